Context: an optimization exercise on an open-source flow, tuned for small area, a short achievable clock period and few clock cycles per item. The choices shown serve that exercise and are no tape-out recipe.
Function was checked by simulation only, so behaviour that the tests miss may differ from the original.
Runs are listed by start time; runs that overlapped did not see each other's results, and the first one shown may already differ from the original design.
The series may have gaps, and a smaller design here may also do less where the tests do not look.
Power and IR drop assume default switching activity.

==> design/flow/design.v <==
`timescale 1ns/1ps
`default_nettype none
module mdu_rv64 #(
    parameter int XLEN = 64
)(
    input  wire                 clk,
    input  wire                 rst_n,
    input  wire                 req_valid,
    output logic                req_ready,
    input  wire [XLEN-1:0]      rs1_data,
    input  wire [XLEN-1:0]      rs2_data,
    input  wire [2:0]           funct3,
    input  wire                 is_word_op,
    output logic                resp_valid,
    output logic [XLEN-1:0]     result
);
    localparam logic [2:0] F3_MUL    = 3'b000;
    localparam logic [2:0] F3_MULH   = 3'b001;
    localparam logic [2:0] F3_MULHSU = 3'b010;
    localparam logic [2:0] F3_MULHU  = 3'b011;
    localparam logic [2:0] F3_DIV    = 3'b100;
    localparam logic [2:0] F3_DIVU   = 3'b101;
    localparam logic [2:0] F3_REM    = 3'b110;
    localparam logic [2:0] F3_REMU   = 3'b111;
    typedef enum logic [2:0] {
        S_IDLE,
        S_MUL_STAGE1,
        S_MUL_STAGE2,
        S_MUL_DONE,
        S_DIV_COMPUTE,
        S_DIV_DONE
    } state_t;
    state_t state, next_state;
    logic [XLEN-1:0]  op1_reg, op2_reg;
    logic [2:0]       funct3_reg;
    logic             is_word_reg;
    logic             op1_signed, op2_signed;
    logic             is_div_op;
    logic             result_negate;
    logic             remainder_negate;
    logic signed [XLEN:0]       mul_op1_signed;
    logic signed [XLEN:0]       mul_op2_signed;
    logic signed [2*XLEN+1:0]   mul_result_full;
    logic [2*XLEN-1:0]          mul_result_reg;
    logic [XLEN-1:0]  dividend_reg;
    logic [XLEN-1:0]  divisor_reg;
    logic [XLEN-1:0]  quotient_reg;
    logic [XLEN-1:0]  remainder_reg;
    logic [6:0]       div_counter;
    logic             div_by_zero;
    logic             div_overflow;
    wire [6:0] div_iterations = is_word_reg ? 7'd32 : 7'd64;
    wire [XLEN-1:0] op1_word = is_word_op ?
        (op1_signed ? {{32{rs1_data[31]}}, rs1_data[31:0]} : {32'b0, rs1_data[31:0]}) :
        rs1_data;
    wire [XLEN-1:0] op2_word = is_word_op ?
        (op2_signed ? {{32{rs2_data[31]}}, rs2_data[31:0]} : {32'b0, rs2_data[31:0]}) :
        rs2_data;
    logic [5:0]      bit_idx;
    logic [XLEN:0]   temp_remainder;
    logic [XLEN-1:0] div_q_final;
    logic [XLEN-1:0] div_r_final;
    always_comb begin
        bit_idx        = (is_word_reg ? 6'd31 : 6'd63) - div_counter[5:0];
        temp_remainder = {remainder_reg, dividend_reg[bit_idx]};
    end
    always_comb begin
        div_q_final = result_negate    ? -quotient_reg  : quotient_reg;
        div_r_final = remainder_negate ? -remainder_reg : remainder_reg;
    end
    always_comb begin
        op1_signed = 1'b0;
        op2_signed = 1'b0;
        is_div_op  = 1'b0;
        case (funct3)
            F3_MUL:    begin op1_signed = 1'b1; op2_signed = 1'b1; end
            F3_MULH:   begin op1_signed = 1'b1; op2_signed = 1'b1; end
            F3_MULHSU: begin op1_signed = 1'b1; op2_signed = 1'b0; end
            F3_MULHU:  begin op1_signed = 1'b0; op2_signed = 1'b0; end
            F3_DIV:    begin op1_signed = 1'b1; op2_signed = 1'b1; is_div_op = 1'b1; end
            F3_DIVU:   begin op1_signed = 1'b0; op2_signed = 1'b0; is_div_op = 1'b1; end
            F3_REM:    begin op1_signed = 1'b1; op2_signed = 1'b1; is_div_op = 1'b1; end
            F3_REMU:   begin op1_signed = 1'b0; op2_signed = 1'b0; is_div_op = 1'b1; end
            default: ;
        endcase
    end
    wire mul_op1_sgn_r = (funct3_reg == F3_MUL) || (funct3_reg == F3_MULH) ||
                         (funct3_reg == F3_MULHSU);
    wire mul_op2_sgn_r = (funct3_reg == F3_MUL) || (funct3_reg == F3_MULH);
    always_ff @(posedge clk) begin
        if (state == S_MUL_STAGE1) begin
            mul_op1_signed <= mul_op1_sgn_r ? $signed({op1_reg[XLEN-1], op1_reg}) :
                                              $signed({1'b0,            op1_reg});
            mul_op2_signed <= mul_op2_sgn_r ? $signed({op2_reg[XLEN-1], op2_reg}) :
                                              $signed({1'b0,            op2_reg});
        end
        if (state == S_MUL_STAGE2)
            mul_result_full <= mul_op1_signed * mul_op2_signed;
    end
    always_comb begin
        next_state = state;
        case (state)
            S_IDLE: begin
                if (req_valid && req_ready) begin
                    if (is_div_op)
                        next_state = S_DIV_COMPUTE;
                    else
                        next_state = S_MUL_STAGE1;
                end
            end
            S_MUL_STAGE1:  next_state = S_MUL_STAGE2;
            S_MUL_STAGE2:  next_state = S_MUL_DONE;
            S_MUL_DONE:    next_state = S_IDLE;
            S_DIV_COMPUTE: begin
                if (div_counter >= (div_iterations - 7'd1) || div_by_zero || div_overflow)
                    next_state = S_DIV_DONE;
            end
            S_DIV_DONE:    next_state = S_IDLE;
            default:       next_state = S_IDLE;
        endcase
    end
    always_ff @(posedge clk or negedge rst_n) begin
        if (!rst_n) begin
            state            <= S_IDLE;
            req_ready        <= 1'b1;
            resp_valid       <= 1'b0;
            result           <= '0;
            op1_reg          <= '0;
            op2_reg          <= '0;
            funct3_reg       <= '0;
            is_word_reg      <= 1'b0;
            mul_result_reg   <= '0;
            dividend_reg     <= '0;
            divisor_reg      <= '0;
            quotient_reg     <= '0;
            remainder_reg    <= '0;
            div_counter      <= '0;
            div_by_zero      <= 1'b0;
            div_overflow     <= 1'b0;
            result_negate    <= 1'b0;
            remainder_negate <= 1'b0;
        end else begin
            state <= next_state;
            case (state)
                S_IDLE: begin
                    resp_valid <= 1'b0;
                    if (req_valid && req_ready) begin
                        req_ready   <= 1'b0;
                        funct3_reg  <= funct3;
                        is_word_reg <= is_word_op;
                        op1_reg     <= op1_word;
                        op2_reg     <= op2_word;
                        if (is_div_op) begin
                            div_counter <= '0;
                            div_by_zero <= (op2_word == '0);
                            if (op1_signed && op2_signed) begin
                                if (is_word_op)
                                    div_overflow <= (rs1_data[31:0] == 32'h8000_0000) &&
                                                    (rs2_data[31:0] == 32'hFFFF_FFFF);
                                else
                                    div_overflow <= (rs1_data == 64'h8000_0000_0000_0000) &&
                                                    (rs2_data == 64'hFFFF_FFFF_FFFF_FFFF);
                            end else begin
                                div_overflow <= 1'b0;
                            end
                            if (funct3 == F3_DIV) begin
                                result_negate    <= (op1_word[XLEN-1] ^ op2_word[XLEN-1]) &&
                                                    op1_signed && (op2_word != '0);
                                remainder_negate <= op1_word[XLEN-1] && op1_signed;
                            end else if (funct3 == F3_REM) begin
                                result_negate    <= op1_word[XLEN-1] && op1_signed;
                                remainder_negate <= op1_word[XLEN-1] && op1_signed;
                            end else begin
                                result_negate    <= 1'b0;
                                remainder_negate <= 1'b0;
                            end
                            dividend_reg  <= (op1_signed && op1_word[XLEN-1]) ? -op1_word : op1_word;
                            divisor_reg   <= (op2_signed && op2_word[XLEN-1]) ? -op2_word : op2_word;
                            quotient_reg  <= '0;
                            remainder_reg <= '0;
                        end
                    end
                end
                S_MUL_STAGE1, S_MUL_STAGE2: ;
                S_MUL_DONE: begin
                    resp_valid <= 1'b1;
                    req_ready  <= 1'b1;
                    case (funct3_reg)
                        F3_MUL: begin
                            if (is_word_reg)
                                result <= {{32{mul_result_full[31]}}, mul_result_full[31:0]};
                            else
                                result <= mul_result_full[XLEN-1:0];
                        end
                        F3_MULH, F3_MULHSU, F3_MULHU:
                            result <= mul_result_full[2*XLEN-1:XLEN];
                        default:
                            result <= mul_result_full[XLEN-1:0];
                    endcase
                end
                S_DIV_COMPUTE: begin
                    if (!div_by_zero && !div_overflow) begin
                        if (temp_remainder >= {1'b0, divisor_reg}) begin
                            remainder_reg <= temp_remainder[XLEN-1:0] - divisor_reg;
                            quotient_reg  <= {quotient_reg[XLEN-2:0], 1'b1};
                        end else begin
                            remainder_reg <= temp_remainder[XLEN-1:0];
                            quotient_reg  <= {quotient_reg[XLEN-2:0], 1'b0};
                        end
                        div_counter <= div_counter + 1;
                    end
                end
                S_DIV_DONE: begin
                    resp_valid <= 1'b1;
                    req_ready  <= 1'b1;
                    if (div_by_zero) begin
                        case (funct3_reg)
                            F3_DIV, F3_DIVU: result <= '1;
                            F3_REM, F3_REMU: begin
                                if (is_word_reg)
                                    result <= {{32{op1_reg[31]}}, op1_reg[31:0]};
                                else
                                    result <= op1_reg;
                            end
                            default: result <= '0;
                        endcase
                    end else if (div_overflow) begin
                        case (funct3_reg)
                            F3_DIV: begin
                                if (is_word_reg)
                                    result <= {{32{1'b1}}, 32'h8000_0000};
                                else
                                    result <= 64'h8000_0000_0000_0000;
                            end
                            F3_REM: result <= '0;
                            default: result <= '0;
                        endcase
                    end else begin
                        case (funct3_reg)
                            F3_DIV, F3_DIVU: begin
                                if (is_word_reg)
                                    result <= {{32{div_q_final[31]}}, div_q_final[31:0]};
                                else
                                    result <= div_q_final;
                            end
                            F3_REM, F3_REMU: begin
                                if (is_word_reg)
                                    result <= {{32{div_r_final[31]}}, div_r_final[31:0]};
                                else
                                    result <= div_r_final;
                            end
                            default: result <= '0;
                        endcase
                    end
                end
                default: begin
                    req_ready  <= 1'b1;
                    resp_valid <= 1'b0;
                end
            endcase
        end
    end
endmodule
==> design/flow/run.sh <==
#!/bin/bash
# synth_recipe.tcl (not shown) runs the flow's synth.tcl, then flattens the netlist and writes it again
# the make line also repeats each setting of config.mk as NAME=value (left out here)
make -C /OpenROAD-flow-scripts/flow DESIGN_CONFIG=/design/flow/config.mk WORK_HOME=/design/flow/orfs CLKGATE_MAP_FILE= SYNTH_SCRIPT=/design/flow/synth_recipe.tcl finish
==> design/flow/config.mk <==
export PLATFORM = sky130hd
export DESIGN_NAME = mdu_rv64
export DESIGN_NICKNAME = mdu_rv64
export VERILOG_FILES = /design/flow/design.v
export SDC_FILE = /design/flow/constraint.sdc
export NUM_CORES = 4
export LEC_CHECK = 0
export CAP_MARGIN = 20
export CORE_MARGIN = 2
export CORE_UTILIZATION = 35
export PLACE_DENSITY = 0.5
export SETUP_SLACK_MARGIN = 0.3
export SLEW_MARGIN = 20
==> design/flow/constraint.sdc <==
create_clock -name core_clock -period 11.0 [get_ports {clk}]
set_input_delay 2.2000 -clock core_clock [delete_from_list [all_inputs] [get_ports {clk}]]
set_output_delay 2.2000 -clock core_clock [all_outputs]
set_load 0.01 [all_outputs]
==> results of run 1 <==
==> synthesized netlist by cell type, types with 9 or more instances <==
cell type and count:
a211oi_1 18, a21o_1 110, a21oi_1 464, a221oi_1 62, a22o_1 18, a31oi_1 41
a32oi_1 16, and2_1 2086, and3_1 41, buf_1 27, buf_2 13, clkbuf_1 1178
dfrtp_1 467, edfxtp_1 258, fa_1 4469, ha_1 516, inv_1 4202, mux2i_1 45
mux4_2 21, nand2_1 2953, nand2b_1 38, nand3_1 75, nand3b_1 9, nand4_1 63
nor2_1 322, nor2b_1 78, nor3_1 77, nor4_1 36, o211ai_1 28, o21a_1 26
o21ai_0 615, o21ai_1 10, o21bai_1 35, o221ai_1 35, o22ai_1 24, o31ai_1 76
o41ai_1 23, or2_2 17, or3_1 41, or4_1 25, xnor2_1 216, xor2_1 232
==> critical path, delay by kind of cell (launching register included) <==
family | cells | cell delay (ns)
xor gates and xnor gates | 1 | 0.54
and+or+nand+nor | 3 | 0.65
buffers and inverters | 4 | 0.49
AOI/OAI and AO/OA | 7 | 1.90
DFF | 1 | 0.95
adders and majority gates | 11 | 5.59
==> final cells by class <==
class                   count  area [um2]  share of cell area, %
flip-flops and latches    726       19500                   10.0
diodes                     13        32.5                 0.0168
inverters                4202       15800                   8.15
multi-input cells       13100      140000                   72.3
well taps                6757        8450                   4.36
repair buffers            644        7030                   3.63
clock buffers             122        2540                   1.31
clock inverters            43         345                  0.178
==> what timing repair did <==
action                     4_1_cts  5_1_grt
pin swaps                        0        2
setup buffers                    6       23
setup endpoints to repair        6       20
gates resized for setup          0        9
hold buffers                     0        0
==> layer usage <==
metal / GRT usage [%] / wire length [um]
met5: 0 / 162
met4: 5.72 / 16700
met3: 2.79 / 32500
met2: 40.0 / 293000
met1: 33.2 / 268000
==> through the flow <==
stage	std cells	utilization [%]	cell area (um2)	hold slack [ns]	setup slack (ns)
2_1_floorplan	19300	-	180000	0.425	0.427
3_3_place_gp	25400	37.2	190000	0.431	0.269
3_5_place_dp	25400	37.2	190000	0.429	0.268
4_1_cts	25600	37.7	193000	0.444	0.306
5_1_grt	25600	37.8	194000	0.457	0.247
6_report	25600	37.8	194000	0.445	0.557
==> worst max path at each step <==
stage / startpoint / endpoint / depth (start not counted)
after CTS: mul_op1_signed[53] / mul_result_full[114] / 28
after global routing: mul_op1_signed[51] / mul_result_full[114] / 30
after detailed placement: mul_op1_signed[55] / mul_result_full[114] / 27
after floorplan: mul_op1_signed[64] / mul_result_full[127] / 30
final: mul_op1_signed[51] / mul_result_full[98] / 26
after global placement: mul_op1_signed[50] / mul_result_full[114] / 27
==> kinds of logic (layout without fill, tap and decap cells) <==
family	after synthesis	in the layout
flops	726	726
compound gates	1696	1696
mux	70	70
xor+xnor	448	448
simple gates	5908	5908
buf+inv	5421	5011
fa+ha+maj	4985	4985
other cells	0	13
==> impl_metrics.csv, run 1 <==
group,metric,value,unit
synthesis,synth_top_family_by_area,"adder cells",
synthesis,yosysTopAreaCell,"fa_1",
setup_path,worstPathArrival,10.87,ns
setup_path,crit_top_cell,"fa_1",
min_path,min_from,"op2_reg[42]",
floorplanning,die_w,721,um
setup_path,cp_max_fo,15,
synthesis,synth_cell_types,95,
timing,tightest_slew,1.13,ns
detailed_routing,wire_per_inst,23.8,um
cells_and_area,area_growth,7.76,%
synthesis,synth_area,180000,um2
status,outcome,"finished clean",
global_route,grt_antenna_before_repair,37,
timing,hold_violations,0,
floorplanning,rows,263,
synthesis,yosys.area_share.simple,16.0,%
floorplanning,core,512000,um2
global_route,grt_max_degree,160,
global_route,grt_pass1_wl,932,mm
setup_path,cpMaxStageDelayCell,"edfxtp_1",
setup_path,rr_startpoint,"mul_op1_signed[51]",
cells_and_area,largest_register,"mul_result_full",
cells_and_area,top_regs,"mul_result_full x128, mul_op1_signed x65, mul_op2_signed x65",
cells_and_area,drive_above_1_share,3.69,%
timing,setup_tns,0,ns
setup_path,worst-r2r-cell-count,26,
detailed_routing,detail_route.first_pass.iterations,6,
global_route,grt_usage,23.9,%
placed_design,io_buffers,200,
detailed_routing,viasPerCell,5.03,
detailed_routing,wl,611,mm
synthesis,synth_nets,24400,
clock_network,cts-buffers-inserted,90,
setup_path,crit_required,11.43,ns
synthesis,yosysWarnings,1,
timing,rsz0062_at_grt,"yes",
min_path,hold_depth,0,
timing,clock_skew,0.0463,ns
detailed_routing,first_iter_violations,9014,
setup_path,r2r-end,"mul_result_full[98]",
setup_path,end_kind,"flop",
setup_path,slowest_delay,0.95,ns
synthesis,netlist_instances,19300,
synthesis,synth-xor-area-share,2.18,%
setup_path,reg2reg_setup_slack,0.56,ns
timing,fin_crit,10.44,ns
detailed_routing,route.vias.total,129000,
timing,timing.fmax,95.8,MHz
synthesis,ys_ff_latch,726,
min_path,holdPathEnd,"mul_op2_signed[42]",
synthesis,synth.avg_cell_area,9.34,um2
setup_path,cp-start-kind,"flop",
synthesis,ys_seq_area_share,10.8,%
min_path,hp-class,"flop to flop",
clock_network,cts.reportedPaths.clkPinSlew,0.06,ns
cells_and_area,nNetsFinal,23900,
global_route,globalRouteOverflowTotal,0,
floorplanning,io-pin-count,201,
synthesis,synth-edff-count,258,
placed_design,hpwlAfterDp,506,mm
synthesis,synthArstFlopShare,64.5,%
clock_network,clock_latency,0.74,ns
timing,final_max_slew_viol_count,0,
timing,finalCritPeriodShare,94.9,%
detailed_routing,drt.antenna.violating_nets,0,
detailed_routing,post-route-drc-count,0,
clock_network,cts_tree,"yes",
clock_network,clockBufferDepth,3,
cells_and_area,largest_reg_flops,128,
floorplanning,start_util,35.1,%
clock_network,cts_sinks,726,
timing,setup_viol_count_final,0,
synthesis,synthTopCellsByArea,"fa_1 50%, inv_1 8.8%, and2_1 7.3%",
synthesis,ys.flop_type,"dfrtp_1",
synthesis,synthAdderAreaFrac,53.4,%
synthesis,synth_compound_area_share,5.74,%
placed_design,gp_congestion,0.933,
setup_path,crit_type,"flop to flop",
synthesis,synthMuxAreaShare,0.539,%
floorplanning,die_h,721,um
synthesis,synth_top_area_share,49.8,%
cells_and_area,layout_commonest_cell,"fa_1",
floorplanning,dieArea,519000,um2
cells_and_area,fillers,51500,
global_route,grt_pass1_vias,141000,
clock_network,cts_max_level,3,
run,cap_viol_max_count,0,
timing,maxSlewHeadroom,24.4,%
clock_network,cts_root_buf,"clkbuf_16",
cells_and_area,final_cell_mix,"4467 x fa_1, 4199 x inv_1, 2952 x nand2_1, 2081 x and2_1, 614 x o21ai_0",
Testbench counts, summed over its fixed seeds: cycles 62,970, items 2,400.
Power of run 1 is left out: the tool's default activity adds up to more than one toggle a clock period on the data nets, which glitch-free logic cannot reach.
==> run 2: changes to the inputs <==
==> design/flow/design.v (replaced) <==
`timescale 1ns/1ps
`default_nettype none
module mdu_rv64 #(
    parameter int XLEN = 64
)(
    input  wire                 clk,
    input  wire                 rst_n,
    input  wire                 req_valid,
    output logic                req_ready,
    input  wire [XLEN-1:0]      rs1_data,
    input  wire [XLEN-1:0]      rs2_data,
    input  wire [2:0]           funct3,
    input  wire                 is_word_op,
    output logic                resp_valid,
    output logic [XLEN-1:0]     result
);
    localparam logic [2:0] F3_MUL    = 3'b000;
    localparam logic [2:0] F3_MULH   = 3'b001;
    localparam logic [2:0] F3_MULHSU = 3'b010;
    localparam logic [2:0] F3_MULHU  = 3'b011;
    localparam logic [2:0] F3_DIV    = 3'b100;
    localparam logic [2:0] F3_DIVU   = 3'b101;
    localparam logic [2:0] F3_REM    = 3'b110;
    localparam logic [2:0] F3_REMU   = 3'b111;
    localparam int W = 70;    
    typedef enum logic [2:0] {
        S_IDLE  = 3'd0,
        S_MIT   = 3'd1,    
        S_MEXT  = 3'd2,    
        S_PRE   = 3'd3,    
        S_ALN   = 3'd4,    
        S_DIT   = 3'd5,    
        S_FIN   = 3'd6     
    } state_t;
    state_t state;
    logic [65:0] X;      
    logic [63:0] Y;      
    logic [65:0] Z;      
    logic        bm1;    
    logic [6:0]  cnt;
    logic [6:0]  clzd;   
    logic [2:0]  f_q;
    logic        w_q;
    logic        dvd_neg, dvs_neg;
    wire is_div = f_q[2];
    wire s1 = (f_q == F3_MUL) || (f_q == F3_MULH) || (f_q == F3_MULHSU) ||
              (f_q == F3_DIV) || (f_q == F3_REM);
    wire s2 = (f_q == F3_MUL) || (f_q == F3_MULH) ||
              (f_q == F3_DIV) || (f_q == F3_REM);
    wire [63:0] xe = w_q ? {{32{s2 & X[31]}}, X[31:0]} : X[63:0];
    wire [63:0] ye = w_q ? {{32{s1 & Y[31]}}, Y[31:0]} : Y;
    wire        xe_neg = s2 & xe[63];
    wire        ye_neg = s1 & ye[63];
    logic [65:0] A;
    logic [2:0]  blo, bhi;      
    logic        zsel_y, zinv, zzero;
    always_comb begin
        A   = (state == S_MIT || state == S_MEXT) ? {{2{xe_neg}}, xe} : X;
        blo = 3'b000;
        bhi = 3'b000;
        zsel_y = 1'b0;
        zinv   = 1'b0;
        zzero  = 1'b0;
        case (state)
            S_MIT: begin
                blo = {Y[1], Y[0], bm1};
                bhi = {Y[3], Y[2], Y[1]};
            end
            S_MEXT: blo = 3'b010;                           
            S_DIT:  blo = dvs_neg ? 3'b010 : 3'b110;        
            S_PRE: begin                                    
                zsel_y = 1'b1;
                zinv   = ye_neg;
            end
            S_FIN: begin                                    
                zsel_y = ~f_q[1];
                zinv   = 1'b1;
            end
            default: zzero = 1'b1;
        endcase
    end
    function automatic [W-1:0] booth_pp(input [65:0] a, input [2:0] t, input hi);
        reg one, two, neg;
        reg [W-1:0] m;
        begin
            one = t[1] ^ t[0];
            two = (t == 3'b011) || (t == 3'b100);
            neg = t[2] & ~(t[1] & t[0]);
            m   = one ? {{(W-66){a[65]}}, a} : two ? {{(W-67){a[65]}}, a, 1'b0} : {W{1'b0}};
            if (hi) m = {m[W-3:0], 2'b00};
            booth_pp = neg ? ~m : m;
        end
    endfunction
    wire nlo = blo[2] & ~(blo[1] & blo[0]);
    wire nhi = bhi[2] & ~(bhi[1] & bhi[0]);
    wire [W-1:0] pp0 = booth_pp(A, blo, 1'b0);
    wire [W-1:0] pp1 = booth_pp(A, bhi, 1'b1);
    wire [65:0]  zraw = zzero ? 66'd0 : (zsel_y ? {{2{ye[63] & s1}}, ye} : Z);
    wire [W-1:0] zop = {{(W-66){zraw[65]}}, zraw} ^ {W{zinv}};
    wire [W-1:0] cs_s = zop ^ pp0 ^ pp1;
    wire [W-1:0] cs_c = {((zop[W-2:0] & pp0[W-2:0]) | (zop[W-2:0] & pp1[W-2:0]) |
                          (pp0[W-2:0] & pp1[W-2:0])), nlo};
    wire         cin  = nhi | zinv;
    wire [W-1:0] S    = cs_s + cs_c + {{(W-1){1'b0}}, cin};
    function automatic [6:0] clz64(input [63:0] v);
        reg [31:0] v5;
        reg [15:0] v4;
        reg [7:0]  v3;
        reg [3:0]  v2;
        reg [1:0]  v1;
        reg [5:0]  n;
        begin
            n[5] = ~|v[63:32];  v5 = n[5] ? v[31:0]  : v[63:32];
            n[4] = ~|v5[31:16]; v4 = n[4] ? v5[15:0] : v5[31:16];
            n[3] = ~|v4[15:8];  v3 = n[3] ? v4[7:0]  : v4[15:8];
            n[2] = ~|v3[7:4];   v2 = n[2] ? v3[3:0]  : v3[7:4];
            n[1] = ~|v2[3:2];   v1 = n[1] ? v2[1:0]  : v2[3:2];
            n[0] = ~v1[1];
            clz64 = (v == 64'd0) ? 7'd64 : {1'b0, n};
        end
    endfunction
    wire [63:0] dvs_abs1 = xe_neg ? ~xe : xe;
    wire [6:0]  clz_dvs  = clz64(dvs_abs1);
    wire [65:0] dvs_norm = {{2{xe_neg}}, xe} << clz_dvs;
    wire        dvs_zero = (xe == 64'd0);
    wire [6:0]  clz_dvd  = clz64(Z[63:0]);
    wire [7:0]  nsteps   = {1'b0, clzd} - {1'b0, clz_dvd};    
    wire        qzero    = nsteps[7];
    wire         qbit  = ~S[W-1];
    wire [63:0]  y_mul = {S[3:0], Y[63:4]};
    wire [63:0]  y_div = {Y[62:0], qbit};
    wire [65:0]  z_div = qbit ? S[65:0] : Z;
    wire [63:0]  rem_dvd = w_q ? {{32{Y[31]}}, Y[31:0]} : Y;    
    wire         need_neg = f_q[1] ? (s1 & dvd_neg) : (s1 & (dvd_neg ^ dvs_neg));
    wire         mulh_ext = ~w_q && (f_q == F3_MULHU) && Y[3];
    wire         wsign = (xe_neg ^ ye_neg) && (xe != 64'd0) && (ye != 64'd0);
    function automatic [63:0] wfix(input [63:0] v, input w);
        wfix = w ? {{32{v[31]}}, v[31:0]} : v;
    endfunction
    wire acc = req_valid && req_ready;
    always_ff @(posedge clk or negedge rst_n) begin
        if (!rst_n) begin
            state      <= S_IDLE;
            req_ready  <= 1'b1;
            resp_valid <= 1'b0;
        end else begin
            resp_valid <= 1'b0;
            case (state)
                S_IDLE: begin
                    if (acc) begin
                        req_ready <= 1'b0;
                        if (funct3[2])                          state <= S_PRE;
                        else if (is_word_op && funct3 != F3_MUL) state <= S_PRE;
                        else                                    state <= S_MIT;
                    end
                end
                S_MIT: if (cnt == 7'd0) begin
                    if (mulh_ext) state <= S_MEXT;
                    else begin
                        state <= S_IDLE; req_ready <= 1'b1; resp_valid <= 1'b1;
                    end
                end
                S_MEXT: begin
                    state <= S_IDLE; req_ready <= 1'b1; resp_valid <= 1'b1;
                end
                S_PRE: begin
                    if (!is_div || dvs_zero) begin
                        state <= S_IDLE; req_ready <= 1'b1; resp_valid <= 1'b1;
                    end else
                        state <= S_ALN;
                end
                S_ALN: begin
                    if (qzero) begin
                        state <= S_IDLE; req_ready <= 1'b1; resp_valid <= 1'b1;
                    end else
                        state <= S_DIT;
                end
                S_DIT: if (cnt == 7'd0) begin
                    if (need_neg) state <= S_FIN;
                    else begin
                        state <= S_IDLE; req_ready <= 1'b1; resp_valid <= 1'b1;
                    end
                end
                S_FIN: begin
                    state <= S_IDLE; req_ready <= 1'b1; resp_valid <= 1'b1;
                end
                default: begin
                    state <= S_IDLE; req_ready <= 1'b1;
                end
            endcase
        end
    end
    always_ff @(posedge clk) begin
        case (state)
            S_IDLE: begin
                X   <= {2'b00, rs2_data};
                Y   <= rs1_data;
                Z   <= '0;
                bm1 <= 1'b0;
                f_q <= funct3;
                w_q <= is_word_op;
                cnt <= is_word_op ? 7'd7 : 7'd15;
            end
            S_MIT: begin
                Z   <= S[69:4];
                Y   <= y_mul;
                bm1 <= Y[3];
                cnt <= cnt - 7'd1;
                if (cnt == 7'd0)
                    result <= (f_q == F3_MUL) ? wfix(w_q ? y_mul[63:32] : y_mul, w_q)
                                              : S[67:4];
            end
            S_MEXT: result <= S[63:0];
            S_PRE: begin
                Z       <= S[65:0];
                X       <= dvs_norm;
                clzd    <= clz_dvs;
                dvd_neg <= ye_neg;
                dvs_neg <= xe_neg;
                if (!is_div)
                    result <= {64{wsign}};
                else
                    result <= f_q[1] ? rem_dvd : 64'hFFFF_FFFF_FFFF_FFFF;
            end
            S_ALN: begin
                X      <= $signed(X) >>> clz_dvd;
                Y      <= '0;
                cnt    <= nsteps[6:0];
                result <= f_q[1] ? rem_dvd : 64'd0;
            end
            S_DIT: begin
                Z   <= z_div;
                Y   <= y_div;
                X   <= $signed(X) >>> 1;
                cnt <= cnt - 7'd1;
                if (cnt == 7'd0)
                    result <= wfix(f_q[1] ? z_div[63:0] : y_div, w_q);
            end
            S_FIN: result <= wfix(S[63:0], w_q);
            default: ;
        endcase
    end
endmodule
==> run 2 against run 1 <==
Net effect:
- still clean
- area after synthesis down 78%
- count of clock-buffer cells in the layout is 72 lower
- setup slack better by 1.3 ns
- register-to-register slack better by 1.3 ns
- first-iteration DRC count down 25%
- critical path type unchanged
- largest cell class unchanged
==> impl_metrics.csv, run 2 <==
group,metric,value,unit
status,outcome,"finished clean",
timing,setup_viol_count_final,0,
synthesis,synth-edff-count,281,
setup_path,reg2reg_setup_slack,1.86,ns
detailed_routing,viasPerCell,6.87,
global_route,grt_pass1_wl,314,mm
pwr,p_leak,16.9,nW
detailed_routing,first_iter_violations,6776,
setup_path,cp-start-kind,"flop",
setup_path,cp_top_family,"compound AO/OA/AOI/OAI gates",
clock_network,cts-buffers-inserted,40,
setup_path,cp_max_fo,48,
detailed_routing,wire_per_inst,34.7,um
detailed_routing,wl_met1,87.2,mm
synthesis,yosysTopAreaCell,"edfxtp_1",
pwr,powerDensity,93.4,nW/um2
detailed_routing,dr.max_layer_used,"met5",
setup_path,startpoint,"state[1]",
setup_path,end_kind,"flop",
global_route,grt_max_degree,130,
placed_design,post-place-ws,2.14,ns
min_path,min_from,"req_ready",
floorplanning,dieArea,115000,um2
floorplanning,io-pin-count,201,
synthesis,yosys-top-cells-count,"486 x nand2_1, 412 x a21oi_1, 395 x o21ai_0, 392 x mux2i_1, 364 x clkbuf_1",
detailed_routing,met3WireLength,24.3,mm
cells_and_area,top_regs,"X x66, Z x66",
placed_design,hpwlAfterDp,161,mm
synthesis,synth_cell_types,111,
synthesis,ys.flop_type,"edfxtp_1",
timing,maxSlewHeadroom,22.4,%
setup_path,cpMaxStageDelayCell,"nor2_1",
clock_network,cts.reportedPaths.clkPinSlew,0.06,ns
synthesis,synthArstFlopShare,1.75,%
detailed_routing,detail_route.first_pass.iterations,9,
clock_network,cts_sinks,286,
detailed_routing,drt.antenna.violating_nets,0,
timing,final_max_slew_viol_count,0,
synthesis,netlist_instances,4979,
detailed_routing,post-route-drc-count,0,
floorplanning,start_util,35.2,%
synthesis,synth_top_area_share,21.4,%
global_route,grt_usage,37.0,%
placed_design,gp_congestion,1.06,
timing,hold_violations,0,
setup_path,worstPathArrival,9.43,ns
clock_network,cts_tree,"yes",
clock_network,cts_max_level,2,
timing,finalCritPeriodShare,83.1,%
timing,fin_crit,9.14,ns
clock_network,cts_root_buf,"clkbuf_16",
timing,clock_skew,0.0599,ns
synthesis,ys_seq_area_share,21.7,%
synthesis,yosysMostFrequentCell,"nand2_1",
setup_path,slowest_delay,0.74,ns
synthesis,synth_area,39400,um2
setup_path,crit_required,11.29,ns
cells_and_area,drive_above_1_share,8.62,%
floorplanning,die_w,339,um
detailed_routing,route.vias.total,44200,
floorplanning,die_h,339,um
setup_path,path_buf_inv,6,
timing,timing.fmax,109,MHz
timing,tightest_slew,1.15,ns
setup_path,rr_startpoint,"state[1]",
pwr,p_total,4.13,mW
run,cap_viol_max_count,0,
cells_and_area,final_cell_mix,"481 x nand2_1, 411 x a21oi_1, 392 x mux2i_1, 392 x o21ai_0, 292 x nor2_1",
clock_network,post-cts-setup-buffers,0,
placed_design,io_buffers,200,
cells_and_area,layout_commonest_cell,"nand2_1",
detailed_routing,wl,223,mm
synthesis,ys_ff_latch,286,
clock_network,cts_hold_buf,0,
global_route,grt_pass1_vias,41600,
global_route,grt_antenna_before_repair,7,
synthesis,synth_nets,5272,
cells_and_area,area_growth,12.2,%
pwr,ir_drop,0.105,mV
timing,setup_ws,1.86,ns
synthesis,synthTopCellsByArea,"edfxtp_1 21%, mux2i_1 10%, a21oi_1 5.2%",
timing,rsz0062_at_grt,"no",
min_path,hp-class,"flop to flop",
clock_network,clock_latency,0.64,ns
timing,hold_ws,0.571,ns
clock_network,cts_resized,0,
setup_path,crit_type,"flop to flop",
synthesis,yosysWarnings,1,
global_route,globalRouteOverflowTotal,0,
floorplanning,core,112000,um2
cells_and_area,nNetsFinal,5194,
floorplanning,rows,123,
synthesis,synth.avg_cell_area,7.91,um2
clock_network,clockBufferDepth,3,
timing,setup_tns,0,ns
detailed_routing,dr_wl_met2,94.3,mm
## run 2: layout make-up
cell class,instances,area [um2]
inverter,99,374
timing repair buffer,381,3420
clock inverter,24,297
multi-input combinational,4093,28600
sequential,286,8570
antenna,2,5.00
fill,11700,67800
tap,1500,1880
clock buffer,50,1040
## run 2: logic make-up (layout without fill, tap and decap cells)
logic type	after synthesis	count (layout)	synth area share (%)
other	0	2	0
AOI/OAI and AO/OA	1861	1861	31.0
DFF	286	286	21.7
adders and majority gates	158	158	6.39
muxes	475	475	13.0
xor gates and xnor gates	283	283	6.29
and+or+nand+nor	1316	1316	15.5
buffers and inverters	600	554	6.14
## run 2: routing by layer
layer | vias up | global-route usage [%]
li1 | 18800 | -
met1 | 21400 | 48.8
met2 | 3314 | 55.3
met3 | 678 | 7.20
met4 | 8 | 23.3
met5 | - | 0
## run 2: worst paths after layout
| kind | end | depth (start not counted) |
|---|---|---|
| setup / recovery | Z[65] | 29 |
| hold / removal | req_ready | 2 |
| setup reg to reg | Z[65] | 29 |
| hold reg to reg | req_ready | 2 |
| max in group asynchronous | req_ready | 1 |
| min in group asynchronous | state[2] | 1 |
## run 2: per-stage QoR
step	cell area, um2	util, %	std cells
2_1_floorplan	39400	-	4979
3_3_place_gp	42900	38.3	6359
3_5_place_dp	42900	38.3	6359
4_1_cts	44200	39.4	6433
5_1_grt	44200	39.4	6433
6_report	44200	39.5	6435
## run 2: worst min-delay path: stages (launching register included)
cell and delay [ns]:
dfstp_2 0.37, a21oi_1 0.13, a31oi_1 0.06
## run 2: power breakdown
group | internal, mW | switching [mW]
Combinational | 0.448 | 0.965
Sequential | 1.22 | 0.0872
Clock | 0.797 | 0.612
Total | 2.47 | 1.66
Testbench counts for the RTL of run 2, summed over its fixed seeds: cycles 25,156, items 2,400.
==> run 3: changes to the inputs <==
==> design/flow/design.v (replaced) <==
`timescale 1ns/1ps
`default_nettype none
module mdu_rv64 #(
    parameter int XLEN = 64
)(
    input  wire                 clk,
    input  wire                 rst_n,
    input  wire                 req_valid,
    output logic                req_ready,
    input  wire [XLEN-1:0]      rs1_data,
    input  wire [XLEN-1:0]      rs2_data,
    input  wire [2:0]           funct3,
    input  wire                 is_word_op,
    output logic                resp_valid,
    output logic [XLEN-1:0]     result
);
    localparam logic [2:0] F3_MUL    = 3'b000;
    localparam logic [2:0] F3_MULH   = 3'b001;
    localparam logic [2:0] F3_MULHSU = 3'b010;
    localparam logic [2:0] F3_MULHU  = 3'b011;
    localparam logic [2:0] F3_DIV    = 3'b100;
    localparam logic [2:0] F3_DIVU   = 3'b101;
    localparam logic [2:0] F3_REM    = 3'b110;
    localparam logic [2:0] F3_REMU   = 3'b111;
    localparam int W = 70;    
    logic st_idle, st_mit, st_mext, st_pre, st_dit, st_fin;
    logic [65:0] X;      
    logic [63:0] Y;      
    logic [65:0] Z;      
    logic [6:0]  cnt;
    logic [2:0]  f_q;
    logic        w_q;
    logic        dvd_neg, dvs_neg;
    logic        one_lo, two_lo, neg_lo, one_hi, two_hi, neg_hi;
    logic        zsel_y, zinv;
    assign result = Z[63:0];
    wire is_div = f_q[2];
    wire s1 = (f_q == F3_MUL) || (f_q == F3_MULH) || (f_q == F3_MULHSU) ||
              (f_q == F3_DIV) || (f_q == F3_REM);
    wire s2 = (f_q == F3_MUL) || (f_q == F3_MULH) ||
              (f_q == F3_DIV) || (f_q == F3_REM);
    wire [63:0] xe = X[63:0];
    wire [63:0] ye = Y;
    wire        xe_neg = X[65];
    logic       ye_neg;
    wire [65:0]  A   = X;
    wire [W-1:0] Ae  = {{(W-66){A[65]}}, A};
    wire [W-1:0] A2  = {Ae[W-2:0], 1'b0};
    wire [W-1:0] m0  = ({W{one_lo}} & Ae) | ({W{two_lo}} & A2);
    wire [W-1:0] m1  = ({W{one_hi}} & Ae) | ({W{two_hi}} & A2);
    wire [W-1:0] pp0 = m0 ^ {W{neg_lo}};
    wire [W-1:0] pp1 = {m1[W-3:0], 2'b00} ^ {W{neg_hi}};
    wire [65:0]  zraw = zsel_y ? {{2{ye_neg}}, ye} : Z;
    wire [W-1:0] zop  = {{(W-66){zraw[65]}}, zraw} ^ {W{zinv}};
    wire [W-1:0] cs_s = zop ^ pp0 ^ pp1;
    wire [W-1:0] cs_c = {((zop[W-2:0] & pp0[W-2:0]) | (zop[W-2:0] & pp1[W-2:0]) |
                          (pp0[W-2:0] & pp1[W-2:0])), neg_lo};
    wire         cin  = neg_hi | zinv;
    function automatic [W-1:0] ks_add(input [W-1:0] a, input [W-1:0] b, input ci);
        reg [W-1:0] g, p, gn, pn, p0;
        integer d, i;
        begin
            p0 = a ^ b;
            g  = a & b;
            p  = p0;
            g[0] = g[0] | (p0[0] & ci);
            for (d = 1; d < W; d = d * 2) begin
                gn = g;
                pn = p;
                for (i = d; i < W; i = i + 1) begin
                    gn[i] = g[i] | (p[i] & g[i-d]);
                    pn[i] = p[i] & p[i-d];
                end
                g = gn;
                p = pn;
            end
            ks_add = p0 ^ {g[W-2:0], ci};
        end
    endfunction
    wire [W-1:0] S = ks_add(cs_s, cs_c, cin);
    function automatic [6:0] clz64(input [63:0] v);
        reg [31:0] v5;
        reg [15:0] v4;
        reg [7:0]  v3;
        reg [3:0]  v2;
        reg [1:0]  v1;
        reg [5:0]  n;
        begin
            n[5] = ~|v[63:32];  v5 = n[5] ? v[31:0]  : v[63:32];
            n[4] = ~|v5[31:16]; v4 = n[4] ? v5[15:0] : v5[31:16];
            n[3] = ~|v4[15:8];  v3 = n[3] ? v4[7:0]  : v4[15:8];
            n[2] = ~|v3[7:4];   v2 = n[2] ? v3[3:0]  : v3[7:4];
            n[1] = ~|v2[3:2];   v1 = n[1] ? v2[1:0]  : v2[3:2];
            n[0] = ~v1[1];
            clz64 = (v == 64'd0) ? 7'd64 : {1'b0, n};
        end
    endfunction
    logic [6:0] cd;      
    logic [6:0] cz;      
    logic       dvs_zero;
    wire [7:0]  sh     = {1'b0, cd} + {7'd0, ye_neg} - {1'b0, cz};    
    wire        qzero  = sh[7];
    wire [65:0] dvs_al = $signed(X) <<< sh[6:0];
    wire         qbit  = ~S[W-1];
    wire [63:0]  y_mul = {S[3:0], Y[63:4]};
    wire [63:0]  y_div = {Y[62:0], qbit};
    wire [65:0]  z_div = qbit ? S[65:0] : Z;
    wire [63:0]  rem_dvd = w_q ? {{32{Y[31]}}, Y[31:0]} : Y;    
    wire         need_neg = f_q[1] ? (s1 & dvd_neg) : (s1 & (dvd_neg ^ dvs_neg));
    wire         mulh_ext = ~w_q && (f_q == F3_MULHU) && Y[3];
    wire         wsign = (xe_neg ^ ye_neg) && (xe != 64'd0) && (ye != 64'd0);
    wire         last  = (cnt == 7'd0);
    function automatic [63:0] wfix(input [63:0] v, input w);
        wfix = w ? {{32{v[31]}}, v[31:0]} : v;
    endfunction
    wire in_pre  = funct3[2] | (is_word_op & (funct3 != F3_MUL));
    wire in_s1   = (funct3 == F3_MUL) || (funct3 == F3_MULH) || (funct3 == F3_MULHSU) ||
                   (funct3 == F3_DIV) || (funct3 == F3_REM);
    wire in_s2   = (funct3 == F3_MUL) || (funct3 == F3_MULH) ||
                   (funct3 == F3_DIV) || (funct3 == F3_REM);
    wire [63:0] in_a = is_word_op ? {{32{in_s1 & rs1_data[31]}}, rs1_data[31:0]} : rs1_data;
    wire [63:0] in_b = is_word_op ? {{32{in_s2 & rs2_data[31]}}, rs2_data[31:0]} : rs2_data;
    wire        in_yneg = in_s1 & in_a[63];
    wire        in_xneg = in_s2 & in_b[63];
    wire pre_done = ~is_div | dvs_zero | qzero;
    always_ff @(posedge clk or negedge rst_n) begin
        if (!rst_n) begin
            st_idle    <= 1'b1;
            st_mit     <= 1'b0;
            st_mext    <= 1'b0;
            st_pre     <= 1'b0;
            st_dit     <= 1'b0;
            st_fin     <= 1'b0;
            req_ready  <= 1'b1;
            resp_valid <= 1'b0;
        end else begin
            resp_valid <= 1'b0;
            if (st_idle) begin
                if (req_valid) begin
                    st_idle   <= 1'b0;
                    req_ready <= 1'b0;
                    st_pre    <= in_pre;
                    st_mit    <= ~in_pre;
                end
            end
            if (st_mit && last) begin
                st_mit <= 1'b0;
                if (mulh_ext) st_mext <= 1'b1;
                else begin
                    st_idle <= 1'b1; req_ready <= 1'b1; resp_valid <= 1'b1;
                end
            end
            if (st_mext) begin
                st_mext <= 1'b0;
                st_idle <= 1'b1; req_ready <= 1'b1; resp_valid <= 1'b1;
            end
            if (st_pre) begin
                st_pre <= 1'b0;
                if (pre_done) begin
                    st_idle <= 1'b1; req_ready <= 1'b1; resp_valid <= 1'b1;
                end else
                    st_dit <= 1'b1;
            end
            if (st_dit && last) begin
                st_dit <= 1'b0;
                if (need_neg) st_fin <= 1'b1;
                else begin
                    st_idle <= 1'b1; req_ready <= 1'b1; resp_valid <= 1'b1;
                end
            end
            if (st_fin) begin
                st_fin  <= 1'b0;
                st_idle <= 1'b1; req_ready <= 1'b1; resp_valid <= 1'b1;
            end
        end
    end
    logic [65:0] z_nx;
    logic [63:0] y_nx;
    wire  [63:0] mul_lo = wfix(w_q ? {32'd0, y_mul[63:32]} : y_mul, w_q);
    always_comb begin
        if (st_idle)
            z_nx = '0;
        else if (st_mit)
            z_nx = (last && !mulh_ext && f_q == F3_MUL) ? {2'b00, mul_lo} : S[69:4];
        else if (st_pre)
            z_nx = !is_div ? {66{wsign}} :
                   dvs_zero ? {2'b00, f_q[1] ? rem_dvd : 64'hFFFF_FFFF_FFFF_FFFF} :
                   qzero ? {2'b00, f_q[1] ? rem_dvd : 64'd0} : S[65:0];
        else if (st_dit)
            z_nx = (!last || need_neg) ? z_div
                                       : {2'b00, wfix(f_q[1] ? z_div[63:0] : y_div, w_q)};
        else if (st_mext)
            z_nx = {2'b00, S[63:0]};
        else
            z_nx = {2'b00, wfix(S[63:0], w_q)};
        if (st_idle)     y_nx = in_a;
        else if (st_mit) y_nx = y_mul;
        else if (st_pre) y_nx = '0;
        else             y_nx = y_div;
    end
    always_ff @(posedge clk) begin
        Z <= z_nx;
        Y <= y_nx;
        one_lo <= 1'b0; two_lo <= 1'b0; neg_lo <= 1'b0;
        one_hi <= 1'b0; two_hi <= 1'b0; neg_hi <= 1'b0;
        zsel_y <= 1'b0; zinv <= 1'b0;
        if (st_idle) begin
            X   <= {{2{in_xneg}}, in_b};
            ye_neg   <= in_yneg;
            cd       <= clz64(in_b ^ {64{in_xneg}});
            cz       <= clz64(in_a ^ {64{in_yneg}});
            dvs_zero <= (in_b == 64'd0);
            f_q <= funct3;
            w_q <= is_word_op;
            cnt <= is_word_op ? 7'd7 : 7'd15;
            one_lo <= rs1_data[0];
            two_lo <= rs1_data[1] & ~rs1_data[0];
            neg_lo <= rs1_data[1];
            one_hi <= rs1_data[2] ^ rs1_data[1];
            two_hi <= (rs1_data[3] & ~rs1_data[2] & ~rs1_data[1]) |
                      (~rs1_data[3] & rs1_data[2] & rs1_data[1]);
            neg_hi <= rs1_data[3] & ~(rs1_data[2] & rs1_data[1]);
            if (in_pre) begin
                one_lo <= 1'b0; two_lo <= 1'b0; neg_lo <= 1'b0;
                one_hi <= 1'b0; two_hi <= 1'b0; neg_hi <= 1'b0;
                zsel_y <= 1'b1;
                zinv   <= in_yneg;
            end
        end
        if (st_mit) begin
            cnt <= cnt - 7'd1;
            if (!last) begin
                one_lo <= Y[4] ^ Y[3];
                two_lo <= (Y[5] & ~Y[4] & ~Y[3]) | (~Y[5] & Y[4] & Y[3]);
                neg_lo <= Y[5] & ~(Y[4] & Y[3]);
                one_hi <= Y[6] ^ Y[5];
                two_hi <= (Y[7] & ~Y[6] & ~Y[5]) | (~Y[7] & Y[6] & Y[5]);
                neg_hi <= Y[7] & ~(Y[6] & Y[5]);
            end else if (mulh_ext) begin
                one_lo <= 1'b1;                           
            end
        end
        if (st_pre) begin
            dvd_neg <= ye_neg;
            dvs_neg <= xe_neg;
            X       <= dvs_al;
            cnt     <= sh[6:0];
            one_lo  <= 1'b1;
            neg_lo  <= ~xe_neg;                           
        end
        if (st_dit) begin
            X    <= $signed(X) >>> 1;
            cnt  <= cnt - 7'd1;
            if (!last) begin
                one_lo <= 1'b1;
                neg_lo <= ~dvs_neg;
            end else if (need_neg) begin
                zsel_y <= ~f_q[1];
                zinv   <= 1'b1;
            end
        end
    end
endmodule
--- a/design/flow/config.mk
+++ b/design/flow/config.mk
@@ -9,5 +9,5 @@
 export CORE_MARGIN = 2
 export CORE_UTILIZATION = 35
 export PLACE_DENSITY = 0.5
-export SETUP_SLACK_MARGIN = 0.3
+export SETUP_SLACK_MARGIN = 5
 export SLEW_MARGIN = 20
==> run 3 against run 2 <==
Net effect:
- first-iteration DRC count is 17% lower
- sequential share of layout area decreased by 3.9 points
- synthesized cell count fell by 6.9%
- register-to-register slack better by 3.3 ns
- die area decreased by 15%
- area after synthesis decreased by 16%
- setup slack improved by 3.2 ns
- global-route usage shrank 2.4 points
- worst hold slack worse by 0.14 ns
- critical path type is now input pin to flop
- critical endpoint is now cd[0]
==> impl_metrics.csv, run 3 <==
group,metric,value,unit
timing,clock_skew,0.0377,ns
global_route,globalRouteOverflowTotal,0,
cells_and_area,nNetsFinal,4784,
detailed_routing,first_iter_violations,5610,
setup_path,end_kind,"flop",
floorplanning,rows,113,
global_route,grt_antenna_before_repair,6,
synthesis,ys_ff_latch,241,
global_route,grt_usage,34.5,%
synthesis,synthTopCellsByArea,"edfxtp_1 8.6%, dfxtp_1 8.3%, a21oi_1 6.3%",
synthesis,ys.flop_type,"dfxtp_1",
clock_network,cts.reportedPaths.clkPinSlew,0.06,ns
cells_and_area,layout_commonest_cell,"nand2_1",
synthesis,synth_area,33300,um2
detailed_routing,post-route-drc-count,0,
synthesis,ys_seq_area_share,17.5,%
cells_and_area,stdcell_count,5788,
global_route,grt_pass1_wl,252,mm
clock_network,cts-buffers-inserted,35,
cells_and_area,area_growth,13.7,%
setup_path,cp_max_fo,29,
clock_network,cts_hold_buf,0,
status,outcome,"finished clean",
cells_and_area,top_regs,"X x66, Z x66, Y x64",
clock_network,cts_root_buf,"clkbuf_16",
floorplanning,die_h,312,um
synthesis,netlist_instances,4634,
run,cap_viol_max_count,0,
clock_network,cts_sinks,241,
cells_and_area,final_cell_mix,"454 x nand2_1, 416 x a21oi_1, 362 x o21ai_0, 340 x nor2_1, 213 x xor2_1",
setup_path,cp-start-kind,"input pin",
placed_design,gp_congestion,1.01,
detailed_routing,route.vias.total,38200,
timing,hold_violations,0,
timing,finalCritPeriodShare,53.7,%
detailed_routing,detail_route.first_pass.iterations,7,
placed_design,dpl-instance-area,35700,um2
global_route,grt_pass1_vias,35400,
timing,final_max_slew_viol_count,0,
synthesis,synthArstFlopShare,3.32,%
synthesis,yosysWarnings,1,
timing,setup_viol_count_final,0,
floorplanning,die_w,312,um
detailed_routing,drt.antenna.violating_nets,0,
setup_path,crit_type,"input pin to flop",
min_path,hold_depth,1,
timing,hold_ws,0.427,ns
clock_network,cts_tree,"yes",
floorplanning,core,94600,um2
timing,fin_crit,5.91,ns
placed_design,io_buffers,200,
timing,rsz0062_at_grt,"yes",
synthesis,synth.avg_cell_area,7.18,um2
clock_network,clock_latency,0.58,ns
timing,maxSlewHeadroom,16.1,%
placed_design,placed_cells,5684,
placed_design,hpwlAfterDp,130,mm
min_path,hp-class,"flop to flop",
setup_path,worstPathArrival,6.29,ns
floorplanning,dieArea,97600,um2
timing,timing.fmax,169,MHz
clock_network,cts_max_level,2,
timing,setup_tns,0,ns
global_route,grt_max_degree,85,
synthesis,synth_nets,4927,
floorplanning,start_util,35.2,%
cells_and_area,fin_area,37800,um2
synthesis,synth_cell_types,88,
detailed_routing,wl,177,mm
clock_network,clockBufferDepth,3,
detailed_routing,viasPerCell,6.60,
setup_path,crit_required,11.38,ns
cells_and_area,drive_above_1_share,8.18,%
synthesis,yosysTopAreaCell,"edfxtp_1",
synthesis,synth_top_area_share,8.57,%
setup_path,worst-r2r-cell-count,19,
detailed_routing,wire_per_inst,30.7,um
synthesis,yosysMostFrequentCell,"nand2_1",
synthesis,synth-edff-count,95,
synthesis,yosys-top-cells-count,"457 x nand2_1, 419 x a21oi_1, 378 x o21ai_0, 366 x clkbuf_1, 348 x nor2_1",
timing,tightest_slew,1.25,ns
floorplanning,io-pin-count,201,
run 3: worst paths after layout:
path | startpoint | endpoint | slack [ns]
max | is_word_op | cd[0] | 5.09
min | st_fin | st_fin | 0.43
max in group asynchronous | rst_n | req_ready | 8.69
max reg2reg | zsel_y | Z[51] | 5.16
min in group asynchronous | rst_n | st_dit | 1.94
min reg2reg | st_fin | st_fin | 0.43
run 3: critical path, stage by stage:
cell,delay [ns]
buf_12,0.14
buf_12,0.15
nand2b_4,0.14
a21oi_2,0.06
buf_8,0.18
or4_4,0.58
a211oi_4,0.35
nand2_2,0.12
buf_12,0.19
mux2i_2,0.17
xnor2_2,0.18
or4_4,0.55
a32o_2,0.28
o211a_1,0.26
a2111o_1,0.46
a311oi_1,0.26
run 3: cell families after synthesis:
family	after synthesis	synth area share [%]
buffers and inverters	708	8.77
AND/OR/NAND/NOR	1369	19.3
AO/OA/AOI/OAI	1646	32.1
adder cells (fa/ha/maj)	158	7.57
flip-flops	241	17.5
XOR/XNOR	289	7.61
multiplexers	223	7.17
run 3: cell type report:
cell class | count | area, um2
Antenna cell | 10 | 25.0
Clock buffer | 47 | 1010
Clock inverter | 12 | 90.1
Fill cell | 9928 | 56800
Inverter | 188 | 721
Multi-Input combinational cell | 3685 | 25200
Sequential cell | 241 | 5850
Tap cell | 1265 | 1580
Timing Repair Buffer | 339 | 3330
Timing Repair inverter | 1 | 8.76
run 3: repair_timing:
action | CTS | global route
endpoints found under the hold margin | 0 | 0
resized for setup | 89 | 94
pin swaps | 3 | 18
endpoints found under the setup margin | 78 | 67
setup buffers | 12 | 20
gates cloned | 0 | 3
run 3: stage by stage:
step	util (%)	setup slack (ns)
finish	40.0	5.09
global route	40.0	4.97
CTS	39.3	4.96
detailed placement	37.7	2.59
global placement	37.7	2.67
floorplan	-	4.97
run 3: metal layers:
layer	global-route usage (%)	vias up	share of wire (%)
met2	51.4	2548	42
met4	19.1	6	6.5
met5	0	-	0.026
li1	-	16700	-
met3	7.64	529	11
met1	46.2	18400	40
Testbench counts for the RTL of run 3, summed over its fixed seeds: cycles 24,156, items 2,400.
Power of run 3 is left out: the tool's default activity adds up to more than one toggle a clock period on the data nets, which glitch-free logic cannot reach.
==> run 4: changes to the inputs <==
==> design/flow/design.v (replaced) <==
`timescale 1ns/1ps
`default_nettype none
module mdu_rv64 #(
    parameter int XLEN = 64
)(
    input  wire                 clk,
    input  wire                 rst_n,
    input  wire                 req_valid,
    output logic                req_ready,
    input  wire [XLEN-1:0]      rs1_data,
    input  wire [XLEN-1:0]      rs2_data,
    input  wire [2:0]           funct3,
    input  wire                 is_word_op,
    output logic                resp_valid,
    output logic [XLEN-1:0]     result
);
    localparam logic [2:0] F3_MUL    = 3'b000;
    localparam logic [2:0] F3_MULH   = 3'b001;
    localparam logic [2:0] F3_MULHSU = 3'b010;
    localparam logic [2:0] F3_MULHU  = 3'b011;
    localparam logic [2:0] F3_DIV    = 3'b100;
    localparam logic [2:0] F3_DIVU   = 3'b101;
    localparam logic [2:0] F3_REM    = 3'b110;
    localparam logic [2:0] F3_REMU   = 3'b111;
    localparam int W = 70;    
    logic st_idle, st_mit, st_mext, st_pre, st_dit, st_fin;
    logic [65:0] X;      
    logic [63:0] Y;      
    logic [65:0] Z;      
    logic [6:0]  cnt;
    logic [2:0]  f_q;
    logic        w_q;
    logic        dvd_neg, dvs_neg;
    logic        one_lo, two_lo, neg_lo, one_hi, two_hi, neg_hi;
    logic        zsel_y, zsel_z, zinv;
    logic        rdy_q;
    assign result = Z[63:0];
    wire is_div = f_q[2];
    wire s1 = (f_q == F3_MUL) || (f_q == F3_MULH) || (f_q == F3_MULHSU) ||
              (f_q == F3_DIV) || (f_q == F3_REM);
    wire s2 = (f_q == F3_MUL) || (f_q == F3_MULH) ||
              (f_q == F3_DIV) || (f_q == F3_REM);
    wire [63:0] xe = X[63:0];
    wire [63:0] ye = Y;
    wire        xe_neg = X[65];
    logic       ye_neg;
    wire [65:0]  A   = X;
    wire [W-1:0] Ae  = {{(W-66){A[65]}}, A};
    wire [W-1:0] A2  = {Ae[W-2:0], 1'b0};
    wire [W-1:0] m0  = ({W{one_lo}} & Ae) | ({W{two_lo}} & A2);
    wire [W-1:0] m1  = ({W{one_hi}} & Ae) | ({W{two_hi}} & A2);
    wire [W-1:0] pp0 = m0 ^ {W{neg_lo}};
    wire [W-1:0] pp1 = {m1[W-3:0], 2'b00} ^ {W{neg_hi}};
    wire [65:0]  zraw = ({66{zsel_y}} & {{2{ye_neg}}, ye}) | ({66{zsel_z}} & Z);
    wire [W-1:0] zop  = {{(W-66){zraw[65]}}, zraw} ^ {W{zinv}};
    wire [W-1:0] cs_s = zop ^ pp0 ^ pp1;
    wire [W-1:0] cs_c = {((zop[W-2:0] & pp0[W-2:0]) | (zop[W-2:0] & pp1[W-2:0]) |
                          (pp0[W-2:0] & pp1[W-2:0])), neg_lo};
    wire         cin  = neg_hi | zinv;
    function automatic [W-1:0] ks_add(input [W-1:0] a, input [W-1:0] b, input ci);
        reg [W-1:0] g, p, gn, pn, p0;
        integer d, i;
        begin
            p0 = a ^ b;
            g  = a & b;
            p  = p0;
            g[0] = g[0] | (p0[0] & ci);
            for (d = 1; d < W; d = d * 2) begin
                gn = g;
                pn = p;
                for (i = d; i < W; i = i + 1) begin
                    gn[i] = g[i] | (p[i] & g[i-d]);
                    pn[i] = p[i] & p[i-d];
                end
                g = gn;
                p = pn;
            end
            ks_add = p0 ^ {g[W-2:0], ci};
        end
    endfunction
    wire [W-1:0] S = ks_add(cs_s, cs_c, cin);
    function automatic [6:0] clz64(input [63:0] v);
        reg [31:0] z1, c1;
        reg [15:0] z2; reg [31:0] c2;
        reg [7:0]  z3; reg [23:0] c3;
        reg [3:0]  z4; reg [15:0] c4;
        reg [1:0]  z5; reg [9:0]  c5;
        reg        z6; reg [5:0]  c6;
        integer i;
        begin
            for (i = 0; i < 32; i = i + 1) begin
                z1[i] = ~(v[2*i+1] | v[2*i]);
                c1[i] = ~v[2*i+1];
            end
            for (i = 0; i < 16; i = i + 1) begin
                z2[i] = z1[2*i+1] & z1[2*i];
                c2[2*i +: 2] = z1[2*i+1] ? {1'b1, c1[2*i]} : {1'b0, c1[2*i+1]};
            end
            for (i = 0; i < 8; i = i + 1) begin
                z3[i] = z2[2*i+1] & z2[2*i];
                c3[3*i +: 3] = z2[2*i+1] ? {1'b1, c2[4*i +: 2]} : {1'b0, c2[4*i+2 +: 2]};
            end
            for (i = 0; i < 4; i = i + 1) begin
                z4[i] = z3[2*i+1] & z3[2*i];
                c4[4*i +: 4] = z3[2*i+1] ? {1'b1, c3[6*i +: 3]} : {1'b0, c3[6*i+3 +: 3]};
            end
            for (i = 0; i < 2; i = i + 1) begin
                z5[i] = z4[2*i+1] & z4[2*i];
                c5[5*i +: 5] = z4[2*i+1] ? {1'b1, c4[8*i +: 4]} : {1'b0, c4[8*i+4 +: 4]};
            end
            z6 = z5[1] & z5[0];
            c6 = z5[1] ? {1'b1, c5[4:0]} : {1'b0, c5[9:5]};
            clz64 = {z6, c6 & {6{~z6}}};
        end
    endfunction
    logic [6:0] cd;      
    logic [6:0] cz;      
    logic       dvs_zero;
    wire [7:0]  sh     = {1'b0, cd} + {7'd0, ye_neg} - {1'b0, cz};    
    wire        qzero  = sh[7];
    wire [65:0] dvs_al = $signed(X) <<< sh[6:0];
    wire         qbit  = ~S[W-1];
    wire [63:0]  y_mul = {S[3:0], Y[63:4]};
    wire [63:0]  y_div = {Y[62:0], qbit};
    wire [65:0]  z_div = qbit ? S[65:0] : Z;
    wire [63:0]  rem_dvd = w_q ? {{32{Y[31]}}, Y[31:0]} : Y;    
    wire         need_neg = f_q[1] ? (s1 & dvd_neg) : (s1 & (dvd_neg ^ dvs_neg));
    wire         mulh_ext = ~w_q && (f_q == F3_MULHU) && Y[3];
    wire         wsign = (xe_neg ^ ye_neg) && (xe != 64'd0) && (ye != 64'd0);
    wire         last  = (cnt == 7'd0);
    function automatic [63:0] wfix(input [63:0] v, input w);
        wfix = w ? {{32{v[31]}}, v[31:0]} : v;
    endfunction
    wire in_pre  = funct3[2] | (is_word_op & (funct3 != F3_MUL));
    wire in_s1   = (funct3 == F3_MUL) || (funct3 == F3_MULH) || (funct3 == F3_MULHSU) ||
                   (funct3 == F3_DIV) || (funct3 == F3_REM);
    wire in_s2   = (funct3 == F3_MUL) || (funct3 == F3_MULH) ||
                   (funct3 == F3_DIV) || (funct3 == F3_REM);
    wire [63:0] in_a = is_word_op ? {{32{in_s1 & rs1_data[31]}}, rs1_data[31:0]} : rs1_data;
    wire [63:0] in_b = is_word_op ? {{32{in_s2 & rs2_data[31]}}, rs2_data[31:0]} : rs2_data;
    wire        in_yneg = in_s1 & in_a[63];
    wire        in_xneg = in_s2 & in_b[63];
    wire in_dvs_zero = (in_b == 64'd0);
    wire pre_done = ~is_div | dvs_zero | qzero;
    wire done = (st_mit & last & ~mulh_ext) | st_mext | (st_pre & pre_done) |
                (st_dit & last & ~need_neg) | st_fin;
    assign req_ready = rdy_q | (st_pre & qzero);
    wire acc = req_ready & req_valid;
    always_ff @(posedge clk or negedge rst_n) begin
        if (!rst_n) begin
            st_idle    <= 1'b1;
            st_mit     <= 1'b0;
            st_mext    <= 1'b0;
            st_pre     <= 1'b0;
            st_dit     <= 1'b0;
            st_fin     <= 1'b0;
            rdy_q      <= 1'b1;
            resp_valid <= 1'b0;
        end else begin
            resp_valid <= done;
            if (req_ready) begin
                st_idle <= ~req_valid;
                st_pre  <= req_valid & in_pre;
                st_mit  <= req_valid & ~in_pre;
                st_mext <= 1'b0;
                st_dit  <= 1'b0;
                st_fin  <= 1'b0;
                rdy_q   <= ~req_valid | (in_pre & (~funct3[2] | in_dvs_zero));
            end else begin
                if (st_mit && last) begin
                    st_mit  <= 1'b0;
                    st_mext <= 1'b1;
                end
                if (st_pre) begin
                    st_pre <= 1'b0;
                    st_dit <= 1'b1;
                end
                if (st_dit && last) begin
                    st_dit <= 1'b0;
                    st_fin <= 1'b1;
                end
                rdy_q <= (st_mit & (cnt == 7'd1) & ~(~w_q & (f_q == F3_MULHU) & Y[7])) |
                         (st_mit & last) |
                         (st_pre & (sh[6:0] == 7'd0) &
                          ~(f_q[1] ? (s1 & ye_neg) : (s1 & (ye_neg ^ xe_neg)))) |
                         (st_dit & (cnt == 7'd1) & ~need_neg) |
                         (st_dit & last);
            end
        end
    end
    logic [65:0] z_nx;
    logic [63:0] y_nx;
    wire  [63:0] mul_lo = wfix(w_q ? {32'd0, y_mul[63:32]} : y_mul, w_q);
    always_comb begin
        if (st_mit || st_idle)
            z_nx = (last && !mulh_ext && f_q == F3_MUL) ? {2'b00, mul_lo} : S[69:4];
        else if (st_pre)
            z_nx = !is_div ? {66{wsign}} :
                   dvs_zero ? {2'b00, f_q[1] ? rem_dvd : 64'hFFFF_FFFF_FFFF_FFFF} :
                   qzero ? {2'b00, f_q[1] ? rem_dvd : 64'd0} : S[65:0];
        else if (st_dit)
            z_nx = (!last || need_neg) ? z_div
                                       : {2'b00, wfix(f_q[1] ? z_div[63:0] : y_div, w_q)};
        else if (st_mext)
            z_nx = {2'b00, S[63:0]};
        else
            z_nx = {2'b00, wfix(S[63:0], w_q)};
        if (req_ready)   y_nx = in_a;
        else if (st_mit) y_nx = y_mul;
        else if (st_pre) y_nx = '0;
        else             y_nx = y_div;
    end
    always_ff @(posedge clk) begin
        Z <= z_nx;
        Y <= y_nx;
        one_lo <= 1'b0; two_lo <= 1'b0; neg_lo <= 1'b0;
        one_hi <= 1'b0; two_hi <= 1'b0; neg_hi <= 1'b0;
        zsel_y <= 1'b0; zsel_z <= 1'b1; zinv <= 1'b0;
        if (req_ready) begin
            X        <= {{2{in_xneg}}, in_b};
            ye_neg   <= in_yneg;
            cd       <= clz64(in_b ^ {64{in_xneg}});
            cz       <= clz64(in_a ^ {64{in_yneg}});
            dvs_zero <= in_dvs_zero;
            f_q      <= funct3;
            w_q      <= is_word_op;
            cnt      <= is_word_op ? 7'd7 : 7'd15;
            if (in_pre) begin
                zsel_y <= 1'b1;
                zsel_z <= 1'b0;
                zinv   <= in_yneg;
            end else begin
                zsel_z <= 1'b0;
                one_lo <= rs1_data[0];
                two_lo <= rs1_data[1] & ~rs1_data[0];
                neg_lo <= rs1_data[1];
                one_hi <= rs1_data[2] ^ rs1_data[1];
                two_hi <= (rs1_data[3] & ~rs1_data[2] & ~rs1_data[1]) |
                          (~rs1_data[3] & rs1_data[2] & rs1_data[1]);
                neg_hi <= rs1_data[3] & ~(rs1_data[2] & rs1_data[1]);
            end
        end else begin
            if (st_mit) begin
                cnt <= cnt - 7'd1;
                if (!last) begin
                    one_lo <= Y[4] ^ Y[3];
                    two_lo <= (Y[5] & ~Y[4] & ~Y[3]) | (~Y[5] & Y[4] & Y[3]);
                    neg_lo <= Y[5] & ~(Y[4] & Y[3]);
                    one_hi <= Y[6] ^ Y[5];
                    two_hi <= (Y[7] & ~Y[6] & ~Y[5]) | (~Y[7] & Y[6] & Y[5]);
                    neg_hi <= Y[7] & ~(Y[6] & Y[5]);
                end else begin
                    one_lo <= 1'b1;                       
                end
            end
            if (st_pre) begin
                dvd_neg <= ye_neg;
                dvs_neg <= xe_neg;
                X       <= dvs_al;
                cnt     <= sh[6:0];
                one_lo  <= 1'b1;
                neg_lo  <= ~xe_neg;                       
            end
            if (st_dit) begin
                X   <= $signed(X) >>> 1;
                cnt <= cnt - 7'd1;
                if (!last) begin
                    one_lo <= 1'b1;
                    neg_lo <= ~dvs_neg;
                end else begin
                    zsel_y <= ~f_q[1];
                    zsel_z <= f_q[1];
                    zinv   <= 1'b1;
                end
            end
        end
    end
endmodule
==> run 4 against run 3 <==
Net effect:
- critical path depth did not move
- clock skew increased by 0.013 ns
- largest cell class unchanged
- maximum frequency rose by 2.4%
- still clean
- final cell count shrank 0.45%
- area after synthesis decreased by 0.49%
- worst hold slack gained 0.081 ns
- count of clock-buffer cells in the layout up 4
- non-clock buffer count fell by 9
==> impl_metrics.csv, run 4 <==
group,metric,value,unit
clock_network,cts-buffers-inserted,35,
timing,maxSlewHeadroom,25.1,%
synthesis,yosysMostFrequentCell,"nand2_1",
clock_network,cts_max_level,2,
min_path,hp-class,"flop to flop",
detailed_routing,wire_per_inst,29.6,um
cells_and_area,nNetsFinal,4770,
global_route,globalRouteOverflowTotal,0,
floorplanning,io-pin-count,201,
status,outcome,"finished clean",
clock_network,cts_sinks,242,
cells_and_area,layout_commonest_cell,"nand2_1",
clock_network,cts_hold_buf,0,
floorplanning,die_w,312,um
floorplanning,dieArea,97100,um2
synthesis,synth_top_area_share,8.80,%
cells_and_area,fillers,10100,
clock_network,clock_latency,0.59,ns
synthesis,synth_area,33100,um2
placed_design,post-place-ws,4.36,ns
clock_network,cts.reportedPaths.clkPinSlew,0.06,ns
global_route,grt_pass1_wl,245,mm
cells_and_area,area_growth,11.6,%
timing,clock_skew,0.0512,ns
synthesis,ys_seq_area_share,17.7,%
cells_and_area,drive_above_1_share,7.31,%
cells_and_area,final_cell_mix,"523 x nand2_1, 467 x a21oi_1, 369 x o21ai_0, 331 x nor2_1, 203 x a22oi_1",
setup_path,worst-r2r-cell-count,16,
clock_network,cts_tree,"yes",
placed_design,gp_congestion,1.01,
synthesis,ys_ff_latch,242,
synthesis,yosys-top-cells-count,"524 x nand2_1, 469 x a21oi_1, 369 x o21ai_0, 354 x clkbuf_1, 335 x nor2_1",
synthesis,synth.avg_cell_area,7.14,um2
timing,timing.fmax,173,MHz
synthesis,synth_cell_types,100,
cells_and_area,regArea,5890,um2
min_path,hold_depth,2,
cells_and_area,top_regs,"X x66, Z x66, Y x64",
placed_design,hpwlAfterDp,126,mm
global_route,grt_pass1_vias,35000,
timing,setup_tns,0,ns
detailed_routing,drt.antenna.violating_nets,0,
floorplanning,start_util,35.4,%
setup_path,cp_top_family,"compound AO/OA/AOI/OAI gates",
timing,final_max_slew_viol_count,0,
clock_network,cts_root_buf,"clkbuf_16",
detailed_routing,detail_route.first_pass.iterations,6,
setup_path,slowest_delay,0.73,ns
setup_path,cp-start-kind,"flop",
timing,setup_ws,5.22,ns
synthesis,synthTopCellsByArea,"edfxtp_1 8.8%, dfxtp_1 8.3%, a21oi_1 7.1%",
setup_path,end_kind,"flop",
synthesis,ys.flop_type,"dfxtp_1",
global_route,grt_usage,33.6,%
setup_path,cpMaxStageDelayCell,"dfxtp_4",
timing,fin_crit,5.78,ns
synthesis,yosysTopAreaCell,"edfxtp_1",
timing,rsz0062_at_grt,"no",
setup_path,worst-path-stages,16,
placed_design,io_buffers,200,
setup_path,crit_required,11.50,ns
cells_and_area,post-route-util,39.5,%
synthesis,synth-edff-count,97,
detailed_routing,route.vias.total,37900,
timing,finalCritPeriodShare,52.5,%
setup_path,worstPathCellList,"buf_6, xor2_1, fa_1, inv_1, ha_1, and4_1, nand2_1, a2111o_1, o21ai_0, a311oi_1, a21oi_1, xor2_1, nand2_1, a32oi_1, a21oi_1, o22ai_1",
detailed_routing,wl,171,mm
synthesis,synth_nets,4929,
timing,tightest_slew,1.12,ns
setup_path,path_buf_inv,2,
floorplanning,core,93600,um2
cells_and_area,multi_input_area,24500,um2
floorplanning,die_h,312,um
global_route,grt_max_degree,107,
synthesis,netlist_instances,4635,
run,cap_viol_max_count,0,
floorplanning,rows,112,
setup_path,cp_max_fo,40,
timing,hold_violations,0,
detailed_routing,post-route-drc-count,0,
setup_path,crit_type,"flop to flop",
synthesis,synthArstFlopShare,3.31,%
setup_path,worstPathArrival,6.28,ns
detailed_routing,viasPerCell,6.57,
timing,setup_viol_count_final,0,
clock_network,clockBufferDepth,3,
synthesis,yosysWarnings,1,
global_route,grt_antenna_before_repair,16,
detailed_routing,first_iter_violations,4949,
## run 4: cell types whose count changed in the layout (fill, tap and decap cells not counted), sizes merged, moves of 23 or more
cell,before,now
a21oi,420,474
nor3b,7,58
a21o,76,36
o22ai,20,55
xor2,218,195
a211oi,128,74
mux2i,181,93
nor3,111,70
nand3,70,109
a22oi,175,203
o31ai,18,50
nand2,457,524
and3,88,26
## run 4: kinds of logic after synthesis
logic type | share of synthesized area (%)
AOI/OAI and AO/OA | 33.7
and+or+nand+nor | 19.2
buffers and inverters | 9.11
xor gates and xnor gates | 7.46
adders and majority gates | 7.64
muxes | 5.23
DFF | 17.7
## run 4: final timing paths
kind | from | end | slack (ns)
max | neg_hi | Z[41] | 5.22
min reg2reg | st_fin | st_fin | 0.51
min | st_fin | st_fin | 0.51
min in group asynchronous | rst_n | st_pre | 1.95
max in group asynchronous | rst_n | st_dit | 8.70
max reg2reg | neg_hi | Z[41] | 5.22
## run 4: stage by stage
step | std cells | hold slack, ns | instance area [um2]
floorplan | 4635 | 0.424 | 33100
detailed placement | 5676 | 0.499 | 35400
finish | 5762 | 0.508 | 37000
global route | 5756 | 0.532 | 36900
CTS | 5742 | 0.511 | 36700
global placement | 5676 | 0.478 | 35400
## run 4: layout make-up
type                       count  area share [%]
clock inverter                12           0.355
tap                         1254            4.24
clock buffer                  51            2.95
inverter                     187            1.97
multi-input combinational   3678            66.3
antenna                        6          0.0406
sequential                   242            15.9
timing repair buffer         330            8.20
timing repair inverter         2          0.0474
## run 4: routing by layer
metal | wire length [um] | global-route usage [%] | vias to the layer above
met2 | 70100 | 48.8 | 2412
met3 | 19500 | 8.97 | 506
met1 | 68900 | 44.4 | 18200
met5 | 82 | 0 | -
li1 | - | - | 16700
met4 | 12200 | 20.0 | 10
## run 4: worst reg2reg max path, delay by kind of cell (launching register included)
family | cells | cell delay (ns)
AO/OA/AOI/OAI | 7 | 2.16
XOR/XNOR | 2 | 0.78
adder cells (fa/ha/maj) | 2 | 1.01
buffers and inverters | 2 | 0.56
flip-flops | 1 | 0.73
AND/OR/NAND/NOR | 3 | 0.48
## run 4: timing repair
| action | in CTS | in global routing |
|---|---|---|
| endpoints found under the setup margin | 27 | 54 |
| resized for setup | 12 | 23 |
| setup buffers | 1 | 13 |
| pin swaps | 1 | 5 |
| gates cloned | 2 | 1 |
Testbench counts for the RTL of run 4, summed over its fixed seeds: cycles 21,764, items 2,400.
Power of run 4 is left out for the same reason.
==> run 5: changes to the inputs <==
--- a/design/flow/design.v
+++ b/design/flow/design.v
@@ -128,6 +128,16 @@
     wire         mulh_ext = ~w_q && (f_q == F3_MULHU) && Y[3];
     wire         wsign = (xe_neg ^ ye_neg) && (xe != 64'd0) && (ye != 64'd0);
     wire         last  = (cnt == 7'd0);
+    wire [4:0]   mdig  = 5'((7'd68 - {1'b0, cz}) >> 2);           
+    wire [4:0]   mpos  = w_q ? 5'd8 : 5'd16;
+    wire [4:0]   mz    = (mdig > mpos) ? 5'd0 : mpos - mdig;
+    wire         mfast = ({2'b00, cnt[4:0]} < {2'b00, mz}) && (cnt[4:0] >= 5'd3);
+    wire         mlast = mfast ? (cnt[4:0] == 5'd3) : last;
+    wire [4:0]   mcnt_nx = cnt[4:0] - (mfast ? 5'd4 : 5'd1);
+    wire         mfast_nx = (mcnt_nx < mz) && (mcnt_nx >= 5'd3);
+    wire         mlast_nx = mfast_nx ? (mcnt_nx == 5'd3) : (mcnt_nx == 5'd0);
+    wire [63:0]  y_fast = {Z[15:0], Y[63:16]};
+    wire [65:0]  z_fast = {{16{Z[65]}}, Z[65:16]};
     function automatic [63:0] wfix(input [63:0] v, input w);
         wfix = w ? {{32{v[31]}}, v[31:0]} : v;
     endfunction
@@ -142,7 +152,7 @@
     wire        in_xneg = in_s2 & in_b[63];
     wire in_dvs_zero = (in_b == 64'd0);
     wire pre_done = ~is_div | dvs_zero | qzero;
-    wire done = (st_mit & last & ~mulh_ext) | st_mext | (st_pre & pre_done) |
+    wire done = (st_mit & mlast & ~mulh_ext) | st_mext | (st_pre & pre_done) |
                 (st_dit & last & ~need_neg) | st_fin;
     assign req_ready = rdy_q | (st_pre & qzero);
     wire acc = req_ready & req_valid;
@@ -167,7 +177,7 @@
                 st_fin  <= 1'b0;
                 rdy_q   <= ~req_valid | (in_pre & (~funct3[2] | in_dvs_zero));
             end else begin
-                if (st_mit && last) begin
+                if (st_mit && mlast) begin
                     st_mit  <= 1'b0;
                     st_mext <= 1'b1;
                 end
@@ -179,8 +189,8 @@
                     st_dit <= 1'b0;
                     st_fin <= 1'b1;
                 end
-                rdy_q <= (st_mit & (cnt == 7'd1) & ~(~w_q & (f_q == F3_MULHU) & Y[7])) |
-                         (st_mit & last) |
+                rdy_q <= (st_mit & ~mlast & mlast_nx & ~(mz == 5'd0 & ~w_q & (f_q == F3_MULHU) & Y[7])) |
+                         (st_mit & mlast) |
                          (st_pre & (sh[6:0] == 7'd0) &
                           ~(f_q[1] ? (s1 & ye_neg) : (s1 & (ye_neg ^ xe_neg)))) |
                          (st_dit & (cnt == 7'd1) & ~need_neg) |
@@ -190,10 +200,12 @@
     end
     logic [65:0] z_nx;
     logic [63:0] y_nx;
-    wire  [63:0] mul_lo = wfix(w_q ? {32'd0, y_mul[63:32]} : y_mul, w_q);
+    wire  [63:0] y_mit  = mfast ? y_fast : y_mul;
+    wire  [63:0] mul_lo = wfix(w_q ? {32'd0, y_mit[63:32]} : y_mit, w_q);
     always_comb begin
         if (st_mit || st_idle)
-            z_nx = (last && !mulh_ext && f_q == F3_MUL) ? {2'b00, mul_lo} : S[69:4];
+            z_nx = (mlast && !mulh_ext && f_q == F3_MUL) ? {2'b00, mul_lo} :
+                   mfast ? z_fast : S[69:4];
         else if (st_pre)
             z_nx = !is_div ? {66{wsign}} :
                    dvs_zero ? {2'b00, f_q[1] ? rem_dvd : 64'hFFFF_FFFF_FFFF_FFFF} :
@@ -206,7 +218,7 @@
         else
             z_nx = {2'b00, wfix(S[63:0], w_q)};
         if (req_ready)   y_nx = in_a;
-        else if (st_mit) y_nx = y_mul;
+        else if (st_mit) y_nx = y_mit;
         else if (st_pre) y_nx = '0;
         else             y_nx = y_div;
     end
@@ -241,8 +253,9 @@
             end
         end else begin
             if (st_mit) begin
-                cnt <= cnt - 7'd1;
-                if (!last) begin
+                cnt <= {2'b00, mcnt_nx};
+                if (mfast) begin
+                end else if (!last) begin
                     one_lo <= Y[4] ^ Y[3];
                     two_lo <= (Y[5] & ~Y[4] & ~Y[3]) | (~Y[5] & Y[4] & Y[3]);
                     neg_lo <= Y[5] & ~(Y[4] & Y[3]);
==> run 5 against run 4 <==
Net effect:
- register-to-register slack got worse by 0.06 ns
- global-route usage grew 3.2 points
- area after synthesis grew 6.0%
- count of clock-buffer cells in the layout shrank 1
- synthesized cell count grew 7.6%
- sequential share of layout area decreased by 0.90 points
- worst hold slack got worse by 0.012 ns
- via count is 9.8% higher
- clock skew up 0.017 ns
==> impl_metrics.csv, run 5 <==
group,metric,value,unit
detailed_routing,post-route-drc-count,0,
detailed_routing,drt.antenna.violating_nets,0,
placed_design,io_buffers,200,
synthesis,synth_area,35100,um2
timing,rsz0062_at_grt,"yes",
synthesis,synth_cell_types,90,
min_path,hold_depth,2,
cells_and_area,area_growth,11.7,%
global_route,grt_antenna_before_repair,10,
min_path,holdPathEnd,"st_fin",
clock_network,cts-buffers-inserted,34,
global_route,grt_pass1_vias,38200,
setup_path,worstPathArrival,6.37,ns
clock_network,cts_root_buf,"clkbuf_16",
cells_and_area,fillers,10600,
synthesis,netlist_instances,4987,
cells_and_area,layout_commonest_cell,"nand2_1",
timing,timing.fmax,171,MHz
timing,hold_violations,0,
detailed_routing,wl,197,mm
synthesis,yosysMostFrequentCell,"nand2_1",
synthesis,ys_seq_area_share,16.7,%
cells_and_area,final_cell_mix,"597 x nand2_1, 506 x a21oi_1, 415 x o21ai_0, 409 x nor2_1, 235 x inv_1",
floorplanning,die_h,321,um
setup_path,cp-start-kind,"flop",
synthesis,synth_nets,5296,
timing,fin_crit,5.84,ns
clock_network,cts_max_level,2,
min_path,hp-class,"flop to flop",
floorplanning,die_w,321,um
timing,tightest_slew,1.24,ns
timing,maxSlewHeadroom,16.5,%
synthesis,yosysTopAreaCell,"edfxtp_1",
setup_path,startpoint,"zsel_y",
global_route,globalRouteOverflowTotal,0,
synthesis,synth_top_area_share,8.30,%
timing,setup_tns,0,ns
detailed_routing,viasPerCell,6.76,
synthesis,synthArstFlopShare,3.31,%
setup_path,cp_max_fo,35,
setup_path,reg2reg_setup_slack,5.16,ns
setup_path,r2r-end,"Z[36]",
clock_network,cts_tree,"yes",
clock_network,cts_hold_buf,0,
clock_network,cts.reportedPaths.clkPinSlew,0.06,ns
clock_network,cts_sinks,242,
synthesis,yosysWarnings,1,
min_path,min_from,"st_fin",
detailed_routing,wire_per_inst,32.1,um
placed_design,gp_congestion,1.04,
synthesis,synthTopCellsByArea,"edfxtp_1 8.3%, dfxtp_1 7.8%, a21oi_1 7.3%",
synthesis,ys_ff_latch,242,
run,cap_viol_max_count,0,
global_route,grt_max_degree,81,
global_route,grt_usage,36.8,%
clock_network,clockBufferDepth,3,
synthesis,yosys-top-cells-count,"599 x nand2_1, 512 x a21oi_1, 419 x o21ai_0, 416 x nor2_1, 340 x clkbuf_1",
synthesis,synth-edff-count,97,
status,outcome,"finished clean",
timing,finalCritPeriodShare,53.1,%
detailed_routing,first_iter_violations,6823,
timing,clock_skew,0.0683,ns
floorplanning,rows,116,
setup_path,crit_required,11.53,ns
setup_path,worst-r2r-cell-count,18,
floorplanning,core,99700,um2
timing,final_max_slew_viol_count,0,
cells_and_area,top_regs,"X x66, Z x66, Y x64",
clock_network,clock_latency,0.64,ns
cells_and_area,drive_above_1_share,7.05,%
placed_design,hpwlAfterDp,148,mm
floorplanning,start_util,35.2,%
floorplanning,dieArea,103000,um2
synthesis,ys.flop_type,"dfxtp_1",
floorplanning,io-pin-count,201,
global_route,grt_pass1_wl,279,mm
detailed_routing,detail_route.first_pass.iterations,9,
setup_path,end_kind,"flop",
setup_path,rr_startpoint,"zsel_y",
synthesis,synth.avg_cell_area,7.04,um2
cells_and_area,nNetsFinal,5132,
setup_path,crit_type,"flop to flop",
detailed_routing,route.vias.total,41600,
timing,setup_viol_count_final,0,
run 5: cell types whose count changed in the layout (fill, tap and decap cells not counted), moves of 27 or more:
| cell | change |
|---|---|
| o22ai_1 | -31 |
| nand2_1 | +74 |
| xor2_1 | +41 |
| a221oi_1 | +29 |
| inv_1 | +54 |
| o21ai_0 | +46 |
| mux2i_1 | +27 |
| xnor2_1 | -39 |
| nor3b_1 | -52 |
| a21oi_1 | +39 |
| nor2_1 | +78 |
run 5: per-stage QoR:
| stage | util, % | area (um2) | instances | hold WS (ns) | worst slack [ns] |
|---|---|---|---|---|---|
| floorplan | - | 35100 | 4987 | 0.463 | 5.04 |
| global placement | 37.6 | 37400 | 6066 | 0.480 | 3.94 |
| detailed placement | 37.6 | 37500 | 6067 | 0.485 | 3.86 |
| CTS | 39.0 | 38900 | 6135 | 0.500 | 4.85 |
| global route | 39.3 | 39200 | 6147 | 0.521 | 4.90 |
| finish | 39.3 | 39200 | 6156 | 0.496 | 5.16 |
run 5: worst max-delay path by stage:
stage | to | slack (ns) | cells past startpoint
final | Z[36] | 5.16 | 18
after global routing | rdy_q | 4.90 | 24
after CTS | cz[0] | 4.85 | 12
after detailed placement | cz[0] | 3.86 | 12
after global placement | cz[0] | 3.94 | 12
after floorplan | req_ready | 5.04 | 12
run 5: metal layers:
layer / GRT usage, % / vias to the layer above / wire (um)
li1: - / 18000 / -
met1: 49.4 / 20000 / 79900
met2: 53.4 / 3048 / 81200
met3: 10.0 / 593 / 23400
met4: 19.5 / 6 / 13000
met5: 0 / - / 35
run 5: kinds of logic (layout without fill, tap and decap cells):
logic type / after synthesis / count (layout) / synth area share (%)
DFF: 242 / 242 / 16.7
muxes: 176 / 176 / 6.73
xor gates and xnor gates: 287 / 287 / 7.16
adders and majority gates: 174 / 174 / 7.74
and+or+nand+nor: 1510 / 1513 / 19.1
other: 0 / 9 / 0
AOI/OAI and AO/OA: 1832 / 1832 / 33.5
buffers and inverters: 766 / 625 / 9.06
run 5: cell type report:
type                       count  area (um2)  share of cell area, %
antenna                        9        22.5                 0.0575
clock buffer                  50        1060                   2.72
clock inverter                12         183                  0.466
inverter                     244         950                   2.42
multi-input combinational   3982       26500                   67.6
sequential                   242        5900                   15.0
tap                         1298        1620                   4.14
timing repair buffer         317        2960                   7.55
timing repair inverter         2        17.5                 0.0447
run 5: worst max-delay path, stage by stage (launching register included):
cell       delay (ns)
dfxtp_4          0.46
buf_6            0.24
a22oi_1          0.60
xor2_1           0.17
fa_1             0.52
inv_1            0.05
ha_1             0.39
and4_1           0.29
nand2_1          0.25
a2bb2oi_1        0.40
a21boi_1         0.19
o21ai_2          0.26
a31oi_2          0.24
o21a_1           0.30
o311a_1          0.41
or2_1            0.34
buf_6            0.24
a21o_1           0.19
a41o_1           0.22
run 5: what timing repair did:
action                     in CTS  in global routing
gates resized for setup        30                 35
buffers inserted                3                  9
pin swaps                       3                  7
setup endpoints to repair     102                 85
gates cloned                    3                  2
Testbench counts for the RTL of run 5, summed over its fixed seeds: cycles 19,835, items 2,400.
Power of run 5 is left out for the same reason.
==> run 6: changes to the inputs <==
--- a/design/flow/design.v
+++ b/design/flow/design.v
@@ -116,26 +116,30 @@
     logic [6:0] cd;      
     logic [6:0] cz;      
     logic       dvs_zero;
-    wire [7:0]  sh     = {1'b0, cd} + {7'd0, ye_neg} - {1'b0, cz};    
+    wire [7:0]  sh     = {1'b0, cd} - {1'b0, cz};    
     wire        qzero  = sh[7];
-    wire [65:0] dvs_al = $signed(X) <<< sh[6:0];
+    wire [5:0]  sh6    = sh[6] ? 6'd63 : sh[5:0];
+    wire [65:0] dvs_al = $signed(X) <<< sh6;
     wire         qbit  = ~S[W-1];
     wire [63:0]  y_mul = {S[3:0], Y[63:4]};
     wire [63:0]  y_div = {Y[62:0], qbit};
     wire [65:0]  z_div = qbit ? S[65:0] : Z;
     wire [63:0]  rem_dvd = w_q ? {{32{Y[31]}}, Y[31:0]} : Y;    
     wire         need_neg = f_q[1] ? (s1 & dvd_neg) : (s1 & (dvd_neg ^ dvs_neg));
-    wire         mulh_ext = ~w_q && (f_q == F3_MULHU) && Y[3];
     wire         wsign = (xe_neg ^ ye_neg) && (xe != 64'd0) && (ye != 64'd0);
     wire         last  = (cnt == 7'd0);
-    wire [4:0]   mdig  = 5'((7'd68 - {1'b0, cz}) >> 2);           
+    logic        mfirst, mext_q;
+    logic [4:0]  mcl;                                              
+    logic [1:0]  mq;                                               
+    wire [6:0]   czm   = 7'd68 - cz - {6'd0, ye_neg};
+    wire [4:0]   mdig  = czm[6:2];                                 
     wire [4:0]   mpos  = w_q ? 5'd8 : 5'd16;
-    wire [4:0]   mz    = (mdig > mpos) ? 5'd0 : mpos - mdig;
-    wire         mfast = ({2'b00, cnt[4:0]} < {2'b00, mz}) && (cnt[4:0] >= 5'd3);
-    wire         mlast = mfast ? (cnt[4:0] == 5'd3) : last;
-    wire [4:0]   mcnt_nx = cnt[4:0] - (mfast ? 5'd4 : 5'd1);
-    wire         mfast_nx = (mcnt_nx < mz) && (mcnt_nx >= 5'd3);
-    wire         mlast_nx = mfast_nx ? (mcnt_nx == 5'd3) : (mcnt_nx == 5'd0);
+    wire [4:0]   md    = (mdig > mpos) ? mpos : mdig;
+    wire [4:0]   mz    = mpos - md;
+    wire [4:0]   mtot  = md + {3'd0, mz[1:0]} + {3'd0, mz[3:2]};
+    wire         mfast = ~mfirst & ({3'd0, mq} >= mcl);
+    wire         mlast = ~mfirst & (mcl == 5'd1);
+    wire         mulh_ext = mext_q;
     wire [63:0]  y_fast = {Z[15:0], Y[63:16]};
     wire [65:0]  z_fast = {{16{Z[65]}}, Z[65:16]};
     function automatic [63:0] wfix(input [63:0] v, input w);
@@ -189,9 +193,9 @@
                     st_dit <= 1'b0;
                     st_fin <= 1'b1;
                 end
-                rdy_q <= (st_mit & ~mlast & mlast_nx & ~(mz == 5'd0 & ~w_q & (f_q == F3_MULHU) & Y[7])) |
+                rdy_q <= (st_mit & ~mfirst & (mcl == 5'd2) & ~mext_q) |
                          (st_mit & mlast) |
-                         (st_pre & (sh[6:0] == 7'd0) &
+                         (st_pre & (sh6 == 6'd0) &
                           ~(f_q[1] ? (s1 & ye_neg) : (s1 & (ye_neg ^ xe_neg)))) |
                          (st_dit & (cnt == 7'd1) & ~need_neg) |
                          (st_dit & last);
@@ -232,11 +236,11 @@
             X        <= {{2{in_xneg}}, in_b};
             ye_neg   <= in_yneg;
             cd       <= clz64(in_b ^ {64{in_xneg}});
-            cz       <= clz64(in_a ^ {64{in_yneg}});
+            cz       <= clz64(in_yneg ? {~in_a[62:0], 1'b1} : in_a);
             dvs_zero <= in_dvs_zero;
             f_q      <= funct3;
             w_q      <= is_word_op;
-            cnt      <= is_word_op ? 7'd7 : 7'd15;
+            mfirst   <= 1'b1;
             if (in_pre) begin
                 zsel_y <= 1'b1;
                 zsel_z <= 1'b0;
@@ -253,9 +257,15 @@
             end
         end else begin
             if (st_mit) begin
-                cnt <= {2'b00, mcnt_nx};
+                mfirst <= 1'b0;
+                mcl    <= mcl - 5'd1;
+                if (mfirst) begin
+                    mcl    <= mtot - 5'd1;
+                    mq     <= mz[3:2];
+                    mext_q <= ~w_q & (f_q == F3_MULHU) & (mdig > 5'd16);
+                end
                 if (mfast) begin
-                end else if (!last) begin
+                end else if (!mlast) begin
                     one_lo <= Y[4] ^ Y[3];
                     two_lo <= (Y[5] & ~Y[4] & ~Y[3]) | (~Y[5] & Y[4] & Y[3]);
                     neg_lo <= Y[5] & ~(Y[4] & Y[3]);
@@ -270,7 +280,7 @@
                 dvd_neg <= ye_neg;
                 dvs_neg <= xe_neg;
                 X       <= dvs_al;
-                cnt     <= sh[6:0];
+                cnt     <= {1'b0, sh6};
                 one_lo  <= 1'b1;
                 neg_lo  <= ~xe_neg;                       
             end
--- a/design/flow/config.mk
+++ b/design/flow/config.mk
@@ -7,7 +7,7 @@
 export LEC_CHECK = 0
 export CAP_MARGIN = 20
 export CORE_MARGIN = 2
-export CORE_UTILIZATION = 35
-export PLACE_DENSITY = 0.5
+export CORE_UTILIZATION = 55
+export PLACE_DENSITY = 0.75
 export SETUP_SLACK_MARGIN = 5
 export SLEW_MARGIN = 20
==> run 6 against run 5 <==
Net effect:
- synthesized cell count about the same
- final cell count down 7.7%
- global-route usage up 17 points
- count of clock-buffer cells in the layout down 3
- still clean
- register-to-register slack worse by 0.09 ns
- die area down 35%
- area after synthesis up 2.0%
- clock skew down 0.051 ns
==> impl_metrics.csv, run 6 <==
group,metric,value,unit
cells_and_area,top_regs,"X x66, Z x66, Y x64",
synthesis,synthArstFlopShare,3.19,%
clock_network,cts-buffers-inserted,34,
min_path,hp-class,"flop to flop",
detailed_routing,wire_per_inst,32.6,um
clock_network,cts_tree,"yes",
detailed_routing,detail_route.first_pass.iterations,12,
timing,fin_crit,5.93,ns
timing,timing.fmax,169,MHz
clock_network,cts_root_buf,"clkbuf_16",
synthesis,ys_seq_area_share,17.1,%
global_route,globalRouteOverflowTotal,0,
cells_and_area,layout_commonest_cell,"nand2_1",
setup_path,worstPathArrival,6.43,ns
setup_path,path_buf_inv,3,
clock_network,clockBufferDepth,3,
clock_network,cts.reportedPaths.clkPinSlew,0.06,ns
detailed_routing,first_iter_violations,9183,
timing,finalCritPeriodShare,53.9,%
floorplanning,dieArea,67100,um2
status,outcome,"finished clean",
cells_and_area,nNetsFinal,5099,
detailed_routing,post-route-drc-count,0,
setup_path,cp_max_fo,66,
global_route,grt_pass1_wl,269,mm
timing,rsz0062_at_grt,"yes",
clock_network,cts_hold_buf,0,
synthesis,ys.flop_type,"dfxtp_1",
timing,setup_ws,5.07,ns
synthesis,synthTopCellsByArea,"edfxtp_1 8.8%, dfxtp_1 7.7%, mux2i_1 6.8%",
synthesis,ys_ff_latch,251,
global_route,grt_max_degree,93,
synthesis,synth_area,35800,um2
global_route,grt_antenna_before_repair,16,
timing,hold_violations,0,
clock_network,cts_max_level,2,
placed_design,io_buffers,200,
synthesis,synth-edff-count,105,
floorplanning,die_w,259,um
timing,setup_viol_count_final,0,
cells_and_area,final_cell_mix,"554 x nand2_1, 466 x a21oi_1, 414 x nor2_1, 325 x o21ai_0, 241 x mux2i_1",
setup_path,cp_top_family,"compound AO/OA/AOI/OAI gates",
synthesis,yosysTopAreaCell,"edfxtp_1",
global_route,grt_pass1_vias,39200,
setup_path,worstPathCellList,"clkbuf_8, a22oi_1, clkbuf_4, xor2_1, fa_1, inv_1, ha_1, nand2_1, nor2_1, nand2_1, nor3_1, a21oi_1, o21bai_1, xor2_1, mux2i_1, a211oi_1, o211ai_1, nand3_1",
timing,setup_tns,0,ns
cells_and_area,fillers,6022,
placed_design,gp_congestion,1.14,
detailed_routing,drt.antenna.violating_nets,0,
detailed_routing,route.vias.total,43000,
setup_path,cp-start-kind,"flop",
global_route,grt_usage,53.7,%
timing,clock_skew,0.0177,ns
setup_path,crit_required,11.50,ns
floorplanning,start_util,55.6,%
clock_network,cts_sinks,251,
placed_design,post-place-ws,4.79,ns
synthesis,yosysWarnings,1,
floorplanning,die_h,259,um
floorplanning,core,64300,um2
setup_path,cpMaxStageDelayCell,"xor2_1",
setup_path,slowest_delay,0.95,ns
placed_design,hpwlAfterDp,134,mm
timing,tightest_slew,1.32,ns
timing,final_max_slew_viol_count,0,
synthesis,netlist_instances,4990,
synthesis,yosys-top-cells-count,"554 x nand2_1, 471 x a21oi_1, 418 x nor2_1, 330 x o21ai_0, 306 x clkbuf_1",
setup_path,end_kind,"flop",
setup_path,crit_type,"flop to flop",
synthesis,synth_top_area_share,8.81,%
detailed_routing,viasPerCell,7.56,
detailed_routing,wl,185,mm
floorplanning,rows,93,
run,cap_viol_max_count,0,
synthesis,synth_nets,5297,
synthesis,yosysMostFrequentCell,"nand2_1",
floorplanning,io-pin-count,201,
clock_network,clock_latency,0.57,ns
cells_and_area,area_growth,8.10,%
synthesis,synth_cell_types,110,
timing,maxSlewHeadroom,11.8,%
cells_and_area,drive_above_1_share,6.27,%
synthesis,synth.avg_cell_area,7.17,um2
-- run 6: cell types whose count changed after synthesis, sizes merged, moves of 45 or more --
cell,before,now
a221oi,98,42
mux2i,120,242
inv,242,195
o21ai,427,359
nand2,599,554
mux4,47,2
-- run 6: per-stage QoR --
step	util, %	hold slack (ns)	instance area (um2)	cells
finish	60.1	0.540	38700	5682
global route	60.1	0.572	38600	5670
CTS	59.7	0.529	38400	5661
detailed placement	57.9	0.517	37300	5602
global placement	57.9	0.480	37200	5601
floorplan	-	0.421	35800	4990
-- run 6: area by class of cell --
class                   count  area [um2]  share of cell area (%)
multi-input cells        3995       26700                    68.9
flip-flops and latches    251        6140                    15.9
repair buffers            311        2880                    7.43
well taps                 855        1070                    2.77
clock buffers              47        1010                    2.62
inverters                 198         749                    1.94
clock inverters            12         146                   0.378
diodes                     12        30.0                  0.0776
repair inverters            1        5.00                  0.0129
-- run 6: path summary, 6_finish.rpt --
check	startpoint	end	slack, ns	cells past startpoint
max	zsel_y	Z[41]	5.07	18
min	st_fin	st_fin	0.54	2
max reg2reg	zsel_y	Z[41]	5.07	18
min reg2reg	st_fin	st_fin	0.54	2
max in group asynchronous	rst_n	st_dit	8.72	1
min in group asynchronous	rst_n	resp_valid	1.94	1
-- run 6: cells by family (layout without fill, tap and decap cells) --
kind of cell / Yosys count / count (layout) / synth area share, %
AND/OR/NAND/NOR: 1490 / 1490 / 19.1
buffers and inverters: 744 / 569 / 9.07
adder cells (fa/ha/maj): 172 / 172 / 7.55
other: 0 / 12 / 0
XOR/XNOR: 287 / 287 / 7.02
AO/OA/AOI/OAI: 1780 / 1780 / 32.6
multiplexers: 266 / 266 / 7.59
flip-flops: 251 / 251 / 17.1
-- run 6: routing by layer --
layer	GRT usage, %	vias up	routed length [um]
met2	72.6	4046	71900
met1	65.7	19900	65500
li1	-	17900	-
met3	24.1	1162	28900
met5	1.35	-	141
met4	41.7	16	18800
-- run 6: what timing repair did --
| item | 4_1_cts | 5_1_grt |
|---|---|---|
| endpoints found under the setup margin | 0 | 70 |
| resized for setup | 0 | 19 |
| setup buffers | 0 | 1 |
-- run 6: tightest hold or removal path, delay by kind of cell, from the launching register on --
family	cells	cell delay, ns
and+or+nand+nor	2	0.15
DFF	1	0.35
Testbench counts for the RTL of run 6, summed over its fixed seeds: cycles 19,835, items 2,400.
Power of run 6 is left out for the same reason.
==> run 7: changes to the inputs <==
--- a/design/flow/design.v
+++ b/design/flow/design.v
@@ -126,7 +126,7 @@
     wire [65:0]  z_div = qbit ? S[65:0] : Z;
     wire [63:0]  rem_dvd = w_q ? {{32{Y[31]}}, Y[31:0]} : Y;    
     wire         need_neg = f_q[1] ? (s1 & dvd_neg) : (s1 & (dvd_neg ^ dvs_neg));
-    wire         wsign = (xe_neg ^ ye_neg) && (xe != 64'd0) && (ye != 64'd0);
+    wire         wsign = (xe_neg ^ ye_neg) & ~dvs_zero & (cz != 7'd64);    
     wire         last  = (cnt == 7'd0);
     logic        mfirst, mext_q;
     logic [4:0]  mcl;                                              
--- a/design/flow/config.mk
+++ b/design/flow/config.mk
@@ -7,7 +7,8 @@
 export LEC_CHECK = 0
 export CAP_MARGIN = 20
 export CORE_MARGIN = 2
-export CORE_UTILIZATION = 55
-export PLACE_DENSITY = 0.75
+export CORE_UTILIZATION = 35
+export CTS_BUF_LIST = sky130_fd_sc_hd__clkbuf_4
+export PLACE_DENSITY = 0.5
 export SETUP_SLACK_MARGIN = 5
 export SLEW_MARGIN = 20
==> run 7 against run 6 <==
Net effect:
- sequential cell count unchanged
- final cell count increased by 5.9%
- critical path depth decreased by 3
- core utilization decreased by 21 points
- first-iteration DRC count decreased by 32%
- non-clock buffer count decreased by 11
- wire length increased by 3.7%
- critical endpoint is now X[63]
- largest cell class unchanged
==> impl_metrics.csv, run 7 <==
group,metric,value,unit
cells_and_area,post-route-util,39.1,%
synthesis,synthTopCellsByArea,"edfxtp_1 9.2%, dfxtp_1 8.0%, a21oi_1 7.1%",
synthesis,ys.flop_type,"dfxtp_1",
floorplanning,dieArea,101000,um2
synthesis,netlist_instances,4770,
setup_path,r2r-end,"X[63]",
synthesis,synth_top_area_share,9.17,%
run,cap_viol_max_count,0,
setup_path,worst-r2r-cell-count,15,
clock_network,cts-buffers-inserted,86,
floorplanning,die_w,317,um
min_path,min_from,"st_fin",
synthesis,synth.avg_cell_area,7.20,um2
detailed_routing,first_iter_violations,6229,
timing,timing.fmax,175,MHz
synthesis,yosysTopAreaCell,"edfxtp_1",
detailed_routing,detail_route.first_pass.iterations,7,
cells_and_area,drive_above_1_share,7.41,%
floorplanning,start_util,35.4,%
synthesis,yosysMostFrequentCell,"nand2_1",
timing,finalCritPeriodShare,52.0,%
global_route,grt_usage,37.0,%
synthesis,synthArstFlopShare,3.19,%
floorplanning,rows,114,
timing,fin_crit,5.72,ns
setup_path,crit_type,"flop to flop",
cells_and_area,top_regs,"X x66, Z x66, Y x64",
clock_network,cts_max_level,3,
setup_path,cp_max_fo,27,
timing,hold_violations,0,
placed_design,io_buffers,200,
setup_path,reg2reg_setup_slack,5.28,ns
floorplanning,core,97000,um2
detailed_routing,route.vias.total,40000,
synthesis,ys_ff_latch,251,
synthesis,synth_area,34400,um2
cells_and_area,final_cell_mix,"552 x nand2_1, 480 x a21oi_1, 393 x nor2_1, 267 x o21ai_0, 229 x mux2i_1",
synthesis,synth_cell_types,102,
min_path,holdPathEnd,"st_fin",
setup_path,crit_required,11.78,ns
timing,rsz0062_at_grt,"no",
cells_and_area,layout_commonest_cell,"nand2_1",
synthesis,yosys-top-cells-count,"552 x nand2_1, 485 x a21oi_1, 404 x nor2_1, 298 x clkbuf_1, 268 x o21ai_0",
timing,final_max_slew_viol_count,0,
cells_and_area,regArea,6140,um2
status,outcome,"finished clean",
clock_network,cts_root_buf,"clkbuf_4",
floorplanning,io-pin-count,201,
global_route,globalRouteOverflowTotal,0,
detailed_routing,wire_per_inst,31.9,um
clock_network,clock_latency,1.02,ns
detailed_routing,wl,192,mm
detailed_routing,drt.antenna.violating_nets,0,
timing,maxSlewHeadroom,16.1,%
synthesis,ys_seq_area_share,17.8,%
cells_and_area,area_growth,10.5,%
placed_design,gp_congestion,1.05,
setup_path,worstPathArrival,6.50,ns
global_route,grt_pass1_wl,272,mm
detailed_routing,viasPerCell,6.65,
setup_path,cp-start-kind,"flop",
cells_and_area,multi_input_area,25600,um2
global_route,grt_antenna_before_repair,14,
clock_network,cts.reportedPaths.clkPinSlew,0.07,ns
timing,setup_tns,0,ns
cells_and_area,nNetsFinal,4989,
cells_and_area,fillers,10400,
clock_network,cts_sinks,251,
timing,clock_skew,0.160,ns
synthesis,synth-edff-count,105,
detailed_routing,post-route-drc-count,0,
min_path,hold_depth,2,
clock_network,clockBufferDepth,3,
timing,tightest_slew,1.25,ns
placed_design,hpwlAfterDp,144,mm
floorplanning,die_h,317,um
setup_path,end_kind,"flop",
setup_path,rr_startpoint,"cz[0]",
timing,setup_viol_count_final,0,
synthesis,yosysWarnings,1,
global_route,grt_pass1_vias,37300,
clock_network,cts_tree,"yes",
global_route,grt_max_degree,101,
min_path,hp-class,"flop to flop",
synthesis,synth_nets,5077,
==> run 7: final cells by class <==
| type | count | area share, % |
|---|---|---|
| Timing Repair inverter | 2 | 0.0461 |
| Sequential cell | 251 | 16.2 |
| Antenna cell | 5 | 0.0330 |
| Inverter | 200 | 2.05 |
| Clock buffer | 125 | 2.47 |
| Tap cell | 1276 | 4.21 |
| Timing Repair Buffer | 300 | 7.46 |
| Clock inverter | 18 | 0.211 |
| Multi-Input combinational cell | 3841 | 67.3 |
==> run 7: worst max-delay path, cell delays in order, from the launching register on <==
cell      delay (ns)
edfxtp_1        0.53
ha_1            0.28
fa_1            0.44
nor2b_1         0.15
o21ai_1         0.09
a21boi_1        0.20
o21a_1          0.17
o21a_1          0.38
nor2_1          0.27
nor2_1          0.29
nand3_1         0.65
nor2_4          0.60
buf_4           0.41
nand2_1         0.47
o22a_1          0.44
o211ai_1        0.12
==> run 7: what timing repair did <==
action,4_1_cts,5_1_grt
gates cloned,2,0
pin swaps,2,2
setup endpoints to repair,39,55
hold endpoints to repair,0,0
gates resized for setup,15,26
hold buffers,0,0
setup buffers,3,0
==> run 7: how the worst max path moves through the flow <==
stage               startpoint   endpoint  slack [ns]
finish                   cz[0]      X[63]        5.28
global route              zinv      Z[37]        5.03
CTS                      cz[1]  req_ready        4.98
floorplan                cz[1]  req_ready        5.23
detailed placement      zsel_y      Z[54]        4.56
global placement        zsel_y      Z[54]        4.43
==> run 7: kinds of logic (layout without fill, tap and decap cells) <==
logic type                 Yosys count  count (layout)  share of synthesized area [%]
AOI/OAI and AO/OA                 1668            1668                           31.4
and+or+nand+nor                   1446            1446                           18.8
buffers and inverters              678             645                           8.43
xor gates and xnor gates           301             301                           7.75
muxes                              254             254                           8.01
DFF                                251             251                           17.8
adders and majority gates          172             172                           7.86
other                                0               5                              0
==> run 7: metrics by stage <==
stage	hold slack (ns)	instances	instance area [um2]	worst slack [ns]
CTS	0.545	6013	37900	4.98
global placement	0.536	5864	36700	4.43
finish	0.544	6018	38000	5.28
detailed placement	0.535	5865	36700	4.56
global route	0.571	6016	38000	5.03
floorplan	0.424	4770	34400	5.23
==> run 7: layer usage <==
metal	global-route usage [%]	routed length, um	vias to the layer above
li1	-	-	17300
met1	49.1	77200	19300
met2	53.4	79200	2814
met3	11.7	24100	539
met4	19.2	11600	8
met5	0	51	-
Testbench counts for the RTL of run 7, summed over its fixed seeds: cycles 19,835, items 2,400.
Power of run 7 is left out for the same reason.
==> run 8: changes to the inputs <==
--- a/design/flow/design.v
+++ b/design/flow/design.v
@@ -115,9 +115,9 @@
     endfunction
     logic [6:0] cd;      
     logic [6:0] cz;      
-    logic       dvs_zero;
     wire [7:0]  sh     = {1'b0, cd} - {1'b0, cz};    
     wire        qzero  = sh[7];
+    wire        dvs_zero = (cd == 7'd64) & ~xe_neg;    
     wire [5:0]  sh6    = sh[6] ? 6'd63 : sh[5:0];
     wire [65:0] dvs_al = $signed(X) <<< sh6;
     wire         qbit  = ~S[W-1];
@@ -154,11 +154,10 @@
     wire [63:0] in_b = is_word_op ? {{32{in_s2 & rs2_data[31]}}, rs2_data[31:0]} : rs2_data;
     wire        in_yneg = in_s1 & in_a[63];
     wire        in_xneg = in_s2 & in_b[63];
-    wire in_dvs_zero = (in_b == 64'd0);
     wire pre_done = ~is_div | dvs_zero | qzero;
     wire done = (st_mit & mlast & ~mulh_ext) | st_mext | (st_pre & pre_done) |
                 (st_dit & last & ~need_neg) | st_fin;
-    assign req_ready = rdy_q | (st_pre & qzero);
+    assign req_ready = rdy_q | (st_pre & (qzero | dvs_zero));
     wire acc = req_ready & req_valid;
     always_ff @(posedge clk or negedge rst_n) begin
         if (!rst_n) begin
@@ -179,7 +178,7 @@
                 st_mext <= 1'b0;
                 st_dit  <= 1'b0;
                 st_fin  <= 1'b0;
-                rdy_q   <= ~req_valid | (in_pre & (~funct3[2] | in_dvs_zero));
+                rdy_q   <= ~req_valid | (in_pre & ~funct3[2]);
             end else begin
                 if (st_mit && mlast) begin
                     st_mit  <= 1'b0;
@@ -237,7 +236,6 @@
             ye_neg   <= in_yneg;
             cd       <= clz64(in_b ^ {64{in_xneg}});
             cz       <= clz64(in_yneg ? {~in_a[62:0], 1'b1} : in_a);
-            dvs_zero <= in_dvs_zero;
             f_q      <= funct3;
             w_q      <= is_word_op;
             mfirst   <= 1'b1;
==> run 8 against run 7 <==
Net effect:
- final cell count grew 0.53%
- design area grew 1.2%
- sequential share of layout area shrank 0.25 points
- count of clock-buffer cells in the layout shrank 9
- first-iteration DRC count grew 3.8%
- critical path type is now flop to primary output
- via count grew 0.87%
- sequential cell count shrank 1
- synthesized cell count shrank 0.27%
- critical path depth shrank 5
- area after synthesis grew 0.42%
==> impl_metrics.csv, run 8 <==
group,metric,value,unit
status,outcome,"finished clean",
global_route,globalRouteOverflowTotal,0,
synthesis,ys.flop_type,"dfxtp_1",
detailed_routing,wl_met1,79.1,mm
clock_network,cts_root_buf,"clkbuf_4",
synthesis,ys_seq_area_share,17.6,%
detailed_routing,drt.antenna.violating_nets,0,
timing,finalCritPeriodShare,54.7,%
global_route,grt_antenna_before_repair,14,
setup_path,crit_type,"flop to primary output",
timing,setup_ws,4.98,ns
cells_and_area,final_cell_mix,"549 x nand2_1, 450 x a21oi_1, 393 x nor2_1, 312 x o21ai_0, 270 x mux2i_1",
setup_path,cp-start-kind,"flop",
floorplanning,die_h,318,um
synthesis,synthTopCellsByArea,"edfxtp_1 9.0%, dfxtp_1 8.0%, mux2i_1 7.9%",
synthesis,synthArstFlopShare,3.20,%
synthesis,yosys-top-cells-count,"550 x nand2_1, 455 x a21oi_1, 401 x nor2_1, 314 x o21ai_0, 282 x clkbuf_1",
cells_and_area,top_regs,"X x66, Z x66, Y x64",
detailed_routing,viasPerCell,6.67,
synthesis,synth-edff-count,104,
synthesis,netlist_instances,4757,
timing,clock_skew,0.151,ns
setup_path,cp_top_family,"compound AO/OA/AOI/OAI gates",
floorplanning,die_w,318,um
detailed_routing,detail_route.first_pass.iterations,8,
synthesis,synth_nets,5064,
cells_and_area,nNetsFinal,5005,
clock_network,clock_latency,1.01,ns
clock_network,clockBufferDepth,3,
synthesis,yosysWarnings,1,
global_route,grt_max_degree,124,
run,cap_viol_max_count,0,
timing,setup_tns,0,ns
synthesis,synth_cell_types,99,
timing,maxSlewHeadroom,15.0,%
setup_path,end_kind,"primary output",
detailed_routing,dr.max_layer_used,"met5",
cells_and_area,fillers,10500,
floorplanning,rows,115,
clock_network,cts_max_level,3,
detailed_routing,first_iter_violations,6463,
timing,tightest_slew,1.24,ns
detailed_routing,dr_wl_met2,78.6,mm
setup_path,slowest_delay,0.56,ns
placed_design,post-place-ws,4.45,ns
global_route,grt_pass1_vias,37600,
synthesis,yosysMostFrequentCell,"nand2_1",
cells_and_area,stdcell_count,6050,
timing,rsz0062_at_grt,"yes",
setup_path,cp_max_fo,22,
timing,hold_violations,0,
placed_design,hpwlAfterDp,145,mm
clock_network,cts_hold_buf,0,
floorplanning,dieArea,101000,um2
setup_path,path_buf_inv,3,
floorplanning,io-pin-count,201,
detailed_routing,route.vias.total,40400,
timing,timing.fmax,166,MHz
global_route,grt_usage,37.3,%
setup_path,worstPathArrival,3.82,ns
cells_and_area,post-route-util,39.2,%
global_route,grt_pass1_wl,277,mm
cells_and_area,layout_commonest_cell,"nand2_1",
placed_design,io_buffers,200,
synthesis,synth_area,34500,um2
setup_path,worstPathCellList,"inv_1, ha_1, nor2b_1, o21ai_0, a21oi_1, o41a_4, nand2_1, a21oi_4, bufinv_16, clkdlybuf4s50_1",
synthesis,synth.avg_cell_area,7.25,um2
min_path,hp-class,"flop to flop",
floorplanning,core,98000,um2
detailed_routing,met3WireLength,23.9,mm
detailed_routing,wl,197,mm
setup_path,reg2reg_setup_slack,5.06,ns
synthesis,ys_ff_latch,250,
cells_and_area,area_growth,11.3,%
placed_design,gp_congestion,1.07,
placed_design,placed_cells,5893,
timing,final_max_slew_viol_count,0,
cells_and_area,drive_above_1_share,7.60,%
detailed_routing,post-route-drc-count,0,
setup_path,cpMaxStageDelayCell,"clkdlybuf4s50_1",
synthesis,yosysTopAreaCell,"edfxtp_1",
floorplanning,start_util,35.2,%
setup_path,crit_required,8.80,ns
timing,fin_crit,6.02,ns
clock_network,cts.reportedPaths.clkPinSlew,0.06,ns
timing,setup_viol_count_final,0,
clock_network,cts_sinks,250,
detailed_routing,wire_per_inst,32.6,um
synthesis,synth_top_area_share,9.05,%
clock_network,cts_tree,"yes",
clock_network,cts-buffers-inserted,82,
run 8: cell families (layout without fill, tap and decap cells):
kind of cell | after synthesis | count (layout) | synth area share (%)
AOI/OAI and AO/OA | 1668 | 1668 | 31.6
xor gates and xnor gates | 284 | 284 | 7.21
adders and majority gates | 172 | 172 | 7.82
buffers and inverters | 651 | 646 | 8.04
DFF | 250 | 250 | 17.6
muxes | 307 | 307 | 9.09
other | 0 | 10 | 0
and+or+nand+nor | 1425 | 1426 | 18.6
run 8: metal layers:
metal | vias to the layer above | track usage [%]
li1 | 17400 | -
met1 | 19400 | 48.9
met2 | 2892 | 52.4
met3 | 692 | 11.9
met4 | 8 | 23.4
met5 | - | 0.898
run 8: layout make-up:
class / instances / area (um2) / share of cell area, %
multi-input cells: 3857 / 25900 / 67.5
flip-flops and latches: 250 / 6120 / 15.9
diodes: 10 / 25.0 / 0.0651
clock inverters: 23 / 179 / 0.466
repair inverters: 2 / 17.5 / 0.0456
well taps: 1287 / 1610 / 4.19
inverters: 201 / 781 / 2.03
clock buffers: 116 / 871 / 2.27
repair buffers: 304 / 2890 / 7.53
run 8: timing repair:
action	in CTS	in global routing
pin swaps	1	2
gates resized for setup	24	20
cloned	1	2
endpoints found under the setup margin	59	45
setup buffers	3	2
run 8: through the flow:
stage	hold slack, ns	instance area, um2
2_1_floorplan	0.424	34500
3_3_place_gp	0.486	37000
3_5_place_dp	0.493	37000
4_1_cts	0.508	38200
5_1_grt	0.582	38400
6_report	0.508	38400
run 8: path summary, 6_finish.rpt:
path	startpoint	end	cells after the start
max in group asynchronous	rst_n	st_dit	1
worst max-delay path	cz[1]	req_ready	10
worst min-delay path	st_fin	st_fin	2
worst min register to register	st_fin	st_fin	2
worst max register to register	zsel_y	Z[46]	16
min in group asynchronous	rst_n	st_pre	1
run 8: worst reg2reg max path: stages, from the launching register on:
cell      delay [ns]
dfxtp_4         0.48
a22oi_1         0.72
xor2_1          0.17
fa_1            0.53
inv_1           0.05
ha_1            0.52
nand2_1         0.10
o21a_1          0.24
o31ai_1         0.86
a211oi_1        0.17
o21a_1          0.27
nand2_1         0.25
xor2_1          0.86
mux2i_1         0.24
a211oi_1        0.30
o211ai_1        0.12
nand2_1         0.08
Testbench counts for the RTL of run 8, summed over its fixed seeds: cycles 19,835, items 2,400.
Power of run 8 is left out for the same reason.
==> run 9: changes to the inputs <==
--- a/design/flow/design.v
+++ b/design/flow/design.v
@@ -115,9 +115,9 @@
     endfunction
     logic [6:0] cd;      
     logic [6:0] cz;      
+    logic       dvs_zero;
     wire [7:0]  sh     = {1'b0, cd} - {1'b0, cz};    
     wire        qzero  = sh[7];
-    wire        dvs_zero = (cd == 7'd64) & ~xe_neg;    
     wire [5:0]  sh6    = sh[6] ? 6'd63 : sh[5:0];
     wire [65:0] dvs_al = $signed(X) <<< sh6;
     wire         qbit  = ~S[W-1];
@@ -154,10 +154,11 @@
     wire [63:0] in_b = is_word_op ? {{32{in_s2 & rs2_data[31]}}, rs2_data[31:0]} : rs2_data;
     wire        in_yneg = in_s1 & in_a[63];
     wire        in_xneg = in_s2 & in_b[63];
+    wire in_dvs_zero = (in_b == 64'd0);
     wire pre_done = ~is_div | dvs_zero | qzero;
     wire done = (st_mit & mlast & ~mulh_ext) | st_mext | (st_pre & pre_done) |
                 (st_dit & last & ~need_neg) | st_fin;
-    assign req_ready = rdy_q | (st_pre & (qzero | dvs_zero));
+    assign req_ready = rdy_q | (st_pre & qzero);
     wire acc = req_ready & req_valid;
     always_ff @(posedge clk or negedge rst_n) begin
         if (!rst_n) begin
@@ -178,7 +179,7 @@
                 st_mext <= 1'b0;
                 st_dit  <= 1'b0;
                 st_fin  <= 1'b0;
-                rdy_q   <= ~req_valid | (in_pre & ~funct3[2]);
+                rdy_q   <= ~req_valid | (in_pre & (~funct3[2] | in_dvs_zero));
             end else begin
                 if (st_mit && mlast) begin
                     st_mit  <= 1'b0;
@@ -236,6 +237,7 @@
             ye_neg   <= in_yneg;
             cd       <= clz64(in_b ^ {64{in_xneg}});
             cz       <= clz64(in_yneg ? {~in_a[62:0], 1'b1} : in_a);
+            dvs_zero <= in_dvs_zero;
             f_q      <= funct3;
             w_q      <= is_word_op;
             mfirst   <= 1'b1;
--- a/design/flow/config.mk
+++ b/design/flow/config.mk
@@ -7,8 +7,8 @@
 export LEC_CHECK = 0
 export CAP_MARGIN = 20
 export CORE_MARGIN = 2
-export CORE_UTILIZATION = 35
+export CORE_UTILIZATION = 45
 export CTS_BUF_LIST = sky130_fd_sc_hd__clkbuf_4
-export PLACE_DENSITY = 0.5
+export PLACE_DENSITY = 0.6
 export SETUP_SLACK_MARGIN = 5
 export SLEW_MARGIN = 20
==> run 9 against run 8 <==
Net effect:
- via count increased by 0.55%
- wire length shrank 5.7%
- maximum frequency grew 3.0%
- die area is 22% lower
- non-clock buffer count rose by 3
- largest cell class unchanged
- global-route usage grew 8.7 points
- register-to-register slack improved by 0.096 ns
- design area fell by 1.5%
- clock skew increased by 0.0075 ns
==> impl_metrics.csv, run 9 <==
group,metric,value,unit
status,outcome,"finished clean",
timing,timing.fmax,171,MHz
cells_and_area,nNetsFinal,4997,
floorplanning,start_util,45.3,%
timing,setup_viol_count_final,0,
detailed_routing,post-route-drc-count,0,
timing,maxSlewHeadroom,14.8,%
cells_and_area,area_growth,10.2,%
setup_path,crit_type,"flop to flop",
clock_network,cts-buffers-inserted,86,
setup_path,cp_max_fo,20,
floorplanning,die_h,280,um
setup_path,crit_required,11.87,ns
synthesis,yosys-top-cells-count,"552 x nand2_1, 485 x a21oi_1, 404 x nor2_1, 298 x clkbuf_1, 268 x o21ai_0",
global_route,grt_antenna_before_repair,19,
clock_network,cts_tree,"yes",
synthesis,ys.flop_type,"dfxtp_1",
cells_and_area,final_cell_mix,"552 x nand2_1, 481 x a21oi_1, 395 x nor2_1, 265 x o21ai_0, 228 x mux2i_1",
timing,tightest_slew,1.28,ns
detailed_routing,drt.antenna.violating_nets,0,
detailed_routing,wl,186,mm
global_route,grt_pass1_wl,264,mm
floorplanning,rows,101,
clock_network,clock_latency,0.96,ns
cells_and_area,layout_commonest_cell,"nand2_1",
setup_path,cp-start-kind,"flop",
synthesis,synth_top_area_share,9.17,%
synthesis,yosysMostFrequentCell,"nand2_1",
timing,final_max_slew_viol_count,0,
run,cap_viol_max_count,0,
setup_path,end_kind,"flop",
synthesis,yosysTopAreaCell,"edfxtp_1",
floorplanning,die_w,280,um
timing,hold_violations,0,
global_route,grt_pass1_vias,37200,
placed_design,dpl-instance-area,36300,um2
floorplanning,dieArea,78600,um2
clock_network,cts_max_level,3,
cells_and_area,fin_area,37900,um2
min_path,hp-class,"flop to flop",
synthesis,synth.avg_cell_area,7.20,um2
timing,setup_tns,0,ns
floorplanning,io-pin-count,201,
synthesis,synth_cell_types,102,
clock_network,clockBufferDepth,3,
global_route,grt_max_degree,89,
clock_network,cts_sinks,251,
synthesis,synth_nets,5077,
synthesis,yosysWarnings,1,
cells_and_area,top_regs,"X x66, Z x66, Y x64",
timing,rsz0062_at_grt,"no",
floorplanning,core,75800,um2
clock_network,cts.reportedPaths.clkPinSlew,0.07,ns
synthesis,ys_seq_area_share,17.8,%
placed_design,io_buffers,200,
clock_network,cts_root_buf,"clkbuf_4",
synthesis,ys_ff_latch,251,
synthesis,synth-edff-count,105,
placed_design,hpwlAfterDp,136,mm
detailed_routing,viasPerCell,7.06,
placed_design,post-place-ws,4.36,ns
synthesis,netlist_instances,4770,
timing,clock_skew,0.159,ns
detailed_routing,detail_route.first_pass.iterations,9,
synthesis,synthArstFlopShare,3.19,%
detailed_routing,route.vias.total,40600,
synthesis,synthTopCellsByArea,"edfxtp_1 9.2%, dfxtp_1 8.0%, a21oi_1 7.1%",
placed_design,gp_congestion,1.08,
global_route,globalRouteOverflowTotal,0,
timing,setup_ws,5.16,ns
synthesis,synth_area,34400,um2
global_route,grt_usage,46.0,%
setup_path,worstPathArrival,6.71,ns
cells_and_area,drive_above_1_share,7.78,%
detailed_routing,first_iter_violations,6913,
timing,fin_crit,5.84,ns
detailed_routing,wire_per_inst,32.3,um
cells_and_area,post-route-util,49.9,%
timing,finalCritPeriodShare,53.1,%
==> run 9: cell types whose count changed in the layout (fill, tap and decap cells not counted), moves of 25 or more <==
cell,delta
a221o_1,+25
o21ai_1,+46
o21ai_0,-47
a221oi_1,-60
and3_1,+43
mux2i_1,-42
a21oi_1,+31
==> run 9: what timing repair did <==
item                                   in CTS  in global routing
buffers inserted                            4                  1
endpoints found under the hold margin       0                  0
pin swaps                                   3                  4
cloned                                      2                  1
resized for setup                          21                 35
setup endpoints to repair                  42                 66
hold buffers                                0                  0
==> run 9: final cells by class <==
cell class                      instances  area [um2]
Tap cell                              978        1220
Timing Repair inverter                  2        17.5
Inverter                              200         777
Antenna cell                           15        37.5
Clock buffer                          119         893
Sequential cell                       251        6140
Timing Repair Buffer                  307        2920
Fill cell                            7718       38000
Multi-Input combinational cell       3842       25700
Clock inverter                         33         151
==> run 9: final timing paths <==
| path | startpoint | cells after the start | to | slack (ns) |
|---|---|---|---|---|
| max | Y[24] | 18 | Z[35] | 5.16 |
| min | st_fin | 2 | st_fin | 0.55 |
| max reg2reg | Y[24] | 18 | Z[35] | 5.16 |
| min reg2reg | st_fin | 2 | st_fin | 0.55 |
| max in group asynchronous | rst_n | 1 | st_idle | 9.00 |
| min in group asynchronous | rst_n | 1 | st_fin | 1.61 |
==> run 9: kinds of logic (layout without fill, tap and decap cells) <==
family | after synthesis | after routing | synth area share [%]
fa+ha+maj | 172 | 172 | 7.86
compound gates | 1668 | 1668 | 31.4
flops | 251 | 251 | 17.8
buf+inv | 678 | 661 | 8.43
mux | 254 | 254 | 8.01
other cells | 0 | 15 | 0
xor+xnor | 301 | 301 | 7.75
simple gates | 1446 | 1447 | 18.8
==> run 9: critical path, stage by stage, from the launching register on <==
cell	delay, ns
dfxtp_1	0.49
a22oi_2	0.64
xor2_1	0.16
fa_1	0.52
inv_1	0.05
ha_1	0.40
nand4_1	0.23
or4_4	0.48
or3_1	0.33
o22ai_2	0.29
o21ai_1	0.22
nand2b_1	0.26
xor2_2	0.44
a21o_4	0.32
buf_4	0.33
a21oi_1	0.06
o21ai_0	0.27
nor3_1	0.09
a211oi_1	0.20
==> run 9: through the flow <==
| step | cells | hold WS [ns] |
|---|---|---|
| 3_5_place_dp | 5567 | 0.539 |
| 3_3_place_gp | 5567 | 0.509 |
| 5_1_grt | 5736 | 0.577 |
| 4_1_cts | 5725 | 0.550 |
| 2_1_floorplan | 4770 | 0.424 |
| 6_report | 5747 | 0.555 |
==> run 9: layer usage <==
layer	vias to the layer above	part of all wire, %	GRT usage (%)
met5	-	0.059	0
met4	18	8.1	30.5
met3	796	15	20.3
met2	3281	40	63.4
met1	19100	37	57.4
li1	17300	-	-
Testbench counts for the RTL of run 9, summed over its fixed seeds: cycles 19,835, items 2,400.
Power of run 9 is left out for the same reason.

[afterwards: timing with drivers on the ports]
The flow's constraints put no driver on any port. The routed layouts listed below were extracted and timed again, unchanged, in two steps. Step 1: set_driving_cell puts a clkbuf_16 on clk and a buf_2 on each other input, an assumption about the parent block. Step 2 times the ports against the registers' clock, not the clock port: input delays grow and output delays shrink by t, the midpoint of the rising clock arrivals with the driver on. a / b / c = ideal / step 1 / step 2; a / b = the first two.
run	t, ns	slack for setup (ns)	hold slack, ns	cell pins on the clock port's net
run 1	0.790	0.557 / 0.557 / 0.557	0.445 / 0.445 / 0.445	1
run 2	0.686	1.864 / 1.864 / 1.864	0.571 / 0.571 / 0.571	1
run 3	0.631	5.088 / 5.092 / 4.461	0.427 / 0.427 / 0.427	1
run 4	0.645	5.224 / 5.224 / 4.662	0.508 / 0.508 / 0.508	1
run 5	0.677	5.160 / 5.160 / 4.587	0.496 / 0.496 / 0.496	1
run 6	0.632	5.068 / 5.068 / 4.835	0.540 / 0.540 / 0.540	1
run 7	1.013	5.276 / 5.276 / 4.657	0.544 / 0.544 / 0.544	1
run 8	1.006	4.982 / 4.907 / 4.422	0.508 / 0.508 / 0.508	1
run 9	0.945	5.156 / 5.125 / 4.445	0.555 / 0.555 / 0.555	1
After both steps setup and hold are still met in every run listed. The setup slack of run 9, which loses most, moves by -0.031 ns with the drivers and by -0.711 ns with both steps.
